What follows belongs to an exercise in optimizing a design on an open flow for small area and a short achievable clock period; a production flow would make more cautious choices. In this exercise RTL edits were held to simulation tests only and were not proved equivalent to the original. Runs are listed by start time; runs that overlapped did not see each other's results, and the first one shown may already differ from the original design. Not every run is shown, and edits may drop behaviour that the tests do not exercise.

<file path="flow/run.sh">
#!/bin/bash
# synth_recipe.tcl (not shown) runs the flow's synth.tcl, then flattens the netlist and writes it again
# the make line also repeats each setting of config.mk as NAME=value (left out here)
make -C /OpenROAD-flow-scripts/flow DESIGN_CONFIG=/design/flow/config.mk WORK_HOME=/design/flow/orfs CLKGATE_MAP_FILE= SYNTH_SCRIPT=/design/flow/synth_recipe.tcl finish
</file>
<file path="flow/config.mk">
export PLATFORM = sky130hd
export DESIGN_NAME = slurm32_cpu_alu
export DESIGN_NICKNAME = slurm32_cpu_alu
export VERILOG_FILES = /design/flow/design.v
export SDC_FILE = /design/flow/constraint.sdc
export NUM_CORES = 4
export LEC_CHECK = 0
export CAP_MARGIN = 20
export CORE_MARGIN = 2
export CORE_UTILIZATION = 35
export CTS_CLUSTER_DIAMETER = 80
export CTS_CLUSTER_SIZE = 20
export SETUP_SLACK_MARGIN = 0.3
export SLEW_MARGIN = 20
</file>
<file path="flow/constraint.sdc">
create_clock -name core_clock -period 12.0 [get_ports {CLK}]
set_input_delay 2.4000 -clock core_clock [delete_from_list [all_inputs] [get_ports {CLK}]]
set_output_delay 2.4000 -clock core_clock [all_outputs]
set_load 0.01 [all_outputs]
</file>
<file path="flow/design.v">
module mult (
	input signed [31:0] A,
	input signed [31:0] B,
	output signed [63:0] out
);
assign out = A*B;
endmodule
module unsigned_mult (
	input [31:0] A,
	input [31:0] B,
	output [63:0] out
);
assign out = A*B;
endmodule
module slurm32_cpu_alu
#(parameter BITS = 32)
(
	input CLK,	 
	input RSTb,
	input [BITS-1:0]  A,
	input [BITS-1:0]  B,
	input [4:0]       aluOp,
	output [BITS-1:0] aluOut,
	output C,  
	output Z,  
	output S,  
	output V,  
	input C_in,
	input Z_in,
	input S_in,
	input V_in,
	input load_flags
);
reg C_flag_reg;
reg C_flag_reg_next;
assign C = C_flag_reg;
reg Z_flag_reg;
reg Z_flag_reg_next;
assign Z = Z_flag_reg;
reg S_flag_reg;
reg S_flag_reg_next;
assign S = S_flag_reg;
reg V_flag_reg;
reg V_flag_reg_next;
assign V = V_flag_reg;
wire [BITS : 0] addOp = {1'b0,A} + {1'b0,B}; 
wire [BITS : 0] subOp = {1'b0,A} - {1'b0,B}; 
wire [BITS : 0] adcOp = {1'b0,A} + {1'b0,B} + {15'b0,C}; 
wire [BITS : 0] sbbOp = {1'b0,A} - {1'b0,B} - {15'b0,C}; 
wire [BITS - 1 : 0] orOp = A | B;
wire [BITS - 1 : 0] andOp = A & B; 
wire [BITS - 1 : 0] xorOp = A ^ B;
wire [BITS - 1 : 0] rolcOp = {B[BITS - 2:0],C};
wire [BITS - 1 : 0] rorcOp = {C, B[BITS - 1:1]};
wire [BITS - 1 : 0] rolOp = {B[BITS - 2:0],B[BITS - 1]};
wire [BITS - 1 : 0] rorOp = {B[0], B[BITS - 1:1]};
wire [BITS - 1 : 0] lslOp = {B[BITS - 2:0],1'b0};
wire [BITS - 1 : 0] asrOp = {B[BITS-1], B[BITS - 1:1]};
wire [BITS - 1 : 0] lsrOp = {1'b0, B[BITS - 1:1]};
wire [2*BITS - 1 : 0] mulOp;
mult m0 (A, B, mulOp);
wire [2*BITS - 1 : 0] umulOp;
unsigned_mult m1 (A, B, umulOp);
wire [BITS - 1 : 0] rlnOp = {B[BITS - 5 : 0], B[BITS - 1 : BITS - 4]};
wire [BITS - 1 : 0] rrnOp = {B[3 : 0], B[BITS - 1 : 4]};
wire [BITS - 1 : 0] bswapOp = {B[7:0], B[BITS - 1:8]};
reg [BITS - 1 : 0] out;
reg [BITS - 1 : 0] out_r;
assign aluOut = out_r;
always @(posedge CLK)
begin
	if (RSTb == 1'b0) begin
		C_flag_reg <= 1'b0;
		Z_flag_reg <= 1'b0;
		S_flag_reg <= 1'b0;
		V_flag_reg <= 1'b0;
		out_r <= {BITS{1'b0}};
	end
	else begin
		if (load_flags == 1'b1) begin
			C_flag_reg <= C_in;
			Z_flag_reg <= Z_in;
			S_flag_reg <= S_in;
			V_flag_reg <= V_in;
		end else begin
			C_flag_reg <= C_flag_reg_next;
			Z_flag_reg <= Z_flag_reg_next;
			S_flag_reg <= S_flag_reg_next;
			V_flag_reg <= V_flag_reg_next;
		end
		out_r <= out;
	end
end
always @(*)
begin
	C_flag_reg_next = C_flag_reg;
	Z_flag_reg_next = Z_flag_reg;
	S_flag_reg_next = S_flag_reg;
	V_flag_reg_next = V_flag_reg;
	out = 0;
	case (aluOp)
		5'd0:	begin  
			out = B;				
		end
		5'd1: begin  
			out = addOp[BITS - 1:0];
			C_flag_reg_next = addOp[BITS];
			Z_flag_reg_next = (addOp[BITS - 1:0] == 16'h0000  ) ? 1'b1 : 1'b0;
			S_flag_reg_next = addOp[BITS - 1] ? 1'b1 : 1'b0;
			S_flag_reg_next = addOp[BITS - 1] ? 1'b1 : 1'b0;
			V_flag_reg_next = !(A[BITS - 1] ^ B[BITS - 1]) & (B[BITS - 1] ^ addOp[BITS - 1]);
		end
		5'd2: begin  
			out = adcOp[BITS - 1:0];
			C_flag_reg_next = adcOp[BITS];
			Z_flag_reg_next = (adcOp[BITS - 1:0] == 16'h0000  ) ? 1'b1 : 1'b0;
			S_flag_reg_next = adcOp[BITS - 1] ? 1'b1 : 1'b0;
			V_flag_reg_next = !(A[BITS - 1] ^ B[BITS - 1]) & (B[BITS - 1] ^ addOp[BITS - 1]);
		end
		5'd3: begin   
			out = subOp[BITS - 1:0];
			C_flag_reg_next = subOp[BITS];
			Z_flag_reg_next = (subOp[BITS - 1:0] == 16'h0000 ) ? 1'b1 : 1'b0;
			S_flag_reg_next = subOp[BITS - 1] ? 1'b1 : 1'b0;
			V_flag_reg_next = (A[BITS - 1] ^ B[BITS - 1]) & !(B[BITS - 1] ^ subOp[BITS - 1]);
		end
		5'd4: begin   
			out = sbbOp[BITS - 1:0];
			C_flag_reg_next = sbbOp[BITS];
			Z_flag_reg_next = (sbbOp[BITS - 1:0] == {BITS{1'b0}}) ? 1'b1 : 1'b0;
			S_flag_reg_next = sbbOp[BITS - 1] ? 1'b1 : 1'b0;
			V_flag_reg_next = (A[BITS - 1] ^ B[BITS - 1]) & !(B[BITS - 1] ^ subOp[BITS - 1]);
		end
		5'd5: begin  
			out = andOp;
			Z_flag_reg_next = (andOp[BITS - 1:0] == {BITS{1'b0}}) ? 1'b1 : 1'b0;
			C_flag_reg_next = 1'b0;
			S_flag_reg_next = andOp[BITS - 1] ? 1'b1 : 1'b0;
		end
		5'd6: begin  
			out = orOp;
			Z_flag_reg_next = (orOp[BITS - 1:0] == {BITS{1'b0}}) ? 1'b1 : 1'b0;	
			C_flag_reg_next = 1'b0;
			S_flag_reg_next = orOp[BITS - 1] ? 1'b1 : 1'b0;	
		end
		5'd7: begin  
			out = xorOp;
			C_flag_reg_next = 1'b0;
			S_flag_reg_next = orOp[BITS - 1] ? 1'b1 : 1'b0;	
			Z_flag_reg_next = (xorOp[BITS - 1:0] == {BITS{1'b0}}) ? 1'b1 : 1'b0;	
		end
		5'd8: begin  
			out = mulOp[BITS - 1:0];
			Z_flag_reg_next = (mulOp[BITS - 1:0] == {BITS{1'b0}}) ? 1'b1 : 1'b0;
			C_flag_reg_next = 1'b0;
			S_flag_reg_next = mulOp[BITS - 1] ? 1'b1 : 1'b0;
		end
		5'd9: begin  
			out = mulOp[2*BITS - 1:BITS];
			Z_flag_reg_next = (mulOp[2*BITS - 1:BITS] == {BITS{1'b0}}) ? 1'b1 : 1'b0;
			C_flag_reg_next = 1'b0;
			S_flag_reg_next = mulOp[2*BITS - 1] ? 1'b1 : 1'b0;
		end
		5'd10:   
			out = rrnOp;	
		5'd11:   
			out = rlnOp;
		5'd12: begin  
			out = A;
			C_flag_reg_next = subOp[BITS];
			Z_flag_reg_next = (subOp[BITS - 1:0] == 16'h0000 ) ? 1'b1 : 1'b0;
			S_flag_reg_next = subOp[BITS - 1] ? 1'b1 : 1'b0;
			V_flag_reg_next = (A[BITS - 1] ^ B[BITS - 1]) & !(B[BITS - 1] ^ subOp[BITS - 1]);
		end	
		5'd13: begin  
			out = A;
			Z_flag_reg_next = (andOp[BITS - 1:0] == {BITS{1'b0}}) ? 1'b1 : 1'b0;	
		end
		5'd14: begin  
			out = umulOp[2*BITS - 1:BITS];
			Z_flag_reg_next = (umulOp[2*BITS - 1:BITS] == {BITS{1'b0}}) ? 1'b1 : 1'b0;
			C_flag_reg_next = 1'b0;
			S_flag_reg_next = umulOp[2*BITS - 1] ? 1'b1 : 1'b0;
		end
		5'd15: begin  
			out = bswapOp;
		end
		5'd16: begin  
			out = asrOp;	
			Z_flag_reg_next = (asrOp[BITS - 1:0] == {BITS{1'b0}}) ? 1'b1 : 1'b0;	
		end
		5'd17: begin  
			out = lsrOp;
			Z_flag_reg_next = (lsrOp[BITS - 1:0] == {BITS{1'b0}}) ? 1'b1 : 1'b0;	
		end
		5'd18: begin  
			out = lslOp;
			Z_flag_reg_next = (lslOp[BITS - 1:0] == {BITS{1'b0}}) ? 1'b1 : 1'b0;	
		end
		5'd19: begin  
			out = rolcOp;
			C_flag_reg_next = B[BITS - 1];	
		end
		5'd20: begin  
			out = rorcOp;
			C_flag_reg_next = B[0];	
		end
		5'd21:   
			out = rolOp;
		5'd22:  
			out = rorOp;
		5'd23:	begin  
			out = 0;		
			C_flag_reg_next = 1'b0;
		end
		5'd24:	begin  
			out = 0;		
			C_flag_reg_next = 1'b1;
		end
		5'd25:	begin  
			out = 0;		
			Z_flag_reg_next = 1'b0;
		end
		5'd26:	begin  
			out = 0;		
			Z_flag_reg_next = 1'b1;
		end
		5'd27: begin  
			out = 0;
			S_flag_reg_next = 1'b0;
		end	
		5'd28: begin  
			out = 0;
			S_flag_reg_next = 1'b1;
		end
		5'd29: begin	 
			out = {12'h000, V, S, C, Z};
		end
		5'd30: begin  
			C_flag_reg_next = B[1];
			S_flag_reg_next = B[2];
			Z_flag_reg_next = B[0];
			V_flag_reg_next = B[3];
		end
		5'd31: ; 
		default: ;  	
	endcase				
end
endmodule  
</file>
==> impl_metrics.env, run 1 <==
export IMPL_outcome="no timing/DRC/antenna violations"
export IMPL_clock_skew_ns=0.0200
export IMPL_hp_start="S_flag_reg"
export IMPL_grtUsageTotal=0.354
export IMPL_drv_cap=0
export IMPL_netlist_area_um2=62700
export IMPL_start_util=0.352
export IMPL_worst_pin_slew_ns=1.16
export IMPL_insertion_delay_ns=0.35
export IMPL_drtIter0Drc=7449
export IMPL_synth_edff_count=0
export IMPL_fmaxAchievable_mhz=85.1
export IMPL_setup_tns_ns=0
export IMPL_worstSetupPathType="primary input to flip-flop"
export IMPL_end_kind="flip-flop"
export IMPL_cts_inserted_buffers=5
export IMPL_clk_path_buf_depth=2
export IMPL_ys_seq_area_frac=0.0115
export IMPL_cts_root_buf="clkbuf_16"
export IMPL_postRouteAntennaNets=0
export IMPL_setup_viol=0
export IMPL_endpoint="Z_flag_reg"
export IMPL_async_flop_share=0
export IMPL_drive_above_1_share=0.117
export IMPL_slew_viol_final=0
export IMPL_whs_ns=0.921
export IMPL_grt_overflow_total=0
export IMPL_drt_wirelength_per_cell_um=31.3
export IMPL_drt_wl_total_mm=323
export IMPL_cp_arrival_ns=12.03
export IMPL_grt_pass1_wl_mm=456
export IMPL_die_area_um2=183000
export IMPL_ys_flop_type="dfxtp_1"
export IMPL_h_tree_depth=2
export IMPL_rsz0062_at_grt="yes"
export IMPL_yosysUniqueCellTypes=113
export IMPL_hold_path_class="flip-flop to flip-flop"
export IMPL_period_share=0.979
export IMPL_yosysWarnings=1
export IMPL_crit_path_start_kind="primary input"
export IMPL_grt_max_degree=34
export IMPL_gp_congestion=1.09
export IMPL_ys_ff_latch=36
export IMPL_critPathMaxStageDelay_ns=0.56
export IMPL_die_x_um=427
export IMPL_hold_viol_final=0
export IMPL_ff2ff_path_depth=14
export IMPL_port_buffers=111
export IMPL_period_needed_ns=11.75
export IMPL_largest_register_ffs=32
export IMPL_slew_headroom=0.220
export IMPL_crit_start="B[6]"
export IMPL_slowest_stage="fa_1"
export IMPL_cts_clk_slew_worst_paths_ns=0.09
export IMPL_rrSetupSlack_ns=6.83
export IMPL_synthToLayoutAreaGrowth_pct=15.9
export IMPL_crit_required_ns=12.28
export IMPL_viasPerCell=5.75
export IMPL_dp_hpwl_mm=269
export IMPL_vias=59300
export IMPL_antenna_found_initial=28
export IMPL_grt_pass1_vias=61600
export IMPL_reg2reg_from="C_flag_reg"
export IMPL_critPathMaxFanout=16
export IMPL_nets=9979
export IMPL_largest_register="out_r"
export IMPL_dr_pass1_iters=10
export IMPL_drc_errors=0
export IMPL_cts_tree="done"
export IMPL_rows=155
export IMPL_clkSinkCount=36
export IMPL_regToRegEndpoint="Z_flag_reg"
export IMPL_cpMostUsedCell="fa_1"
export IMPL_syn_area_per_cell_um2=8.44
export IMPL_syn_inst=7426
export IMPL_core_um2=178000
export IMPL_ioPinCount=112
export IMPL_syn_nets=9461
export IMPL_die_y_um=427
-- placed cells by master, fill, tap and decap left out, types with 21 or more instances in the layout --
| cell type | netlist | layout |
|---|---|---|
| a211oi_1 | 52 | 46 |
| a21o_1 | 49 | 49 |
| a21oi_1 | 265 | 261 |
| a221oi_1 | 98 | 97 |
| a22oi_1 | 40 | 40 |
| a31oi_1 | 37 | 37 |
| and2_1 | 29 | 27 |
| and3_1 | 46 | 46 |
| buf_12 | 0 | 86 |
| buf_4 | 3 | 682 |
| clkdlybuf4s50_1 | 0 | 91 |
| clkinv_1 | 24 | 22 |
| dfxtp_1 | 36 | 36 |
| fa_1 | 1473 | 1469 |
| ha_1 | 486 | 481 |
| inv_1 | 1664 | 1661 |
| nand2_1 | 755 | 755 |
| nand2b_1 | 32 | 32 |
| nand3_1 | 97 | 95 |
| nand4_1 | 84 | 84 |
| nor2_1 | 736 | 724 |
| nor2b_1 | 32 | 32 |
| nor3_1 | 79 | 75 |
| nor4_1 | 53 | 50 |
| o2111ai_1 | 21 | 21 |
| o211ai_1 | 41 | 41 |
| o21a_1 | 27 | 27 |
| o21ai_0 | 195 | 194 |
| o221ai_1 | 22 | 22 |
| o31ai_1 | 24 | 21 |
| or3_1 | 23 | 23 |
| xnor2_1 | 131 | 130 |
| xor2_1 | 58 | 57 |
-- worst min-delay path by stage --
stage          cells after the start  slack, ns    endpoint
6_report                           2       0.92  S_flag_reg
5_1_grt                            2       1.01  S_flag_reg
4_1_cts                            2       0.95  S_flag_reg
3_5_place_dp                       2       0.94  S_flag_reg
3_3_place_gp                       2       0.94  S_flag_reg
2_1_floorplan                      2       0.63  S_flag_reg
-- logic make-up (layout without fill, tap and decap cells) --
logic type | Yosys count | count (layout) | synth area share
AND/OR/NAND/NOR | 2082 | 2082 | 0.149
AO/OA/AOI/OAI | 1076 | 1076 | 0.118
multiplexers | 14 | 14 | 0.00232
XOR/XNOR | 192 | 192 | 0.0272
adder cells (fa/ha/maj) | 1959 | 1959 | 0.567
other | 0 | 20 | 0
buffers and inverters | 2067 | 2586 | 0.124
flip-flops | 36 | 36 | 0.0115
-- layout make-up --
cell class | count | area [µm²]
antenna | 20 | 50.0
clock buffer | 6 | 139
clock inverter | 2 | 15.0
fill | 18100 | 106000
inverter | 1696 | 6370
multi-input combinational | 5323 | 54500
sequential | 36 | 721
tap | 2355 | 2950
timing repair buffer | 882 | 7950
-- synthesized netlist by cell type, drive strengths merged (17+ instances only) --
cell	instances	area (µm²)
o22ai	20	125
nand3	97	485
o31ai	24	180
dfxtp	36	721
a21oi	266	1340
nand4	84	526
o2111ai	22	210
o21ai	208	1040
nor4	57	408
a221oi	99	873
clkbuf	270	1010
buf	101	422
nor3	82	432
xnor2	133	1180
or2	17	106
inv	1672	6280
xor2	59	524
nor2b	33	209
and2	31	195
nand2	755	2830
a31oi	37	231
o221ai	22	193
clkinv	24	90.1
a22oi	40	300
and3	46	288
a211oi	57	453
nand2b	33	214
ha	486	6080
or3	24	155
a21o	49	368
fa	1473	29500
nor2	737	2770
o211ai	41	308
o21a	29	220
or4	17	135
-- stage by stage --
step / utilization / cells / instance area (µm²) / setup WS, ns
6_report: 0.408 / 10300 / 72700 / 0.252
3_3_place_gp: 0.405 / 10300 / 72200 / -0.517
4_1_cts: 0.406 / 10300 / 72400 / 0.102
3_5_place_dp: 0.405 / 10300 / 72200 / -0.503
5_1_grt: 0.408 / 10300 / 72600 / 0.0826
2_1_floorplan: - / 7426 / 62700 / 0.719
-- routing by layer --
metal  track usage  part of all wire  vias to the layer above
li1              -                 -                    24400
met1         0.451              0.38                    30200
met2         0.526              0.42                     3751
met3        0.0916              0.11                     1040
met4         0.239             0.088                       16
met5      0.000265           0.00045                        -
-- timing repair --
| item | CTS | global route |
|---|---|---|
| endpoints found under the setup margin | 7 | 16 |
| setup buffers | 0 | 2 |
| hold buffers | 0 | 0 |
| resized for setup | 5 | 59 |
| endpoints found under the hold margin | 0 | 0 |
| pin swaps | 0 | 16 |
-- worst max-delay path, delay by kind of cell --
family	cells	cell delay, ns
adder cells (fa/ha/maj)	9	4.35
AO/OA/AOI/OAI	5	1.23
AND/OR/NAND/NOR	9	2.13
buffers and inverters	12	1.88
Power of run 1 is left out: the tool's default activity adds up to more than one toggle a clock period on the data nets, which glitch-free logic cannot reach.
--- run 2: outline of the changes from run 1 ---
flow/design.v: 249 -> 4259 lines; modules unchanged: 0
  slurm32_mul: new, 4097 lines, shown in part
  slurm32_cpu_alu: edited, 235 -> 162 lines
  removed: mult, unsigned_mult
==> module slurm32_mul as of run 2, first 157 of 4097 lines <==
module slurm32_mul (
	input  [32:0] a,
	input  [32:0] b,
	output [63:0] out,
	output zlo,
	output zhi
);
wire pp1;
wire pp2;
wire pp3;
wire pp4;
wire pp5;
wire pp6;
wire pp7;
wire pp8;
wire pp9;
wire pp10;
wire pp11;
wire pp12;
wire pp13;
wire pp14;
wire pp15;
wire pp16;
wire pp17;
wire pp18;
wire pp19;
wire pp20;
wire pp21;
wire pp22;
wire pp23;
wire pp24;
wire pp25;
wire pp26;
wire pp27;
wire pp28;
wire pp29;
wire pp30;
wire pp31;
wire pp32;
wire pp33;
wire pp34;
wire pp35;
wire pp36;
wire pp37;
wire pp38;
wire pp39;
wire pp40;
wire pp41;
wire pp42;
wire pp43;
wire pp44;
wire pp45;
wire pp46;
wire pp47;
wire pp48;
wire pp49;
wire pp50;
wire pp51;
wire pp52;
wire pp53;
wire pp54;
wire pp55;
wire pp56;
wire pp57;
wire pp58;
wire pp59;
wire pp60;
wire pp61;
wire pp62;
wire pp63;
wire pp64;
wire pp65;
wire pp66;
wire pp67;
wire pp68;
wire pp69;
wire pp70;
wire pp71;
wire pp72;
wire pp73;
wire pp74;
wire pp75;
wire pp76;
wire pp77;
wire pp78;
wire pp79;
wire pp80;
wire pp81;
wire pp82;
wire pp83;
wire pp84;
wire pp85;
wire pp86;
wire pp87;
wire pp88;
wire pp89;
wire pp90;
wire pp91;
wire pp92;
wire pp93;
wire pp94;
wire pp95;
wire pp96;
wire pp97;
wire pp98;
wire pp99;
wire pp100;
wire pp101;
wire pp102;
wire pp103;
wire pp104;
wire pp105;
wire pp106;
wire pp107;
wire pp108;
wire pp109;
wire pp110;
wire pp111;
wire pp112;
wire pp113;
wire pp114;
wire pp115;
wire pp116;
wire pp117;
wire pp118;
wire pp119;
wire pp120;
wire pp121;
wire pp122;
wire pp123;
wire pp124;
wire pp125;
wire pp126;
wire pp127;
wire pp128;
wire pp129;
wire pp130;
wire pp131;
wire pp132;
wire pp133;
wire pp134;
wire pp135;
wire pp136;
wire pp137;
wire pp138;
wire pp139;
wire pp140;
wire pp141;
wire pp142;
wire pp143;
wire pp144;
wire pp145;
wire pp146;
wire pp147;
wire pp148;
wire pp149;
wire pp150;
==> module slurm32_cpu_alu as of run 2 <==
module slurm32_cpu_alu
#(parameter BITS = 32)
(
	input CLK,	 
	input RSTb,
	input [BITS-1:0]  A,
	input [BITS-1:0]  B,
	input [4:0]       aluOp,
	output [BITS-1:0] aluOut,
	output C,  
	output Z,  
	output S,  
	output V,  
	input C_in,
	input Z_in,
	input S_in,
	input V_in,
	input load_flags
);
reg C_flag_reg;
reg Z_flag_reg;
reg S_flag_reg;
reg V_flag_reg;
assign C = C_flag_reg;
assign Z = Z_flag_reg;
assign S = S_flag_reg;
assign V = V_flag_reg;
reg [31:0] out_r;
assign aluOut = out_r;
wire op_mov   = aluOp == 5'd0;
wire op_add   = aluOp == 5'd1;
wire op_adc   = aluOp == 5'd2;
wire op_sub   = aluOp == 5'd3;
wire op_sbb   = aluOp == 5'd4;
wire op_and   = aluOp == 5'd5;
wire op_or    = aluOp == 5'd6;
wire op_xor   = aluOp == 5'd7;
wire op_mul   = aluOp == 5'd8;
wire op_mulu  = aluOp == 5'd9;
wire op_rrn   = aluOp == 5'd10;
wire op_rln   = aluOp == 5'd11;
wire op_cmp   = aluOp == 5'd12;
wire op_test  = aluOp == 5'd13;
wire op_umulu = aluOp == 5'd14;
wire op_bswap = aluOp == 5'd15;
wire op_asr   = aluOp == 5'd16;
wire op_lsr   = aluOp == 5'd17;
wire op_lsl   = aluOp == 5'd18;
wire op_rolc  = aluOp == 5'd19;
wire op_rorc  = aluOp == 5'd20;
wire op_rol   = aluOp == 5'd21;
wire op_ror   = aluOp == 5'd22;
wire op_clc   = aluOp == 5'd23;
wire op_stc   = aluOp == 5'd24;
wire op_clz   = aluOp == 5'd25;
wire op_stz   = aluOp == 5'd26;
wire op_cls   = aluOp == 5'd27;
wire op_sts   = aluOp == 5'd28;
wire op_stf   = aluOp == 5'd29;
wire op_rsf   = aluOp == 5'd30;
wire is_sub = op_sub | op_sbb | op_cmp;
wire is_arith = op_add | op_adc | is_sub;
wire cin = op_add ? 1'b0 : op_adc ? C_flag_reg : (op_sbb ? ~C_flag_reg : 1'b1);
wire [31:0] Bx = B ^ {32{is_sub}};
wire [32:0] sum = {1'b0, A} + {1'b0, Bx} + {32'b0, cin};
wire [31:0] sum_k = {1'b0, A[30:0]} + {1'b0, Bx[30:0]} + {31'b0, is_sub};
wire v_arith = ~(A[31] ^ Bx[31]) & (A[31] ^ sum_k[31]);
wire c_arith = sum[32] ^ is_sub;
wire z_arith = sum[31:0] == 32'b0;
wire msgn = ~op_umulu;
wire [63:0] prod;
wire zlo, zhi;
slurm32_mul m0 (.a({msgn & A[31], A}), .b({msgn & B[31], B}), .out(prod), .zlo(zlo), .zhi(zhi));
wire mul_hi = op_mulu | op_umulu;
wire [31:0] andOp = A & B;
wire [31:0] orOp  = A | B;
wire [31:0] xorOp = A ^ B;
wire z_and = andOp == 32'b0;
wire [31:0] out =
	({32{op_mov}}   & B) |
	({32{is_arith & ~op_cmp}} & sum[31:0]) |
	({32{op_and}}   & andOp) |
	({32{op_or}}    & orOp) |
	({32{op_xor}}   & xorOp) |
	({32{op_mul}}   & prod[31:0]) |
	({32{mul_hi}}   & prod[63:32]) |
	({32{op_rrn}}   & {B[3:0], B[31:4]}) |
	({32{op_rln}}   & {B[27:0], B[31:28]}) |
	({32{op_cmp | op_test}} & A) |
	({32{op_bswap}} & {B[7:0], B[31:8]}) |
	({32{op_asr}}   & {B[31], B[31:1]}) |
	({32{op_lsr}}   & {1'b0, B[31:1]}) |
	({32{op_lsl}}   & {B[30:0], 1'b0}) |
	({32{op_rolc}}  & {B[30:0], C_flag_reg}) |
	({32{op_rorc}}  & {C_flag_reg, B[31:1]}) |
	({32{op_rol}}   & {B[30:0], B[31]}) |
	({32{op_ror}}   & {B[0], B[31:1]}) |
	({32{op_stf}}   & {28'b0, V_flag_reg, S_flag_reg, C_flag_reg, Z_flag_reg});
wire z_b31_1 = B[31:1] == 31'b0;
reg C_next, Z_next, S_next, V_next;
always @(*) begin
	C_next = C_flag_reg;
	Z_next = Z_flag_reg;
	S_next = S_flag_reg;
	V_next = V_flag_reg;
	if (is_arith) begin
		C_next = c_arith;
		Z_next = z_arith;
		S_next = sum[31];
		V_next = v_arith;
	end
	if (op_and | op_or | op_xor | op_mul | op_mulu | op_umulu)
		C_next = 1'b0;
	if (op_and) begin Z_next = z_and;        S_next = andOp[31]; end
	if (op_or)  begin Z_next = orOp == 32'b0; S_next = orOp[31]; end
	if (op_xor) begin Z_next = A == B;        S_next = orOp[31]; end
	if (op_mul) begin Z_next = zlo;           S_next = prod[31]; end
	if (mul_hi) begin Z_next = zhi;           S_next = prod[63]; end
	if (op_test) Z_next = z_and;
	if (op_asr) Z_next = z_b31_1 & ~B[31];
	if (op_lsr) Z_next = z_b31_1;
	if (op_lsl) Z_next = B[30:0] == 31'b0;
	if (op_rolc) C_next = B[31];
	if (op_rorc) C_next = B[0];
	if (op_clc) C_next = 1'b0;
	if (op_stc) C_next = 1'b1;
	if (op_clz) Z_next = 1'b0;
	if (op_stz) Z_next = 1'b1;
	if (op_cls) S_next = 1'b0;
	if (op_sts) S_next = 1'b1;
	if (op_rsf) begin
		Z_next = B[0];
		C_next = B[1];
		S_next = B[2];
		V_next = B[3];
	end
end
always @(posedge CLK)
begin
	if (RSTb == 1'b0) begin
		C_flag_reg <= 1'b0;
		Z_flag_reg <= 1'b0;
		S_flag_reg <= 1'b0;
		V_flag_reg <= 1'b0;
		out_r <= 32'b0;
	end
	else begin
		if (load_flags == 1'b1) begin
			C_flag_reg <= C_in;
			Z_flag_reg <= Z_in;
			S_flag_reg <= S_in;
			V_flag_reg <= V_in;
		end else begin
			C_flag_reg <= C_next;
			Z_flag_reg <= Z_next;
			S_flag_reg <= S_next;
			V_flag_reg <= V_next;
		end
		out_r <= out;
	end
end
endmodule
==> run 2 against run 1 <==
- global-route usage fell by 0.93 points
- non-clock buffer count shrank 577
- sequential cell count did not move
- setup slack gained 0.68 ns
- synthesized cell count shrank 30%
- first-iteration DRC count down 28%
- area after synthesis is 40% lower
- sequential share of layout area rose by 0.81 points
- register-to-register slack worse by 0.23 ns
- via count shrank 35%
- die area shrank 40%
- final area down 45%
- critical endpoint is now out_r[15]
==> impl_metrics.env, run 2 <==
export IMPL_cts_inserted_buffers=5
export IMPL_largest_register="out_r"
export IMPL_outcome="no timing/DRC/antenna violations"
export IMPL_ys_seq_area_frac=0.0193
export IMPL_yosysUniqueCellTypes=84
export IMPL_endpoint="out_r[15]"
export IMPL_holdBufCountCts=0
export IMPL_highest_layer="met5"
export IMPL_die_area_um2=109000
export IMPL_grtUsageTotal=0.344
export IMPL_ff2ff_path_depth=18
export IMPL_crit_start="B[4]"
export IMPL_ys_top_cells_by_count="1029 x nand2_1, 666 x inv_1, 622 x xnor2_1"
export IMPL_synth_edff_count=0
export IMPL_cts_tree="done"
export IMPL_rows=119
export IMPL_rsz0062_at_grt="no"
export IMPL_rrSetupSlack_ns=6.60
export IMPL_synth_area_top_cells="fa_1 25%, xnor2_1 15%, ha_1 10%, nand2_1 10%, o21ai_0 8.2%"
export IMPL_ys_flop_type="dfxtp_1"
export IMPL_grt_pass1_vias=37100
export IMPL_setup_tns_ns=0
export IMPL_worstSetupPathType="primary input to flip-flop"
export IMPL_ioPinCount=112
export IMPL_viasPerCell=5.96
export IMPL_cp_arrival_ns=11.22
export IMPL_grt_overflow_total=0
export IMPL_hold_path_class="flip-flop to flip-flop"
export IMPL_largest_register_ffs=32
export IMPL_drc_errors=0
export IMPL_period_needed_ns=11.07
export IMPL_slew_headroom=0.168
export IMPL_syn_nets=6067
export IMPL_grt_pass1_wl_mm=271
export IMPL_ys_ff_latch=36
export IMPL_final_common_cell="nand2_1"
export IMPL_grt_max_degree=62
export IMPL_clk_path_buf_depth=2
export IMPL_gp_congestion=1.07
export IMPL_drt_wl_total_mm=191
export IMPL_crit_required_ns=12.15
export IMPL_crit_path_start_kind="primary input"
export IMPL_slew_viol_final=0
export IMPL_end_kind="flip-flop"
export IMPL_cts_root_buf="clkbuf_16"
export IMPL_dp_hpwl_mm=143
export IMPL_insertion_delay_ns=0.31
export IMPL_worst_pin_slew_ns=1.24
export IMPL_fmaxAchievable_mhz=90.3
export IMPL_start_util=0.354
export IMPL_utilization=0.379
export IMPL_synth_largest_area_cell="fa_1"
export IMPL_hold_viol_final=0
export IMPL_postRouteAntennaNets=0
export IMPL_netlist_area_um2=37300
export IMPL_setup_viol=0
export IMPL_wl_met1_mm=73.6
export IMPL_dr_pass1_iters=12
export IMPL_regToRegEndpoint="out_r[22]"
export IMPL_wl_met2_mm=80.9
export IMPL_vias=38500
export IMPL_cts_clk_slew_worst_paths_ns=0.06
export IMPL_nets=5914
export IMPL_clkSinkCount=36
export IMPL_dpl_worst_slack_ns=0.823
export IMPL_num_fill_cells=11000
export IMPL_h_tree_depth=2
export IMPL_reg2reg_from="C_flag_reg"
export IMPL_cts_resized=0
export IMPL_fin_ws_ns=0.931
export IMPL_post_cts_buffers=0
export IMPL_drtIter0Drc=5361
export IMPL_yosysWarnings=1
export IMPL_die_y_um=331
export IMPL_syn_area_per_cell_um2=7.16
export IMPL_placed_area_um2=39800
export IMPL_drive_above_1_share=0.0611
export IMPL_period_share=0.922
export IMPL_syn_inst=5211
export IMPL_clock_skew_ns=0.00693
export IMPL_yosysMostFrequentCell="nand2_1"
export IMPL_final_area_um2=40000
export IMPL_final_cell_mix="1029 x nand2_1, 665 x inv_1, 622 x xnor2_1"
export IMPL_drv_cap=0
export IMPL_min_path_cells=2
export IMPL_critPathMaxFanout=12
export IMPL_async_flop_share=0
export IMPL_drt_wirelength_per_cell_um=29.6
export IMPL_antenna_found_initial=9
export IMPL_wl_met3_mm=22.3
export IMPL_port_buffers=111
export IMPL_synthDominantCellAreaShare=0.253
export IMPL_synthToLayoutAreaGrowth_pct=7.09
export IMPL_die_x_um=331
export IMPL_core_um2=106000
==> run 2: critical path: stages <==
cell	delay, ns
clkdlybuf4s50_1	0.46
buf_4	0.21
inv_1	0.21
ha_1	0.85
buf_4	0.33
nand2_1	0.07
o21ai_0	0.22
xnor2_1	0.16
fa_1	0.51
fa_1	0.42
fa_1	0.45
fa_1	0.48
fa_1	0.50
inv_1	0.05
fa_1	0.38
fa_1	0.52
ha_1	0.46
and4_1	0.31
nand3_1	0.09
o211ai_1	0.17
a21o_1	0.20
a31oi_4	0.09
a211oi_1	0.47
o311ai_0	0.22
and2b_1	0.29
o21a_1	0.20
o211ai_1	0.49
==> run 2: logic make-up (layout without fill, tap and decap cells) <==
group,count (synthesis),after routing,synth area share
AO/OA/AOI/OAI,1177,1177,0.193
XOR/XNOR,655,655,0.154
adder cells (fa/ha/maj),780,780,0.356
buffers and inverters,1142,990,0.115
flip-flops,36,36,0.0193
multiplexers,7,7,0.00191
other,0,4,0
AND/OR/NAND/NOR,1414,1414,0.161
==> run 2: how the worst min path moves through the flow <==
stage            endpoint  startpoint  slack, ns
2_1_floorplan  V_flag_reg  V_flag_reg       0.57
3_3_place_gp   V_flag_reg  V_flag_reg       0.65
3_5_place_dp   V_flag_reg  V_flag_reg       0.66
4_1_cts        V_flag_reg  V_flag_reg       0.68
5_1_grt        V_flag_reg  V_flag_reg       0.71
6_report       V_flag_reg  V_flag_reg       0.68
==> run 2: per-layer routing <==
layer  vias to the layer above  GRT usage
met5                         -          0
met4                        10      0.211
met3                       595     0.0868
met2                      2613      0.523
met1                     18700      0.439
li1                      16500          -
==> run 2: layout make-up <==
class	instances	area, µm²	share of cell area
Clock buffer	5	125	0.00313
Antenna cell	4	10.0	0.000250
Inverter	677	2540	0.0636
Sequential cell	36	721	0.0180
Tap cell	1391	1740	0.0435
Multi-Input combinational cell	4033	32400	0.811
Clock inverter	3	23.8	0.000595
Timing Repair Buffer	305	2400	0.0602
==> run 2: stage by stage <==
| step | hold slack (ns) | cells |
|---|---|---|
| after global placement | 0.654 | 6442 |
| after global routing | 0.706 | 6450 |
| after CTS | 0.679 | 6450 |
| final | 0.683 | 6454 |
| after floorplan | 0.568 | 5211 |
| after detailed placement | 0.655 | 6442 |
Power of run 2 is left out for the same reason.
--- run 3: outline of the changes from run 2 ---
flow/design.v: 4259 -> 4563 lines; modules unchanged: 0
  slurm32_mul: edited, 4097 -> 4147 lines, shown in part
  slurm32_add: new, 246 lines
  slurm32_cpu_alu: edited, 162 -> 170 lines
==> module slurm32_mul as of run 3, first 170 of 4147 lines <==
module slurm32_mul (
	input  [32:0] a,
	input  [32:0] b,
	output [63:0] out,
	output zlo,
	output zhi
);
wire G1;
wire P2;
wire G3;
wire P4;
wire G5;
wire P6;
wire G7;
wire P8;
wire G9;
wire P10;
wire G11;
wire P12;
wire G13;
wire P14;
wire G15;
wire P16;
wire G17;
wire P18;
wire G19;
wire P20;
wire G21;
wire P22;
wire G23;
wire P24;
wire G25;
wire P26;
wire G27;
wire P28;
wire G29;
wire P30;
wire G31;
wire P32;
wire G33;
wire P34;
wire G35;
wire P36;
wire G37;
wire P38;
wire G39;
wire P40;
wire G41;
wire P42;
wire G43;
wire P44;
wire G45;
wire P46;
wire G47;
wire P48;
wire G49;
wire P50;
wire G51;
wire P52;
wire G53;
wire P54;
wire G55;
wire P56;
wire G57;
wire P58;
wire G59;
wire P60;
wire G61;
wire P62;
wire G63;
wire P64;
wire G65;
wire P66;
wire G67;
wire P68;
wire G69;
wire P70;
wire G71;
wire P72;
wire G73;
wire P74;
wire G75;
wire P76;
wire G77;
wire P78;
wire G79;
wire P80;
wire G81;
wire P82;
wire G83;
wire P84;
wire G85;
wire P86;
wire G87;
wire P88;
wire G89;
wire P90;
wire G91;
wire P92;
wire G93;
wire P94;
wire G95;
wire P96;
wire G97;
wire P98;
wire G99;
wire P100;
wire G101;
wire P102;
wire G103;
wire P104;
wire G105;
wire P106;
wire G107;
wire P108;
wire G109;
wire P110;
wire G111;
wire P112;
wire G113;
wire P114;
wire G115;
wire P116;
wire G117;
wire P118;
wire G119;
wire P120;
wire G121;
wire P122;
wire G123;
wire P124;
wire G125;
wire P126;
wire G127;
wire P128;
wire G129;
wire P130;
wire G131;
wire P132;
wire G133;
wire P134;
wire G135;
wire P136;
wire G137;
wire P138;
wire G139;
wire P140;
wire G141;
wire P142;
wire G143;
wire P144;
wire G145;
wire P146;
wire G147;
wire P148;
wire G149;
wire P150;
wire G151;
wire P152;
wire G153;
wire P154;
wire G155;
wire P156;
wire G157;
wire P158;
wire G159;
wire P160;
wire G161;
wire P162;
wire G163;
==> module slurm32_add as of run 3 <==
module slurm32_add (
	input  [31:0] a,
	input  [31:0] b,
	input  cin,
	input  kin,
	output [31:0] sum,
	output cout,
	output c31k
);
wire [31:0] g = a & b;
wire [31:0] p = a ^ b;
wire G2029;
wire P2030;
wire G2031;
wire P2032;
wire G2033;
wire P2034;
wire G2035;
wire P2036;
wire G2037;
wire P2038;
wire G2039;
wire P2040;
wire G2041;
wire P2042;
wire G2043;
wire P2044;
wire G2045;
wire P2046;
wire G2047;
wire P2048;
wire G2049;
wire P2050;
wire G2051;
wire P2052;
wire G2053;
wire P2054;
wire G2055;
wire P2056;
wire G2057;
wire P2058;
wire G2059;
wire P2060;
wire G2061;
wire P2062;
wire G2063;
wire P2064;
wire G2065;
wire P2066;
wire G2067;
wire P2068;
wire G2069;
wire P2070;
wire G2071;
wire P2072;
wire G2073;
wire P2074;
wire G2075;
wire P2076;
wire G2077;
wire P2078;
wire G2079;
wire P2080;
wire G2081;
wire P2082;
wire G2083;
wire P2084;
wire G2085;
wire P2086;
wire G2087;
wire P2088;
wire G2089;
wire P2090;
wire G2091;
wire P2092;
wire G2093;
wire P2094;
wire G2095;
wire P2096;
wire G2097;
wire P2098;
wire G2099;
wire P2100;
wire G2101;
wire P2102;
wire G2103;
wire P2104;
wire G2105;
wire P2106;
wire G2107;
wire P2108;
wire G2109;
wire P2110;
wire G2111;
wire P2112;
wire G2113;
wire P2114;
wire G2115;
wire P2116;
wire G2117;
wire P2118;
wire G2119;
wire P2120;
wire G2121;
wire P2122;
wire G2123;
wire P2124;
wire G2125;
wire P2126;
wire G2127;
wire P2128;
wire G2129;
wire P2130;
wire G2131;
wire P2132;
wire G2133;
wire P2134;
wire G2135;
wire P2136;
wire G2137;
wire P2138;
wire G2139;
wire P2140;
wire G2141;
wire P2142;
assign G2029 = g[1] | (p[1] & g[0]);
assign P2030 = p[1] & p[0];
assign G2031 = g[3] | (p[3] & g[2]);
assign P2032 = p[3] & p[2];
assign G2033 = g[5] | (p[5] & g[4]);
assign P2034 = p[5] & p[4];
assign G2035 = g[7] | (p[7] & g[6]);
assign P2036 = p[7] & p[6];
assign G2037 = g[9] | (p[9] & g[8]);
assign P2038 = p[9] & p[8];
assign G2039 = g[11] | (p[11] & g[10]);
assign P2040 = p[11] & p[10];
assign G2041 = g[13] | (p[13] & g[12]);
assign P2042 = p[13] & p[12];
assign G2043 = g[15] | (p[15] & g[14]);
assign P2044 = p[15] & p[14];
assign G2045 = g[17] | (p[17] & g[16]);
assign P2046 = p[17] & p[16];
assign G2047 = g[19] | (p[19] & g[18]);
assign P2048 = p[19] & p[18];
assign G2049 = g[21] | (p[21] & g[20]);
assign P2050 = p[21] & p[20];
assign G2051 = g[23] | (p[23] & g[22]);
assign P2052 = p[23] & p[22];
assign G2053 = g[25] | (p[25] & g[24]);
assign P2054 = p[25] & p[24];
assign G2055 = g[27] | (p[27] & g[26]);
assign P2056 = p[27] & p[26];
assign G2057 = g[29] | (p[29] & g[28]);
assign P2058 = p[29] & p[28];
assign G2059 = g[31] | (p[31] & g[30]);
assign P2060 = p[31] & p[30];
assign G2061 = G2031 | (P2032 & G2029);
assign P2062 = P2032 & P2030;
assign G2063 = G2035 | (P2036 & G2033);
assign P2064 = P2036 & P2034;
assign G2065 = G2039 | (P2040 & G2037);
assign P2066 = P2040 & P2038;
assign G2067 = G2043 | (P2044 & G2041);
assign P2068 = P2044 & P2042;
assign G2069 = G2047 | (P2048 & G2045);
assign P2070 = P2048 & P2046;
assign G2071 = G2051 | (P2052 & G2049);
assign P2072 = P2052 & P2050;
assign G2073 = G2055 | (P2056 & G2053);
assign P2074 = P2056 & P2054;
assign G2075 = G2059 | (P2060 & G2057);
assign P2076 = P2060 & P2058;
assign G2077 = G2063 | (P2064 & G2061);
assign P2078 = P2064 & P2062;
assign G2079 = G2067 | (P2068 & G2065);
assign P2080 = P2068 & P2066;
assign G2081 = G2071 | (P2072 & G2069);
assign P2082 = P2072 & P2070;
assign G2083 = G2075 | (P2076 & G2073);
assign P2084 = P2076 & P2074;
assign G2085 = G2079 | (P2080 & G2077);
assign P2086 = P2080 & P2078;
assign G2087 = G2083 | (P2084 & G2081);
assign P2088 = P2084 & P2082;
assign G2089 = G2087 | (P2088 & G2085);
assign P2090 = P2088 & P2086;
assign G2091 = G2081 | (P2082 & G2085);
assign P2092 = P2082 & P2086;
assign G2093 = G2065 | (P2066 & G2077);
assign P2094 = P2066 & P2078;
assign G2095 = G2069 | (P2070 & G2085);
assign P2096 = P2070 & P2086;
assign G2097 = G2073 | (P2074 & G2091);
assign P2098 = P2074 & P2092;
assign G2099 = G2033 | (P2034 & G2061);
assign P2100 = P2034 & P2062;
assign G2101 = G2037 | (P2038 & G2077);
assign P2102 = P2038 & P2078;
assign G2103 = G2041 | (P2042 & G2093);
assign P2104 = P2042 & P2094;
assign G2105 = G2045 | (P2046 & G2085);
assign P2106 = P2046 & P2086;
assign G2107 = G2049 | (P2050 & G2095);
assign P2108 = P2050 & P2096;
assign G2109 = G2053 | (P2054 & G2091);
assign P2110 = P2054 & P2092;
assign G2111 = G2057 | (P2058 & G2097);
assign P2112 = P2058 & P2098;
assign G2113 = g[2] | (p[2] & G2029);
assign P2114 = p[2] & P2030;
assign G2115 = g[4] | (p[4] & G2061);
assign P2116 = p[4] & P2062;
assign G2117 = g[6] | (p[6] & G2099);
assign P2118 = p[6] & P2100;
assign G2119 = g[8] | (p[8] & G2077);
assign P2120 = p[8] & P2078;
assign G2121 = g[10] | (p[10] & G2101);
assign P2122 = p[10] & P2102;
assign G2123 = g[12] | (p[12] & G2093);
assign P2124 = p[12] & P2094;
assign G2125 = g[14] | (p[14] & G2103);
assign P2126 = p[14] & P2104;
assign G2127 = g[16] | (p[16] & G2085);
assign P2128 = p[16] & P2086;
assign G2129 = g[18] | (p[18] & G2105);
assign P2130 = p[18] & P2106;
assign G2131 = g[20] | (p[20] & G2095);
assign P2132 = p[20] & P2096;
assign G2133 = g[22] | (p[22] & G2107);
assign P2134 = p[22] & P2108;
assign G2135 = g[24] | (p[24] & G2091);
assign P2136 = p[24] & P2092;
assign G2137 = g[26] | (p[26] & G2109);
assign P2138 = p[26] & P2110;
assign G2139 = g[28] | (p[28] & G2097);
assign P2140 = p[28] & P2098;
assign G2141 = g[30] | (p[30] & G2111);
assign P2142 = p[30] & P2112;
wire [31:0] gg = {G2089, G2141, G2111, G2139, G2097, G2137, G2109, G2135, G2091, G2133, G2107, G2131, G2095, G2129, G2105, G2127, G2085, G2125, G2103, G2123, G2093, G2121, G2101, G2119, G2077, G2117, G2099, G2115, G2061, G2113, G2029, g[0]};
wire [31:0] pp = {P2090, P2142, P2112, P2140, P2098, P2138, P2110, P2136, P2092, P2134, P2108, P2132, P2096, P2130, P2106, P2128, P2086, P2126, P2104, P2124, P2094, P2122, P2102, P2120, P2078, P2118, P2100, P2116, P2062, P2114, P2030, p[0]};
wire [32:0] c = {gg | (pp & {32{cin}}), cin};
assign sum = p ^ c[31:0];
assign cout = c[32];
assign c31k = gg[30] | (pp[30] & kin);
endmodule
==> module slurm32_cpu_alu as of run 3 <==
module slurm32_cpu_alu
#(parameter BITS = 32)
(
	input CLK,	 
	input RSTb,
	input [BITS-1:0]  A,
	input [BITS-1:0]  B,
	input [4:0]       aluOp,
	output [BITS-1:0] aluOut,
	output C,  
	output Z,  
	output S,  
	output V,  
	input C_in,
	input Z_in,
	input S_in,
	input V_in,
	input load_flags
);
reg C_flag_reg;
reg Z_flag_reg;
reg S_flag_reg;
reg V_flag_reg;
assign C = C_flag_reg;
assign Z = Z_flag_reg;
assign S = S_flag_reg;
assign V = V_flag_reg;
reg [31:0] out_r;
assign aluOut = out_r;
wire op_mov   = aluOp == 5'd0;
wire op_add   = aluOp == 5'd1;
wire op_adc   = aluOp == 5'd2;
wire op_sub   = aluOp == 5'd3;
wire op_sbb   = aluOp == 5'd4;
wire op_and   = aluOp == 5'd5;
wire op_or    = aluOp == 5'd6;
wire op_xor   = aluOp == 5'd7;
wire op_mul   = aluOp == 5'd8;
wire op_mulu  = aluOp == 5'd9;
wire op_rrn   = aluOp == 5'd10;
wire op_rln   = aluOp == 5'd11;
wire op_cmp   = aluOp == 5'd12;
wire op_test  = aluOp == 5'd13;
wire op_umulu = aluOp == 5'd14;
wire op_bswap = aluOp == 5'd15;
wire op_asr   = aluOp == 5'd16;
wire op_lsr   = aluOp == 5'd17;
wire op_lsl   = aluOp == 5'd18;
wire op_rolc  = aluOp == 5'd19;
wire op_rorc  = aluOp == 5'd20;
wire op_rol   = aluOp == 5'd21;
wire op_ror   = aluOp == 5'd22;
wire op_clc   = aluOp == 5'd23;
wire op_stc   = aluOp == 5'd24;
wire op_clz   = aluOp == 5'd25;
wire op_stz   = aluOp == 5'd26;
wire op_cls   = aluOp == 5'd27;
wire op_sts   = aluOp == 5'd28;
wire op_stf   = aluOp == 5'd29;
wire op_rsf   = aluOp == 5'd30;
wire is_sub   = op_sub | op_sbb | op_cmp;
wire is_arith = op_add | op_adc | is_sub;
wire cin = op_adc ? C_flag_reg : op_sbb ? ~C_flag_reg : is_sub;
wire [31:0] Bx = B ^ {32{is_sub}};
wire [31:0] sum;
wire cout, c31k;
slurm32_add add0 (.a(A), .b(Bx), .cin(cin), .kin(is_sub), .sum(sum), .cout(cout), .c31k(c31k));
wire v_arith = ~(A[31] ^ Bx[31]) & (A[31] ^ c31k);
wire c_arith = cout ^ is_sub;
wire z_arith = ~|sum;
wire msgn = ~op_umulu;
wire [63:0] prod;
wire zlo, zhi;
slurm32_mul m0 (.a({msgn & A[31], A}), .b({msgn & B[31], B}), .out(prod), .zlo(zlo), .zhi(zhi));
wire mul_hi = op_mulu | op_umulu;
wire [3:0] tt = ({4{op_mov}} & 4'b1010) | ({4{op_and}} & 4'b1000) |
                ({4{op_or}}  & 4'b1110) | ({4{op_xor}} & 4'b0110) |
                ({4{op_cmp | op_test}} & 4'b1100);
wire [3:0] ttr = tt & {4{RSTb}};
wire [31:0] lg = (ttr[3] ? (A & B) : 32'b0) | (ttr[2] ? (A & ~B) : 32'b0) |
                 (ttr[1] ? (~A & B) : 32'b0) | (ttr[0] ? ~(A | B) : 32'b0);
wire sel_r1 = op_asr | op_lsr | op_rorc | op_ror;
wire sel_l1 = op_lsl | op_rolc | op_rol;
wire fill_r = (op_asr & B[31]) | (op_rorc & C_flag_reg) | (op_ror & B[0]);
wire fill_l = (op_rolc & C_flag_reg) | (op_rol & B[31]);
wire [31:0] r1 = {fill_r, B[31:1]};
wire [31:0] l1 = {B[30:0], fill_l};
wire s_sum = RSTb & is_arith & ~op_cmp;
wire s_lo  = RSTb & op_mul;
wire s_hi  = RSTb & mul_hi;
wire s_r1  = RSTb & sel_r1;
wire s_l1  = RSTb & sel_l1;
wire s_r4  = RSTb & op_rrn;
wire s_l4  = RSTb & op_rln;
wire s_r8  = RSTb & op_bswap;
wire s_stf = RSTb & op_stf;
wire [31:0] out = lg |
	({32{s_sum}} & sum) |
	({32{s_lo}}  & prod[31:0]) |
	({32{s_hi}}  & prod[63:32]) |
	({32{s_r1}}  & r1) |
	({32{s_l1}}  & l1) |
	({32{s_r4}}  & {B[3:0], B[31:4]}) |
	({32{s_l4}}  & {B[27:0], B[31:28]}) |
	({32{s_r8}}  & {B[7:0], B[31:8]}) |
	({32{s_stf}} & {28'b0, V_flag_reg, S_flag_reg, C_flag_reg, Z_flag_reg});
wire z_b31_1 = ~|B[31:1];
wire z_lg = ~|lg;
wire z_and = ~|(A & B);
reg C_next, Z_next, S_next, V_next;
always @(*) begin
	C_next = C_flag_reg;
	Z_next = Z_flag_reg;
	S_next = S_flag_reg;
	V_next = V_flag_reg;
	if (is_arith) begin
		C_next = c_arith;
		Z_next = z_arith;
		S_next = sum[31];
		V_next = v_arith;
	end
	if (op_and | op_or | op_xor | op_mul | op_mulu | op_umulu)
		C_next = 1'b0;
	if (op_and | op_or | op_xor) Z_next = z_lg;
	if (op_and | op_or) S_next = lg[31];
	if (op_xor) S_next = A[31] | B[31];
	if (op_mul) begin Z_next = zlo; S_next = prod[31]; end
	if (mul_hi) begin Z_next = zhi; S_next = prod[63]; end
	if (op_test) Z_next = z_and;
	if (op_asr) Z_next = z_b31_1 & ~B[31];
	if (op_lsr) Z_next = z_b31_1;
	if (op_lsl) Z_next = ~|B[30:0];
	if (op_rolc) C_next = B[31];
	if (op_rorc) C_next = B[0];
	if (op_clc) C_next = 1'b0;
	if (op_stc) C_next = 1'b1;
	if (op_clz) Z_next = 1'b0;
	if (op_stz) Z_next = 1'b1;
	if (op_cls) S_next = 1'b0;
	if (op_sts) S_next = 1'b1;
	if (op_rsf) begin
		Z_next = B[0];
		C_next = B[1];
		S_next = B[2];
		V_next = B[3];
	end
	if (load_flags) begin
		C_next = C_in;
		Z_next = Z_in;
		S_next = S_in;
		V_next = V_in;
	end
end
always @(posedge CLK)
begin
	if (RSTb == 1'b0) begin
		C_flag_reg <= 1'b0;
		Z_flag_reg <= 1'b0;
		S_flag_reg <= 1'b0;
		V_flag_reg <= 1'b0;
	end
	else begin
		C_flag_reg <= C_next;
		Z_flag_reg <= Z_next;
		S_flag_reg <= S_next;
		V_flag_reg <= V_next;
	end
	out_r <= out;
end
endmodule
removed: flow/run.sh
==> flow/flow/run.sh (new file) <==
#!/bin/bash
# The standard layout (standard.sh), with one change to synthesis: Yosys's
# synth runs without its internal "abc -fast" (-noabc), so that extract_fa
# sees the full/half adders as written in the RTL and maps them without
# extra inverters. Everything else (the final abc mapping, flattening,
# renaming, floorplan to finish) is the standard flow.
set -euo pipefail
WORK=$(pwd)
sed '1s/.*/proc synth {args} { yosys synth -nofsm -noshare -noabc {*}$args }/' \
  synth_recipe.tcl > noabc_synth.tcl
grep -q 'synth -nofsm -noshare -noabc' noabc_synth.tcl
sed "s#SYNTH_SCRIPT=[^ ]*#SYNTH_SCRIPT=$WORK/noabc_synth.tcl#" standard.sh > noabc_standard.sh
grep -q "SYNTH_SCRIPT=$WORK/noabc_synth.tcl" noabc_standard.sh
bash noabc_standard.sh finish > flow_make.log 2>&1
==> flow/standard.sh (new file) <==
#!/bin/bash
# synth_recipe.tcl (not shown) runs the flow's synth.tcl, then flattens the netlist and writes it again
# the make line also repeats each setting of config.mk as NAME=value (left out here)
make -C /OpenROAD-flow-scripts/flow DESIGN_CONFIG=/design/flow/config.mk WORK_HOME=/design/flow/orfs CLKGATE_MAP_FILE= SYNTH_SCRIPT=/design/flow/synth_recipe.tcl "${@:-finish}"
--- a/flow/config.mk
+++ b/flow/config.mk
@@ -7,8 +7,8 @@
 export LEC_CHECK = 0
 export CAP_MARGIN = 20
 export CORE_MARGIN = 2
-export CORE_UTILIZATION = 35
+export CORE_UTILIZATION = 45
 export CTS_CLUSTER_DIAMETER = 80
 export CTS_CLUSTER_SIZE = 20
-export SETUP_SLACK_MARGIN = 0.3
+export SETUP_SLACK_MARGIN = 4.0
 export SLEW_MARGIN = 20
==> run 3 against run 2 <==
- still clean
- maximum frequency up 8.3%
- via count down 5.1%
- clock-buffer cell count unchanged
- area after synthesis down 15%
- first-iteration DRC count up 46%
- critical path depth up 28
- sequential cell count unchanged
- die area down 34%
- final area down 5.8%
- synthesized cell count down 20%
- critical path type unchanged
==> impl_metrics.env, run 3 <==
export IMPL_multi_input_area_um2=30600
export IMPL_cpMostUsedCell="buf_4"
export IMPL_grt_pass1_wl_mm=239
export IMPL_whs_ns=0.528
export IMPL_die_area_um2=72500
export IMPL_grt_max_degree=46
export IMPL_hp_start="V_flag_reg"
export IMPL_grtUsageTotal=0.436
export IMPL_netlist_area_um2=31700
export IMPL_clock_skew_ns=0.0139
export IMPL_port_buffers=111
export IMPL_h_tree_depth=2
export IMPL_cts_clk_slew_worst_paths_ns=0.07
export IMPL_fmaxAchievable_mhz=97.8
export IMPL_whs_endpoint="V_flag_reg"
export IMPL_setup_tns_ns=0
export IMPL_die_y_um=269
export IMPL_synthToLayoutAreaGrowth_pct=18.9
export IMPL_nets=4750
export IMPL_postRouteAntennaNets=0
export IMPL_ys_seq_area_frac=0.0228
export IMPL_top_usage_layer="met2"
export IMPL_synth_compound_area_frac=0.314
export IMPL_async_flop_share=0
export IMPL_utilization=0.539
export IMPL_yosysWarnings=1
export IMPL_syn_area_per_cell_um2=7.62
export IMPL_yosysUniqueCellTypes=93
export IMPL_synth_top_family_by_area="compound AO/OA/AOI/OAI gates"
export IMPL_reg2reg_from="C_flag_reg"
export IMPL_holdBufCountCts=0
export IMPL_yosys_area_share_adder=0.280
export IMPL_period_share=0.852
export IMPL_slew_headroom=0.235
export IMPL_crit_required_ns=12.22
export IMPL_grt_overflow_total=0
export IMPL_outcome="no timing/DRC/antenna violations"
export IMPL_dr_pass1_iters=17
export IMPL_fin_cells=5077
export IMPL_end_kind="flip-flop"
export IMPL_ys_ff_latch=36
export IMPL_drive_above_1_share=0.204
export IMPL_dp_cells=4894
export IMPL_cp_arrival_ns=10.45
export IMPL_antenna_found_initial=7
export IMPL_syn_inst=4155
export IMPL_grtUsageMet3=0.152
export IMPL_gp_congestion=1.05
export IMPL_drtIter0Drc=7830
export IMPL_cts_root_buf="clkbuf_16"
export IMPL_critPathMaxStageDelay_ns=0.57
export IMPL_vias=36500
export IMPL_yosysMostFrequentCell="clkbuf_1"
export IMPL_ff2ff_path_depth=11
export IMPL_synthSimpleGateAreaFrac=0.120
export IMPL_grt_met1_usage=0.556
export IMPL_core_um2=69800
export IMPL_final_cell_mix="371 x xor2_1, 349 x o21ai_0, 323 x a222oi_1"
export IMPL_rrSetupSlack_ns=8.06
export IMPL_period_needed_ns=10.22
export IMPL_slew_viol_final=0
export IMPL_synth_xor_area_share=0.161
export IMPL_cts_tree="done"
export IMPL_slowest_stage="or4_4"
export IMPL_min_path_cells=2
export IMPL_insertion_delay_ns=0.31
export IMPL_worst_pin_slew_ns=1.15
export IMPL_rows=97
export IMPL_largest_register_ffs=32
export IMPL_drt_wirelength_per_cell_um=32.7
export IMPL_grt_met2_usage=0.617
export IMPL_critPathMaxFanout=4
export IMPL_rsz0062_at_grt="yes"
export IMPL_largest_register="out_r"
export IMPL_syn_nets=4770
export IMPL_drt_wl_total_mm=166
export IMPL_final_common_cell="xor2_1"
export IMPL_ys_flop_type="dfxtp_1"
export IMPL_synth_largest_area_cell="fa_1"
export IMPL_ys_top_cells_by_count="447 x clkbuf_1, 403 x o21ai_0, 384 x xor2_1"
export IMPL_num_fill_cells=6630
export IMPL_cts_inserted_buffers=5
export IMPL_setup_viol=0
export IMPL_synthDominantCellAreaShare=0.178
export IMPL_clk_path_buf_depth=2
export IMPL_crit_path_start_kind="primary input"
export IMPL_dp_hpwl_mm=117
export IMPL_clkSinkCount=36
export IMPL_synth_area_top_cells="fa_1 18%, xor2_1 11%, a222oi_1 10%, ha_1 10%, o21ai_0 6.4%"
export IMPL_worstSetupPathType="primary input to flip-flop"
export IMPL_viasPerCell=7.19
export IMPL_seq_area_um2=721
export IMPL_drv_cap=0
export IMPL_regToRegEndpoint="Z_flag_reg"
export IMPL_drc_errors=0
export IMPL_hold_path_class="flip-flop to flip-flop"
export IMPL_hold_viol_final=0
export IMPL_start_util=0.454
export IMPL_muxShareOfSynthArea=0.0118
export IMPL_synth_edff_count=0
export IMPL_die_x_um=269
export IMPL_ioPinCount=112
export IMPL_grt_pass1_vias=34600
[run 3: cell count changes after synthesis, sizes merged, moves of 187 or more]
cell | previous run | this run
xor2 | 33 | 384
nand2 | 1029 | 263
o21ai | 615 | 428
a222oi | 41 | 323
xnor2 | 622 | 197
fa | 471 | 281
inv | 673 | 275
[run 3: cell families after synthesis]
family,after synthesis
xor gates and xnor gates,581
DFF,36
and+or+nand+nor,792
adders and majority gates,539
AOI/OAI and AO/OA,1404
buffers and inverters,766
muxes,37
[run 3: metrics by stage]
step | setup WS, ns | instance area (µm²)
after floorplan | 2.35 | 32200
after global placement | 0.911 | 33800
after detailed placement | 0.781 | 33800
after CTS | 1.95 | 36300
after global routing | 1.65 | 37600
final | 1.78 | 37600
[run 3: metal layers]
layer | share of wire | up-vias
met3 | 0.16 | 818
met5 | 0.00030 | -
met4 | 0.086 | 8
met1 | 0.36 | 17300
met2 | 0.40 | 3305
li1 | - | 15100
[run 3: critical path: cells and delay by family]
family	cells	cell delay [ns]
and+or+nand+nor	2	0.65
AOI/OAI and AO/OA	8	1.41
xor gates and xnor gates	1	0.16
adders and majority gates	2	0.55
buffers and inverters	42	5.23
[run 3: layout make-up]
type                            count  share of cell area
Multi-Input combinational cell   3353               0.814
Timing Repair Buffer              463               0.103
Tap cell                          940              0.0312
Inverter                          276              0.0278
Sequential cell                    36              0.0191
Clock buffer                        5             0.00332
Clock inverter                      3             0.00113
Antenna cell                        1           0.0000665
[run 3: how the worst max path moves through the flow]
| stage | startpoint | cells past startpoint | slack, ns | endpoint |
|---|---|---|---|---|
| after floorplan | A[13] | 33 | 2.35 | out_r[27] |
| after global placement | A[10] | 31 | 0.91 | out_r[26] |
| after detailed placement | A[10] | 32 | 0.78 | S_flag_reg |
| after CTS | A[2] | 33 | 1.95 | out_r[30] |
| after global routing | A[1] | 34 | 1.65 | S_flag_reg |
| final | A[1] | 55 | 1.78 | Z_flag_reg |
[run 3: timing repair]
item                       CTS  global route
hold endpoints to repair     0             0
pin swaps                  119           120
gates resized for setup    257           216
setup endpoints to repair   34            34
buffers inserted           126            48
Power of run 3 is left out for the same reason.
==> run 4, diff against run 3 <==
--- a/flow/design.v
+++ b/flow/design.v
@@ -1,9 +1,9 @@
 module slurm32_mul (
 	input  [32:0] a,
 	input  [32:0] b,
-	output [63:0] out,
-	output zlo,
-	output zhi
+	output [63:0] xo,
+	output [63:0] yo,
+	output c32
 );
 wire G1;
 wire P2;
@@ -1391,648 +1391,68 @@
 wire c1384;
 wire s1385;
 wire c1386;
-wire G1387;
-wire P1388;
-wire G1389;
-wire P1390;
-wire G1391;
-wire P1392;
-wire G1393;
-wire P1394;
-wire G1395;
-wire P1396;
-wire G1397;
-wire P1398;
-wire G1399;
-wire P1400;
-wire G1401;
-wire P1402;
-wire G1403;
-wire P1404;
-wire G1405;
-wire P1406;
-wire G1407;
-wire P1408;
-wire G1409;
-wire P1410;
-wire G1411;
-wire P1412;
-wire G1413;
-wire P1414;
-wire G1415;
-wire P1416;
-wire G1417;
-wire P1418;
-wire G1419;
-wire P1420;
-wire G1421;
-wire P1422;
-wire G1423;
-wire P1424;
-wire G1425;
-wire P1426;
-wire G1427;
-wire P1428;
-wire G1429;
-wire P1430;
-wire G1431;
-wire P1432;
-wire G1433;
-wire P1434;
-wire G1435;
-wire P1436;
-wire G1437;
-wire P1438;
-wire G1439;
-wire P1440;
-wire G1441;
-wire P1442;
-wire G1443;
-wire P1444;
-wire G1445;
-wire P1446;
-wire G1447;
-wire P1448;
-wire G1449;
-wire P1450;
-wire G1451;
-wire P1452;
-wire G1453;
-wire P1454;
-wire G1455;
-wire P1456;
-wire G1457;
-wire P1458;
-wire G1459;
-wire P1460;
-wire G1461;
-wire P1462;
-wire G1463;
-wire P1464;
-wire G1465;
-wire P1466;
-wire G1467;
-wire P1468;
-wire G1469;
-wire P1470;
-wire G1471;
-wire P1472;
-wire G1473;
-wire P1474;
-wire G1475;
-wire P1476;
-wire G1477;
-wire P1478;
-wire G1479;
-wire P1480;
-wire G1481;
-wire P1482;
-wire G1483;
-wire P1484;
-wire G1485;
-wire P1486;
-wire G1487;
-wire P1488;
-wire G1489;
-wire P1490;
-wire G1491;
-wire P1492;
-wire G1493;
-wire P1494;
-wire G1495;
-wire P1496;
-wire G1497;
-wire P1498;
-wire G1499;
-wire P1500;
-wire G1501;
-wire P1502;
-wire G1503;
-wire P1504;
-wire G1505;
-wire P1506;
-wire G1507;
-wire P1508;
-wire G1509;
-wire P1510;
-wire G1511;
-wire P1512;
-wire G1513;
-wire P1514;
-wire G1515;
-wire P1516;
-wire G1517;
-wire P1518;
-wire G1519;
-wire P1520;
-wire G1521;
-wire P1522;
-wire G1523;
-wire P1524;
-wire G1525;
-wire P1526;
-wire G1527;
-wire P1528;
-wire G1529;
-wire P1530;
-wire G1531;
-wire P1532;
-wire G1533;
-wire P1534;
-wire G1535;
-wire P1536;
-wire G1537;
-wire P1538;
-wire G1539;
-wire P1540;
-wire G1541;
-wire P1542;
-wire G1543;
-wire P1544;
-wire G1545;
-wire P1546;
-wire G1547;
-wire P1548;
-wire G1549;
-wire P1550;
-wire G1551;
-wire P1552;
-wire G1553;
-wire P1554;
-wire G1555;
-wire P1556;
-wire G1557;
-wire P1558;
-wire G1559;
-wire P1560;
-wire G1561;
-wire P1562;
-wire G1563;
-wire P1564;
-wire G1565;
-wire P1566;
-wire G1567;
-wire P1568;
-wire G1569;
-wire P1570;
-wire G1571;
-wire P1572;
-wire G1573;
-wire P1574;
-wire G1575;
-wire P1576;
-wire G1577;
-wire P1578;
-wire G1579;
-wire P1580;
-wire G1581;
-wire P1582;
-wire G1583;
-wire P1584;
-wire G1585;
-wire P1586;
-wire G1587;
-wire P1588;
-wire G1589;
-wire P1590;
-wire G1591;
-wire P1592;
-wire G1593;
-wire P1594;
-wire G1595;
-wire P1596;
-wire G1597;
-wire P1598;
-wire G1599;
-wire P1600;
-wire G1601;
-wire P1602;
-wire G1603;
-wire P1604;
-wire G1605;
-wire P1606;
-wire G1607;
-wire P1608;
-wire G1609;
-wire P1610;
-wire G1611;
-wire P1612;
-wire G1613;
-wire P1614;
-wire G1615;
-wire P1616;
-wire G1617;
-wire P1618;
-wire G1619;
-wire P1620;
-wire G1621;
-wire P1622;
-wire G1623;
-wire P1624;
-wire G1625;
-wire P1626;
-wire G1627;
-wire P1628;
-wire G1629;
-wire P1630;
-wire G1631;
-wire P1632;
-wire G1633;
-wire P1634;
-wire G1635;
-wire P1636;
-wire G1637;
-wire P1638;
-wire G1639;
-wire P1640;
-wire G1641;
-wire P1642;
-wire G1643;
-wire P1644;
-wire G1645;
-wire P1646;
-wire G1647;
-wire P1648;
-wire G1649;
-wire P1650;
-wire G1651;
-wire P1652;
-wire G1653;
-wire P1654;
-wire G1655;
-wire P1656;
-wire G1657;
-wire P1658;
-wire G1659;
-wire P1660;
-wire G1661;
-wire P1662;
-wire G1663;
-wire P1664;
-wire G1665;
-wire P1666;
-wire G1667;
-wire P1668;
-wire G1669;
-wire P1670;
-wire G1671;
-wire P1672;
-wire G1673;
-wire P1674;
-wire G1675;
-wire P1676;
-wire G1677;
-wire P1678;
-wire G1679;
-wire P1680;
-wire G1681;
-wire P1682;
-wire G1683;
-wire P1684;
-wire G1685;
-wire P1686;
-wire G1687;
-wire P1688;
-wire G1689;
-wire P1690;
-wire G1691;
-wire P1692;
-wire G1693;
-wire P1694;
-wire G1695;
-wire P1696;
-wire G1697;
-wire P1698;
-wire G1699;
-wire P1700;
-wire G1701;
-wire P1702;
-wire G1703;
-wire P1704;
-wire G1705;
-wire P1706;
-wire G1707;
-wire P1708;
-wire G1709;
-wire P1710;
-wire G1711;
-wire P1712;
-wire G1713;
-wire P1714;
-wire G1715;
-wire P1716;
-wire G1717;
-wire P1718;
-wire G1719;
-wire P1720;
-wire G1721;
-wire P1722;
-wire G1723;
-wire P1724;
-wire G1725;
-wire P1726;
-wire G1727;
-wire P1728;
-wire G1729;
-wire P1730;
-wire G1731;
-wire P1732;
-wire G1733;
-wire P1734;
-wire G1735;
-wire P1736;
-wire G1737;
-wire P1738;
-wire G1739;
-wire P1740;
-wire G1741;
-wire P1742;
-wire G1743;
-wire P1744;
-wire G1745;
-wire P1746;
-wire G1747;
-wire P1748;
-wire G1749;
-wire P1750;
-wire G1751;
-wire P1752;
-wire G1753;
-wire P1754;
-wire G1755;
-wire P1756;
-wire G1757;
-wire P1758;
-wire G1759;
-wire P1760;
-wire G1761;
-wire P1762;
-wire G1763;
-wire P1764;
-wire G1765;
-wire P1766;
-wire G1767;
-wire P1768;
-wire G1769;
-wire P1770;
-wire G1771;
-wire P1772;
-wire G1773;
-wire P1774;
-wire G1775;
-wire P1776;
-wire G1777;
-wire P1778;
-wire G1779;
-wire P1780;
-wire G1781;
-wire P1782;
-wire G1783;
-wire P1784;
-wire G1785;
-wire P1786;
-wire G1787;
-wire P1788;
-wire G1789;
-wire P1790;
-wire G1791;
-wire P1792;
-wire G1793;
-wire P1794;
-wire G1795;
-wire P1796;
-wire G1797;
-wire P1798;
-wire G1799;
-wire P1800;
-wire G1801;
-wire P1802;
-wire G1803;
-wire P1804;
-wire G1805;
-wire P1806;
-wire G1807;
-wire P1808;
-wire G1809;
-wire P1810;
-wire G1811;
-wire P1812;
-wire G1813;
-wire P1814;
-wire G1815;
-wire P1816;
-wire G1817;
-wire P1818;
-wire G1819;
-wire P1820;
-wire G1821;
-wire P1822;
-wire G1823;
-wire P1824;
-wire G1825;
-wire P1826;
-wire G1827;
-wire P1828;
-wire G1829;
-wire P1830;
-wire G1831;
-wire P1832;
-wire G1833;
-wire P1834;
-wire G1835;
-wire P1836;
-wire G1837;
-wire P1838;
-wire G1839;
-wire P1840;
-wire G1841;
-wire P1842;
-wire G1843;
-wire P1844;
-wire G1845;
-wire P1846;
-wire G1847;
-wire P1848;
-wire G1849;
-wire P1850;
-wire G1851;
-wire P1852;
-wire G1853;
-wire P1854;
-wire G1855;
-wire P1856;
-wire G1857;
-wire P1858;
-wire G1859;
-wire P1860;
-wire G1861;
-wire P1862;
-wire G1863;
-wire P1864;
-wire G1865;
-wire P1866;
-wire G1867;
-wire P1868;
-wire G1869;
-wire P1870;
-wire G1871;
-wire P1872;
-wire G1873;
-wire P1874;
-wire G1875;
-wire P1876;
-wire G1877;
-wire P1878;
-wire G1879;
-wire P1880;
-wire G1881;
-wire P1882;
-wire G1883;
-wire P1884;
-wire G1885;
-wire P1886;
-wire G1887;
-wire P1888;
-wire G1889;
-wire P1890;
-wire G1891;
-wire P1892;
-wire G1893;
-wire P1894;
-wire G1895;
-wire P1896;
-wire G1897;
-wire P1898;
-wire G1899;
-wire P1900;
-wire G1901;
-wire P1902;
-wire G1903;
-wire P1904;
-wire G1905;
-wire P1906;
-wire G1907;
-wire P1908;
-wire G1909;
-wire P1910;
-wire G1911;
-wire P1912;
-wire G1913;
-wire P1914;
-wire G1915;
-wire P1916;
-wire G1917;
-wire P1918;
-wire G1919;
-wire P1920;
-wire G1921;
-wire P1922;
-wire G1923;
-wire P1924;
-wire G1925;
-wire P1926;
-wire G1927;
-wire P1928;
-wire G1929;
-wire P1930;
-wire G1931;
-wire P1932;
-wire G1933;
-wire P1934;
-wire G1935;
-wire P1936;
-wire G1937;
-wire P1938;
-wire G1939;
-wire P1940;
-wire G1941;
-wire P1942;
-wire G1943;
-wire P1944;
-wire G1945;
-wire P1946;
-wire G1947;
-wire P1948;
-wire G1949;
-wire P1950;
-wire G1951;
-wire P1952;
-wire G1953;
-wire P1954;
-wire G1955;
-wire P1956;
-wire G1957;
-wire P1958;
-wire G1959;
-wire P1960;
-wire G1961;
-wire P1962;
-wire G1963;
-wire P1964;
-wire G1965;
-wire P1966;
-wire G1967;
-wire P1968;
-wire G1969;
-wire P1970;
-wire G1971;
-wire P1972;
-wire G1973;
-wire P1974;
-wire G1975;
-wire P1976;
-wire G1977;
-wire P1978;
-wire G1979;
-wire P1980;
-wire G1981;
-wire P1982;
-wire G1983;
-wire P1984;
-wire G1985;
-wire P1986;
-wire G1987;
-wire P1988;
-wire G1989;
-wire P1990;
-wire G1991;
-wire P1992;
-wire G1993;
-wire P1994;
-wire G1995;
-wire P1996;
-wire G1997;
-wire P1998;
-wire G1999;
-wire P2000;
-wire G2001;
-wire P2002;
-wire G2003;
-wire P2004;
-wire G2005;
-wire P2006;
-wire G2007;
-wire P2008;
-wire G2009;
-wire P2010;
-wire G2011;
-wire P2012;
-wire G2013;
-wire P2014;
-wire G2015;
-wire P2016;
-wire G2017;
-wire P2018;
-wire G2019;
-wire P2020;
-wire G2021;
-wire P2022;
-wire G2023;
-wire P2024;
-wire G2025;
-wire P2026;
-wire G2027;
-wire P2028;
+wire CG1387;
+wire CT1388;
+wire CG1389;
+wire CT1390;
+wire CG1391;
+wire CT1392;
+wire CG1393;
+wire CT1394;
+wire CG1395;
+wire CT1396;
+wire CG1397;
+wire CT1398;
+wire CG1399;
+wire CT1400;
+wire CG1401;
+wire CT1402;
+wire CG1403;
+wire CT1404;
+wire CG1405;
+wire CT1406;
+wire CG1407;
+wire CT1408;
+wire CG1409;
+wire CT1410;
+wire CG1411;
+wire CT1412;
+wire CG1413;
+wire CT1414;
+wire CG1415;
+wire CT1416;
+wire CG1417;
+wire CT1418;
+wire CG1419;
+wire CT1420;
+wire CG1421;
+wire CT1422;
+wire CG1423;
+wire CT1424;
+wire CG1425;
+wire CT1426;
+wire CG1427;
+wire CT1428;
+wire CG1429;
+wire CT1430;
+wire CG1431;
+wire CT1432;
+wire CG1433;
+wire CT1434;
+wire CG1435;
+wire CT1436;
+wire CG1437;
+wire CT1438;
+wire CG1439;
+wire CT1440;
+wire CG1441;
+wire CT1442;
+wire CG1443;
+wire CT1444;
+wire CG1445;
+wire CT1446;
+wire CG1447;
+wire CT1448;
 wire [34:0] a3x = {a[32], a[32], a};
 wire [34:0] a3y = {a[32], a, 1'b0};
 wire [34:0] a3g = a3x & a3y;
@@ -3493,657 +2913,71 @@
 assign c1386 = pp688;
 wire [63:0] x = {c1384, c1382, c1378, c1374, c1370, c1364, c1358, c1352, c1344, c1336, c1328, c1318, c1308, c1298, c1286, c1274, c1262, c1248, c1234, c1220, c1204, c1188, c1172, c1154, c1136, c1118, c1098, c1078, c1058, c1038, c1018, c998, c978, c958, c940, c922, c904, c888, c872, c856, c842, c828, c814, c802, s799, c778, c768, c758, c748, c740, s737, c724, c718, s715, s709, c702, s699, s695, c692, c690, pp331, pp297, pp296, pp295};
 wire [63:0] y = {s1385, s1383, s1381, s1377, s1373, s1369, s1363, s1357, s1351, s1343, s1335, s1327, s1317, s1307, s1297, s1285, s1273, s1261, s1247, s1233, s1219, s1203, s1187, s1171, s1153, s1135, s1117, s1097, s1077, s1057, s1037, s1017, s997, s977, s957, s939, s921, s903, s887, s871, s855, s841, s827, s813, s801, s789, s777, s767, s757, s747, s739, s731, s723, s717, s711, s705, s701, s697, s693, s691, s689, 1'b0, 1'b0, neg0};
-wire [63:0] g = x & y;
-wire [63:0] p = x ^ y;
-assign G1387 = g[1] | (p[1] & g[0]);
-assign P1388 = p[1] & p[0];
-assign G1389 = g[2] | (p[2] & g[1]);
-assign P1390 = p[2] & p[1];
-assign G1391 = g[3] | (p[3] & g[2]);
-assign P1392 = p[3] & p[2];
-assign G1393 = g[4] | (p[4] & g[3]);
-assign P1394 = p[4] & p[3];
-assign G1395 = g[5] | (p[5] & g[4]);
-assign P1396 = p[5] & p[4];
-assign G1397 = g[6] | (p[6] & g[5]);
-assign P1398 = p[6] & p[5];
-assign G1399 = g[7] | (p[7] & g[6]);
-assign P1400 = p[7] & p[6];
-assign G1401 = g[8] | (p[8] & g[7]);
-assign P1402 = p[8] & p[7];
-assign G1403 = g[9] | (p[9] & g[8]);
-assign P1404 = p[9] & p[8];
-assign G1405 = g[10] | (p[10] & g[9]);
-assign P1406 = p[10] & p[9];
-assign G1407 = g[11] | (p[11] & g[10]);
-assign P1408 = p[11] & p[10];
-assign G1409 = g[12] | (p[12] & g[11]);
-assign P1410 = p[12] & p[11];
-assign G1411 = g[13] | (p[13] & g[12]);
-assign P1412 = p[13] & p[12];
-assign G1413 = g[14] | (p[14] & g[13]);
-assign P1414 = p[14] & p[13];
-assign G1415 = g[15] | (p[15] & g[14]);
-assign P1416 = p[15] & p[14];
-assign G1417 = g[16] | (p[16] & g[15]);
-assign P1418 = p[16] & p[15];
-assign G1419 = g[17] | (p[17] & g[16]);
-assign P1420 = p[17] & p[16];
-assign G1421 = g[18] | (p[18] & g[17]);
-assign P1422 = p[18] & p[17];
-assign G1423 = g[19] | (p[19] & g[18]);
-assign P1424 = p[19] & p[18];
-assign G1425 = g[20] | (p[20] & g[19]);
-assign P1426 = p[20] & p[19];
-assign G1427 = g[21] | (p[21] & g[20]);
-assign P1428 = p[21] & p[20];
-assign G1429 = g[22] | (p[22] & g[21]);
-assign P1430 = p[22] & p[21];
-assign G1431 = g[23] | (p[23] & g[22]);
-assign P1432 = p[23] & p[22];
-assign G1433 = g[24] | (p[24] & g[23]);
-assign P1434 = p[24] & p[23];
-assign G1435 = g[25] | (p[25] & g[24]);
-assign P1436 = p[25] & p[24];
-assign G1437 = g[26] | (p[26] & g[25]);
-assign P1438 = p[26] & p[25];
-assign G1439 = g[27] | (p[27] & g[26]);
-assign P1440 = p[27] & p[26];
-assign G1441 = g[28] | (p[28] & g[27]);
-assign P1442 = p[28] & p[27];
-assign G1443 = g[29] | (p[29] & g[28]);
-assign P1444 = p[29] & p[28];
-assign G1445 = g[30] | (p[30] & g[29]);
-assign P1446 = p[30] & p[29];
-assign G1447 = g[31] | (p[31] & g[30]);
-assign P1448 = p[31] & p[30];
-assign G1449 = g[32] | (p[32] & g[31]);
-assign P1450 = p[32] & p[31];
-assign G1451 = g[33] | (p[33] & g[32]);
-assign P1452 = p[33] & p[32];
-assign G1453 = g[34] | (p[34] & g[33]);
-assign P1454 = p[34] & p[33];
-assign G1455 = g[35] | (p[35] & g[34]);
-assign P1456 = p[35] & p[34];
-assign G1457 = g[36] | (p[36] & g[35]);
-assign P1458 = p[36] & p[35];
-assign G1459 = g[37] | (p[37] & g[36]);
-assign P1460 = p[37] & p[36];
-assign G1461 = g[38] | (p[38] & g[37]);
-assign P1462 = p[38] & p[37];
-assign G1463 = g[39] | (p[39] & g[38]);
-assign P1464 = p[39] & p[38];
-assign G1465 = g[40] | (p[40] & g[39]);
-assign P1466 = p[40] & p[39];
-assign G1467 = g[41] | (p[41] & g[40]);
-assign P1468 = p[41] & p[40];
-assign G1469 = g[42] | (p[42] & g[41]);
-assign P1470 = p[42] & p[41];
-assign G1471 = g[43] | (p[43] & g[42]);
-assign P1472 = p[43] & p[42];
-assign G1473 = g[44] | (p[44] & g[43]);
-assign P1474 = p[44] & p[43];
-assign G1475 = g[45] | (p[45] & g[44]);
-assign P1476 = p[45] & p[44];
-assign G1477 = g[46] | (p[46] & g[45]);
-assign P1478 = p[46] & p[45];
-assign G1479 = g[47] | (p[47] & g[46]);
-assign P1480 = p[47] & p[46];
-assign G1481 = g[48] | (p[48] & g[47]);
-assign P1482 = p[48] & p[47];
-assign G1483 = g[49] | (p[49] & g[48]);
-assign P1484 = p[49] & p[48];
-assign G1485 = g[50] | (p[50] & g[49]);
-assign P1486 = p[50] & p[49];
-assign G1487 = g[51] | (p[51] & g[50]);
-assign P1488 = p[51] & p[50];
-assign G1489 = g[52] | (p[52] & g[51]);
-assign P1490 = p[52] & p[51];
-assign G1491 = g[53] | (p[53] & g[52]);
-assign P1492 = p[53] & p[52];
-assign G1493 = g[54] | (p[54] & g[53]);
-assign P1494 = p[54] & p[53];
-assign G1495 = g[55] | (p[55] & g[54]);
-assign P1496 = p[55] & p[54];
-assign G1497 = g[56] | (p[56] & g[55]);
-assign P1498 = p[56] & p[55];
-assign G1499 = g[57] | (p[57] & g[56]);
-assign P1500 = p[57] & p[56];
-assign G1501 = g[58] | (p[58] & g[57]);
-assign P1502 = p[58] & p[57];
-assign G1503 = g[59] | (p[59] & g[58]);
-assign P1504 = p[59] & p[58];
-assign G1505 = g[60] | (p[60] & g[59]);
-assign P1506 = p[60] & p[59];
-assign G1507 = g[61] | (p[61] & g[60]);
-assign P1508 = p[61] & p[60];
-assign G1509 = g[62] | (p[62] & g[61]);
-assign P1510 = p[62] & p[61];
-assign G1511 = g[63] | (p[63] & g[62]);
-assign P1512 = p[63] & p[62];
-assign G1513 = G1389 | (P1390 & g[0]);
-assign P1514 = P1390 & p[0];
-assign G1515 = G1391 | (P1392 & G1387);
-assign P1516 = P1392 & P1388;
-assign G1517 = G1393 | (P1394 & G1389);
-assign P1518 = P1394 & P1390;
-assign G1519 = G1395 | (P1396 & G1391);
-assign P1520 = P1396 & P1392;
-assign G1521 = G1397 | (P1398 & G1393);
-assign P1522 = P1398 & P1394;
-assign G1523 = G1399 | (P1400 & G1395);
-assign P1524 = P1400 & P1396;
-assign G1525 = G1401 | (P1402 & G1397);
-assign P1526 = P1402 & P1398;
-assign G1527 = G1403 | (P1404 & G1399);
-assign P1528 = P1404 & P1400;
-assign G1529 = G1405 | (P1406 & G1401);
-assign P1530 = P1406 & P1402;
-assign G1531 = G1407 | (P1408 & G1403);
-assign P1532 = P1408 & P1404;
-assign G1533 = G1409 | (P1410 & G1405);
-assign P1534 = P1410 & P1406;
-assign G1535 = G1411 | (P1412 & G1407);
-assign P1536 = P1412 & P1408;
-assign G1537 = G1413 | (P1414 & G1409);
-assign P1538 = P1414 & P1410;
-assign G1539 = G1415 | (P1416 & G1411);
-assign P1540 = P1416 & P1412;
-assign G1541 = G1417 | (P1418 & G1413);
-assign P1542 = P1418 & P1414;
-assign G1543 = G1419 | (P1420 & G1415);
-assign P1544 = P1420 & P1416;
-assign G1545 = G1421 | (P1422 & G1417);
-assign P1546 = P1422 & P1418;
-assign G1547 = G1423 | (P1424 & G1419);
-assign P1548 = P1424 & P1420;
-assign G1549 = G1425 | (P1426 & G1421);
-assign P1550 = P1426 & P1422;
-assign G1551 = G1427 | (P1428 & G1423);
-assign P1552 = P1428 & P1424;
-assign G1553 = G1429 | (P1430 & G1425);
-assign P1554 = P1430 & P1426;
-assign G1555 = G1431 | (P1432 & G1427);
-assign P1556 = P1432 & P1428;
-assign G1557 = G1433 | (P1434 & G1429);
-assign P1558 = P1434 & P1430;
-assign G1559 = G1435 | (P1436 & G1431);
-assign P1560 = P1436 & P1432;
-assign G1561 = G1437 | (P1438 & G1433);
-assign P1562 = P1438 & P1434;
-assign G1563 = G1439 | (P1440 & G1435);
-assign P1564 = P1440 & P1436;
-assign G1565 = G1441 | (P1442 & G1437);
-assign P1566 = P1442 & P1438;
-assign G1567 = G1443 | (P1444 & G1439);
-assign P1568 = P1444 & P1440;
-assign G1569 = G1445 | (P1446 & G1441);
-assign P1570 = P1446 & P1442;
-assign G1571 = G1447 | (P1448 & G1443);
-assign P1572 = P1448 & P1444;
-assign G1573 = G1449 | (P1450 & G1445);
-assign P1574 = P1450 & P1446;
-assign G1575 = G1451 | (P1452 & G1447);
-assign P1576 = P1452 & P1448;
-assign G1577 = G1453 | (P1454 & G1449);
-assign P1578 = P1454 & P1450;
-assign G1579 = G1455 | (P1456 & G1451);
-assign P1580 = P1456 & P1452;
-assign G1581 = G1457 | (P1458 & G1453);
-assign P1582 = P1458 & P1454;
-assign G1583 = G1459 | (P1460 & G1455);
-assign P1584 = P1460 & P1456;
-assign G1585 = G1461 | (P1462 & G1457);
-assign P1586 = P1462 & P1458;
-assign G1587 = G1463 | (P1464 & G1459);
-assign P1588 = P1464 & P1460;
-assign G1589 = G1465 | (P1466 & G1461);
-assign P1590 = P1466 & P1462;
-assign G1591 = G1467 | (P1468 & G1463);
-assign P1592 = P1468 & P1464;
-assign G1593 = G1469 | (P1470 & G1465);
-assign P1594 = P1470 & P1466;
-assign G1595 = G1471 | (P1472 & G1467);
-assign P1596 = P1472 & P1468;
-assign G1597 = G1473 | (P1474 & G1469);
-assign P1598 = P1474 & P1470;
-assign G1599 = G1475 | (P1476 & G1471);
-assign P1600 = P1476 & P1472;
-assign G1601 = G1477 | (P1478 & G1473);
-assign P1602 = P1478 & P1474;
-assign G1603 = G1479 | (P1480 & G1475);
-assign P1604 = P1480 & P1476;
-assign G1605 = G1481 | (P1482 & G1477);
-assign P1606 = P1482 & P1478;
-assign G1607 = G1483 | (P1484 & G1479);
-assign P1608 = P1484 & P1480;
-assign G1609 = G1485 | (P1486 & G1481);
-assign P1610 = P1486 & P1482;
-assign G1611 = G1487 | (P1488 & G1483);
-assign P1612 = P1488 & P1484;
-assign G1613 = G1489 | (P1490 & G1485);
-assign P1614 = P1490 & P1486;
-assign G1615 = G1491 | (P1492 & G1487);
-assign P1616 = P1492 & P1488;
-assign G1617 = G1493 | (P1494 & G1489);
-assign P1618 = P1494 & P1490;
-assign G1619 = G1495 | (P1496 & G1491);
-assign P1620 = P1496 & P1492;
-assign G1621 = G1497 | (P1498 & G1493);
-assign P1622 = P1498 & P1494;
-assign G1623 = G1499 | (P1500 & G1495);
-assign P1624 = P1500 & P1496;
-assign G1625 = G1501 | (P1502 & G1497);
-assign P1626 = P1502 & P1498;
-assign G1627 = G1503 | (P1504 & G1499);
-assign P1628 = P1504 & P1500;
-assign G1629 = G1505 | (P1506 & G1501);
-assign P1630 = P1506 & P1502;
-assign G1631 = G1507 | (P1508 & G1503);
-assign P1632 = P1508 & P1504;
-assign G1633 = G1509 | (P1510 & G1505);
-assign P1634 = P1510 & P1506;
-assign G1635 = G1511 | (P1512 & G1507);
-assign P1636 = P1512 & P1508;
-assign G1637 = G1517 | (P1518 & g[0]);
-assign P1638 = P1518 & p[0];
-assign G1639 = G1519 | (P1520 & G1387);
-assign P1640 = P1520 & P1388;
-assign G1641 = G1521 | (P1522 & G1513);
-assign P1642 = P1522 & P1514;
-assign G1643 = G1523 | (P1524 & G1515);
-assign P1644 = P1524 & P1516;
-assign G1645 = G1525 | (P1526 & G1517);
-assign P1646 = P1526 & P1518;
-assign G1647 = G1527 | (P1528 & G1519);
-assign P1648 = P1528 & P1520;
-assign G1649 = G1529 | (P1530 & G1521);
-assign P1650 = P1530 & P1522;
-assign G1651 = G1531 | (P1532 & G1523);
-assign P1652 = P1532 & P1524;
-assign G1653 = G1533 | (P1534 & G1525);
-assign P1654 = P1534 & P1526;
-assign G1655 = G1535 | (P1536 & G1527);
-assign P1656 = P1536 & P1528;
-assign G1657 = G1537 | (P1538 & G1529);
-assign P1658 = P1538 & P1530;
-assign G1659 = G1539 | (P1540 & G1531);
-assign P1660 = P1540 & P1532;
-assign G1661 = G1541 | (P1542 & G1533);
-assign P1662 = P1542 & P1534;
-assign G1663 = G1543 | (P1544 & G1535);
-assign P1664 = P1544 & P1536;
-assign G1665 = G1545 | (P1546 & G1537);
-assign P1666 = P1546 & P1538;
-assign G1667 = G1547 | (P1548 & G1539);
-assign P1668 = P1548 & P1540;
-assign G1669 = G1549 | (P1550 & G1541);
-assign P1670 = P1550 & P1542;
-assign G1671 = G1551 | (P1552 & G1543);
-assign P1672 = P1552 & P1544;
-assign G1673 = G1553 | (P1554 & G1545);
-assign P1674 = P1554 & P1546;
-assign G1675 = G1555 | (P1556 & G1547);
-assign P1676 = P1556 & P1548;
-assign G1677 = G1557 | (P1558 & G1549);
-assign P1678 = P1558 & P1550;
-assign G1679 = G1559 | (P1560 & G1551);
-assign P1680 = P1560 & P1552;
-assign G1681 = G1561 | (P1562 & G1553);
-assign P1682 = P1562 & P1554;
-assign G1683 = G1563 | (P1564 & G1555);
-assign P1684 = P1564 & P1556;
-assign G1685 = G1565 | (P1566 & G1557);
-assign P1686 = P1566 & P1558;
-assign G1687 = G1567 | (P1568 & G1559);
-assign P1688 = P1568 & P1560;
-assign G1689 = G1569 | (P1570 & G1561);
-assign P1690 = P1570 & P1562;
-assign G1691 = G1571 | (P1572 & G1563);
-assign P1692 = P1572 & P1564;
-assign G1693 = G1573 | (P1574 & G1565);
-assign P1694 = P1574 & P1566;
-assign G1695 = G1575 | (P1576 & G1567);
-assign P1696 = P1576 & P1568;
-assign G1697 = G1577 | (P1578 & G1569);
-assign P1698 = P1578 & P1570;
-assign G1699 = G1579 | (P1580 & G1571);
-assign P1700 = P1580 & P1572;
-assign G1701 = G1581 | (P1582 & G1573);
-assign P1702 = P1582 & P1574;
-assign G1703 = G1583 | (P1584 & G1575);
-assign P1704 = P1584 & P1576;
-assign G1705 = G1585 | (P1586 & G1577);
-assign P1706 = P1586 & P1578;
-assign G1707 = G1587 | (P1588 & G1579);
-assign P1708 = P1588 & P1580;
-assign G1709 = G1589 | (P1590 & G1581);
-assign P1710 = P1590 & P1582;
-assign G1711 = G1591 | (P1592 & G1583);
-assign P1712 = P1592 & P1584;
-assign G1713 = G1593 | (P1594 & G1585);
-assign P1714 = P1594 & P1586;
-assign G1715 = G1595 | (P1596 & G1587);
-assign P1716 = P1596 & P1588;
-assign G1717 = G1597 | (P1598 & G1589);
-assign P1718 = P1598 & P1590;
-assign G1719 = G1599 | (P1600 & G1591);
-assign P1720 = P1600 & P1592;
-assign G1721 = G1601 | (P1602 & G1593);
-assign P1722 = P1602 & P1594;
-assign G1723 = G1603 | (P1604 & G1595);
-assign P1724 = P1604 & P1596;
-assign G1725 = G1605 | (P1606 & G1597);
-assign P1726 = P1606 & P1598;
-assign G1727 = G1607 | (P1608 & G1599);
-assign P1728 = P1608 & P1600;
-assign G1729 = G1609 | (P1610 & G1601);
-assign P1730 = P1610 & P1602;
-assign G1731 = G1611 | (P1612 & G1603);
-assign P1732 = P1612 & P1604;
-assign G1733 = G1613 | (P1614 & G1605);
-assign P1734 = P1614 & P1606;
-assign G1735 = G1615 | (P1616 & G1607);
-assign P1736 = P1616 & P1608;
-assign G1737 = G1617 | (P1618 & G1609);
-assign P1738 = P1618 & P1610;
-assign G1739 = G1619 | (P1620 & G1611);
-assign P1740 = P1620 & P1612;
-assign G1741 = G1621 | (P1622 & G1613);
-assign P1742 = P1622 & P1614;
-assign G1743 = G1623 | (P1624 & G1615);
-assign P1744 = P1624 & P1616;
-assign G1745 = G1625 | (P1626 & G1617);
-assign P1746 = P1626 & P1618;
-assign G1747 = G1627 | (P1628 & G1619);
-assign P1748 = P1628 & P1620;
-assign G1749 = G1629 | (P1630 & G1621);
-assign P1750 = P1630 & P1622;
-assign G1751 = G1631 | (P1632 & G1623);
-assign P1752 = P1632 & P1624;
-assign G1753 = G1633 | (P1634 & G1625);
-assign P1754 = P1634 & P1626;
-assign G1755 = G1635 | (P1636 & G1627);
-assign P1756 = P1636 & P1628;
-assign G1757 = G1645 | (P1646 & g[0]);
-assign P1758 = P1646 & p[0];
-assign G1759 = G1647 | (P1648 & G1387);
-assign P1760 = P1648 & P1388;
-assign G1761 = G1649 | (P1650 & G1513);
-assign P1762 = P1650 & P1514;
-assign G1763 = G1651 | (P1652 & G1515);
-assign P1764 = P1652 & P1516;
-assign G1765 = G1653 | (P1654 & G1637);
-assign P1766 = P1654 & P1638;
-assign G1767 = G1655 | (P1656 & G1639);
-assign P1768 = P1656 & P1640;
-assign G1769 = G1657 | (P1658 & G1641);
-assign P1770 = P1658 & P1642;
-assign G1771 = G1659 | (P1660 & G1643);
-assign P1772 = P1660 & P1644;
-assign G1773 = G1661 | (P1662 & G1645);
-assign P1774 = P1662 & P1646;
-assign G1775 = G1663 | (P1664 & G1647);
-assign P1776 = P1664 & P1648;
-assign G1777 = G1665 | (P1666 & G1649);
-assign P1778 = P1666 & P1650;
-assign G1779 = G1667 | (P1668 & G1651);
-assign P1780 = P1668 & P1652;
-assign G1781 = G1669 | (P1670 & G1653);
-assign P1782 = P1670 & P1654;
-assign G1783 = G1671 | (P1672 & G1655);
-assign P1784 = P1672 & P1656;
-assign G1785 = G1673 | (P1674 & G1657);
-assign P1786 = P1674 & P1658;
-assign G1787 = G1675 | (P1676 & G1659);
-assign P1788 = P1676 & P1660;
-assign G1789 = G1677 | (P1678 & G1661);
-assign P1790 = P1678 & P1662;
-assign G1791 = G1679 | (P1680 & G1663);
-assign P1792 = P1680 & P1664;
-assign G1793 = G1681 | (P1682 & G1665);
-assign P1794 = P1682 & P1666;
-assign G1795 = G1683 | (P1684 & G1667);
-assign P1796 = P1684 & P1668;
-assign G1797 = G1685 | (P1686 & G1669);
-assign P1798 = P1686 & P1670;
-assign G1799 = G1687 | (P1688 & G1671);
-assign P1800 = P1688 & P1672;
-assign G1801 = G1689 | (P1690 & G1673);
-assign P1802 = P1690 & P1674;
-assign G1803 = G1691 | (P1692 & G1675);
-assign P1804 = P1692 & P1676;
-assign G1805 = G1693 | (P1694 & G1677);
-assign P1806 = P1694 & P1678;
-assign G1807 = G1695 | (P1696 & G1679);
-assign P1808 = P1696 & P1680;
-assign G1809 = G1697 | (P1698 & G1681);
-assign P1810 = P1698 & P1682;
-assign G1811 = G1699 | (P1700 & G1683);
-assign P1812 = P1700 & P1684;
-assign G1813 = G1701 | (P1702 & G1685);
-assign P1814 = P1702 & P1686;
-assign G1815 = G1703 | (P1704 & G1687);
-assign P1816 = P1704 & P1688;
-assign G1817 = G1705 | (P1706 & G1689);
-assign P1818 = P1706 & P1690;
-assign G1819 = G1707 | (P1708 & G1691);
-assign P1820 = P1708 & P1692;
-assign G1821 = G1709 | (P1710 & G1693);
-assign P1822 = P1710 & P1694;
-assign G1823 = G1711 | (P1712 & G1695);
-assign P1824 = P1712 & P1696;
-assign G1825 = G1713 | (P1714 & G1697);
-assign P1826 = P1714 & P1698;
-assign G1827 = G1715 | (P1716 & G1699);
-assign P1828 = P1716 & P1700;
-assign G1829 = G1717 | (P1718 & G1701);
-assign P1830 = P1718 & P1702;
-assign G1831 = G1719 | (P1720 & G1703);
-assign P1832 = P1720 & P1704;
-assign G1833 = G1721 | (P1722 & G1705);
-assign P1834 = P1722 & P1706;
-assign G1835 = G1723 | (P1724 & G1707);
-assign P1836 = P1724 & P1708;
-assign G1837 = G1725 | (P1726 & G1709);
-assign P1838 = P1726 & P1710;
-assign G1839 = G1727 | (P1728 & G1711);
-assign P1840 = P1728 & P1712;
-assign G1841 = G1729 | (P1730 & G1713);
-assign P1842 = P1730 & P1714;
-assign G1843 = G1731 | (P1732 & G1715);
-assign P1844 = P1732 & P1716;
-assign G1845 = G1733 | (P1734 & G1717);
-assign P1846 = P1734 & P1718;
-assign G1847 = G1735 | (P1736 & G1719);
-assign P1848 = P1736 & P1720;
-assign G1849 = G1737 | (P1738 & G1721);
-assign P1850 = P1738 & P1722;
-assign G1851 = G1739 | (P1740 & G1723);
-assign P1852 = P1740 & P1724;
-assign G1853 = G1741 | (P1742 & G1725);
-assign P1854 = P1742 & P1726;
-assign G1855 = G1743 | (P1744 & G1727);
-assign P1856 = P1744 & P1728;
-assign G1857 = G1745 | (P1746 & G1729);
-assign P1858 = P1746 & P1730;
-assign G1859 = G1747 | (P1748 & G1731);
-assign P1860 = P1748 & P1732;
-assign G1861 = G1749 | (P1750 & G1733);
-assign P1862 = P1750 & P1734;
-assign G1863 = G1751 | (P1752 & G1735);
-assign P1864 = P1752 & P1736;
-assign G1865 = G1753 | (P1754 & G1737);
-assign P1866 = P1754 & P1738;
-assign G1867 = G1755 | (P1756 & G1739);
-assign P1868 = P1756 & P1740;
-assign G1869 = G1773 | (P1774 & g[0]);
-assign P1870 = P1774 & p[0];
-assign G1871 = G1775 | (P1776 & G1387);
-assign P1872 = P1776 & P1388;
-assign G1873 = G1777 | (P1778 & G1513);
-assign P1874 = P1778 & P1514;
-assign G1875 = G1779 | (P1780 & G1515);
-assign P1876 = P1780 & P1516;
-assign G1877 = G1781 | (P1782 & G1637);
-assign P1878 = P1782 & P1638;
-assign G1879 = G1783 | (P1784 & G1639);
-assign P1880 = P1784 & P1640;
-assign G1881 = G1785 | (P1786 & G1641);
-assign P1882 = P1786 & P1642;
-assign G1883 = G1787 | (P1788 & G1643);
-assign P1884 = P1788 & P1644;
-assign G1885 = G1789 | (P1790 & G1757);
-assign P1886 = P1790 & P1758;
-assign G1887 = G1791 | (P1792 & G1759);
-assign P1888 = P1792 & P1760;
-assign G1889 = G1793 | (P1794 & G1761);
-assign P1890 = P1794 & P1762;
-assign G1891 = G1795 | (P1796 & G1763);
-assign P1892 = P1796 & P1764;
-assign G1893 = G1797 | (P1798 & G1765);
-assign P1894 = P1798 & P1766;
-assign G1895 = G1799 | (P1800 & G1767);
-assign P1896 = P1800 & P1768;
-assign G1897 = G1801 | (P1802 & G1769);
-assign P1898 = P1802 & P1770;
-assign G1899 = G1803 | (P1804 & G1771);
-assign P1900 = P1804 & P1772;
-assign G1901 = G1805 | (P1806 & G1773);
-assign P1902 = P1806 & P1774;
-assign G1903 = G1807 | (P1808 & G1775);
-assign P1904 = P1808 & P1776;
-assign G1905 = G1809 | (P1810 & G1777);
-assign P1906 = P1810 & P1778;
-assign G1907 = G1811 | (P1812 & G1779);
-assign P1908 = P1812 & P1780;
-assign G1909 = G1813 | (P1814 & G1781);
-assign P1910 = P1814 & P1782;
-assign G1911 = G1815 | (P1816 & G1783);
-assign P1912 = P1816 & P1784;
-assign G1913 = G1817 | (P1818 & G1785);
-assign P1914 = P1818 & P1786;
-assign G1915 = G1819 | (P1820 & G1787);
-assign P1916 = P1820 & P1788;
-assign G1917 = G1821 | (P1822 & G1789);
-assign P1918 = P1822 & P1790;
-assign G1919 = G1823 | (P1824 & G1791);
-assign P1920 = P1824 & P1792;
-assign G1921 = G1825 | (P1826 & G1793);
-assign P1922 = P1826 & P1794;
-assign G1923 = G1827 | (P1828 & G1795);
-assign P1924 = P1828 & P1796;
-assign G1925 = G1829 | (P1830 & G1797);
-assign P1926 = P1830 & P1798;
-assign G1927 = G1831 | (P1832 & G1799);
-assign P1928 = P1832 & P1800;
-assign G1929 = G1833 | (P1834 & G1801);
-assign P1930 = P1834 & P1802;
-assign G1931 = G1835 | (P1836 & G1803);
-assign P1932 = P1836 & P1804;
-assign G1933 = G1837 | (P1838 & G1805);
-assign P1934 = P1838 & P1806;
-assign G1935 = G1839 | (P1840 & G1807);
-assign P1936 = P1840 & P1808;
-assign G1937 = G1841 | (P1842 & G1809);
-assign P1938 = P1842 & P1810;
-assign G1939 = G1843 | (P1844 & G1811);
-assign P1940 = P1844 & P1812;
-assign G1941 = G1845 | (P1846 & G1813);
-assign P1942 = P1846 & P1814;
-assign G1943 = G1847 | (P1848 & G1815);
-assign P1944 = P1848 & P1816;
-assign G1945 = G1849 | (P1850 & G1817);
-assign P1946 = P1850 & P1818;
-assign G1947 = G1851 | (P1852 & G1819);
-assign P1948 = P1852 & P1820;
-assign G1949 = G1853 | (P1854 & G1821);
-assign P1950 = P1854 & P1822;
-assign G1951 = G1855 | (P1856 & G1823);
-assign P1952 = P1856 & P1824;
-assign G1953 = G1857 | (P1858 & G1825);
-assign P1954 = P1858 & P1826;
-assign G1955 = G1859 | (P1860 & G1827);
-assign P1956 = P1860 & P1828;
-assign G1957 = G1861 | (P1862 & G1829);
-assign P1958 = P1862 & P1830;
-assign G1959 = G1863 | (P1864 & G1831);
-assign P1960 = P1864 & P1832;
-assign G1961 = G1865 | (P1866 & G1833);
-assign P1962 = P1866 & P1834;
-assign G1963 = G1867 | (P1868 & G1835);
-assign P1964 = P1868 & P1836;
-assign G1965 = G1901 | (P1902 & g[0]);
-assign P1966 = P1902 & p[0];
-assign G1967 = G1903 | (P1904 & G1387);
-assign P1968 = P1904 & P1388;
-assign G1969 = G1905 | (P1906 & G1513);
-assign P1970 = P1906 & P1514;
-assign G1971 = G1907 | (P1908 & G1515);
-assign P1972 = P1908 & P1516;
-assign G1973 = G1909 | (P1910 & G1637);
-assign P1974 = P1910 & P1638;
-assign G1975 = G1911 | (P1912 & G1639);
-assign P1976 = P1912 & P1640;
-assign G1977 = G1913 | (P1914 & G1641);
-assign P1978 = P1914 & P1642;
-assign G1979 = G1915 | (P1916 & G1643);
-assign P1980 = P1916 & P1644;
-assign G1981 = G1917 | (P1918 & G1757);
-assign P1982 = P1918 & P1758;
-assign G1983 = G1919 | (P1920 & G1759);
-assign P1984 = P1920 & P1760;
-assign G1985 = G1921 | (P1922 & G1761);
-assign P1986 = P1922 & P1762;
-assign G1987 = G1923 | (P1924 & G1763);
-assign P1988 = P1924 & P1764;
-assign G1989 = G1925 | (P1926 & G1765);
-assign P1990 = P1926 & P1766;
-assign G1991 = G1927 | (P1928 & G1767);
-assign P1992 = P1928 & P1768;
-assign G1993 = G1929 | (P1930 & G1769);
-assign P1994 = P1930 & P1770;
-assign G1995 = G1931 | (P1932 & G1771);
-assign P1996 = P1932 & P1772;
-assign G1997 = G1933 | (P1934 & G1869);
-assign P1998 = P1934 & P1870;
-assign G1999 = G1935 | (P1936 & G1871);
-assign P2000 = P1936 & P1872;
-assign G2001 = G1937 | (P1938 & G1873);
-assign P2002 = P1938 & P1874;
-assign G2003 = G1939 | (P1940 & G1875);
-assign P2004 = P1940 & P1876;
-assign G2005 = G1941 | (P1942 & G1877);
-assign P2006 = P1942 & P1878;
-assign G2007 = G1943 | (P1944 & G1879);
-assign P2008 = P1944 & P1880;
-assign G2009 = G1945 | (P1946 & G1881);
-assign P2010 = P1946 & P1882;
-assign G2011 = G1947 | (P1948 & G1883);
-assign P2012 = P1948 & P1884;
-assign G2013 = G1949 | (P1950 & G1885);
-assign P2014 = P1950 & P1886;
-assign G2015 = G1951 | (P1952 & G1887);
-assign P2016 = P1952 & P1888;
-assign G2017 = G1953 | (P1954 & G1889);
-assign P2018 = P1954 & P1890;
-assign G2019 = G1955 | (P1956 & G1891);
-assign P2020 = P1956 & P1892;
-assign G2021 = G1957 | (P1958 & G1893);
-assign P2022 = P1958 & P1894;
-assign G2023 = G1959 | (P1960 & G1895);
-assign P2024 = P1960 & P1896;
-assign G2025 = G1961 | (P1962 & G1897);
-assign P2026 = P1962 & P1898;
-assign G2027 = G1963 | (P1964 & G1899);
-assign P2028 = P1964 & P1900;
-wire [63:0] cy = {G2027, G2025, G2023, G2021, G2019, G2017, G2015, G2013, G2011, G2009, G2007, G2005, G2003, G2001, G1999, G1997, G1995, G1993, G1991, G1989, G1987, G1985, G1983, G1981, G1979, G1977, G1975, G1973, G1971, G1969, G1967, G1965, G1899, G1897, G1895, G1893, G1891, G1889, G1887, G1885, G1883, G1881, G1879, G1877, G1875, G1873, G1871, G1869, G1771, G1769, G1767, G1765, G1763, G1761, G1759, G1757, G1643, G1641, G1639, G1637, G1515, G1513, G1387, g[0]};
-assign out = p ^ {cy[62:0], 1'b0};
-wire [63:0] k = x | y;
-wire [63:0] t = p ^ {k[62:0], 1'b0};
-assign zlo = ~|t[31:0];
-wire zrest = ~|t[63:33];
-assign zhi = cy[31] ? (zrest & p[32]) : (zrest & ~p[32]);
+assign CG1387 = (x[31] & y[31]) | ((x[31] | y[31]) & (x[30] & y[30]));
+assign CT1388 = (x[31] | y[31]) & (x[30] | y[30]);
+assign CG1389 = (x[29] & y[29]) | ((x[29] | y[29]) & (x[28] & y[28]));
+assign CT1390 = (x[29] | y[29]) & (x[28] | y[28]);
+assign CG1391 = CG1387 | (CT1388 & CG1389);
+assign CT1392 = CT1388 & CT1390;
+assign CG1393 = (x[27] & y[27]) | ((x[27] | y[27]) & (x[26] & y[26]));
+assign CT1394 = (x[27] | y[27]) & (x[26] | y[26]);
+assign CG1395 = (x[25] & y[25]) | ((x[25] | y[25]) & (x[24] & y[24]));
+assign CT1396 = (x[25] | y[25]) & (x[24] | y[24]);
+assign CG1397 = CG1393 | (CT1394 & CG1395);
+assign CT1398 = CT1394 & CT1396;
+assign CG1399 = CG1391 | (CT1392 & CG1397);
+assign CT1400 = CT1392 & CT1398;
+assign CG1401 = (x[23] & y[23]) | ((x[23] | y[23]) & (x[22] & y[22]));
+assign CT1402 = (x[23] | y[23]) & (x[22] | y[22]);
+assign CG1403 = (x[21] & y[21]) | ((x[21] | y[21]) & (x[20] & y[20]));
+assign CT1404 = (x[21] | y[21]) & (x[20] | y[20]);
+assign CG1405 = CG1401 | (CT1402 & CG1403);
+assign CT1406 = CT1402 & CT1404;
+assign CG1407 = (x[19] & y[19]) | ((x[19] | y[19]) & (x[18] & y[18]));
+assign CT1408 = (x[19] | y[19]) & (x[18] | y[18]);
+assign CG1409 = (x[17] & y[17]) | ((x[17] | y[17]) & (x[16] & y[16]));
+assign CT1410 = (x[17] | y[17]) & (x[16] | y[16]);
+assign CG1411 = CG1407 | (CT1408 & CG1409);
+assign CT1412 = CT1408 & CT1410;
+assign CG1413 = CG1405 | (CT1406 & CG1411);
+assign CT1414 = CT1406 & CT1412;
+assign CG1415 = CG1399 | (CT1400 & CG1413);
+assign CT1416 = CT1400 & CT1414;
+assign CG1417 = (x[15] & y[15]) | ((x[15] | y[15]) & (x[14] & y[14]));
+assign CT1418 = (x[15] | y[15]) & (x[14] | y[14]);
+assign CG1419 = (x[13] & y[13]) | ((x[13] | y[13]) & (x[12] & y[12]));
+assign CT1420 = (x[13] | y[13]) & (x[12] | y[12]);
+assign CG1421 = CG1417 | (CT1418 & CG1419);
+assign CT1422 = CT1418 & CT1420;
+assign CG1423 = (x[11] & y[11]) | ((x[11] | y[11]) & (x[10] & y[10]));
+assign CT1424 = (x[11] | y[11]) & (x[10] | y[10]);
+assign CG1425 = (x[9] & y[9]) | ((x[9] | y[9]) & (x[8] & y[8]));
+assign CT1426 = (x[9] | y[9]) & (x[8] | y[8]);
+assign CG1427 = CG1423 | (CT1424 & CG1425);
+assign CT1428 = CT1424 & CT1426;
+assign CG1429 = CG1421 | (CT1422 & CG1427);
+assign CT1430 = CT1422 & CT1428;
+assign CG1431 = (x[7] & y[7]) | ((x[7] | y[7]) & (x[6] & y[6]));
+assign CT1432 = (x[7] | y[7]) & (x[6] | y[6]);
+assign CG1433 = (x[5] & y[5]) | ((x[5] | y[5]) & (x[4] & y[4]));
+assign CT1434 = (x[5] | y[5]) & (x[4] | y[4]);
+assign CG1435 = CG1431 | (CT1432 & CG1433);
+assign CT1436 = CT1432 & CT1434;
+assign CG1437 = (x[3] & y[3]) | ((x[3] | y[3]) & (x[2] & y[2]));
+assign CT1438 = (x[3] | y[3]) & (x[2] | y[2]);
+assign CG1439 = (x[1] & y[1]) | ((x[1] | y[1]) & (x[0] & y[0]));
+assign CT1440 = (x[1] | y[1]) & (x[0] | y[0]);
+assign CG1441 = CG1437 | (CT1438 & CG1439);
+assign CT1442 = CT1438 & CT1440;
+assign CG1443 = CG1435 | (CT1436 & CG1441);
+assign CT1444 = CT1436 & CT1442;
+assign CG1445 = CG1429 | (CT1430 & CG1443);
+assign CT1446 = CT1430 & CT1444;
+assign CG1447 = CG1415 | (CT1416 & CG1445);
+assign CT1448 = CT1416 & CT1446;
+assign c32 = CG1447;
+assign xo = x;
+assign yo = y;
 endmodule
 module slurm32_add (
 	input  [31:0] a,
@@ -4152,244 +2986,247 @@
 	input  kin,
 	output [31:0] sum,
 	output cout,
-	output c31k
+	output c31k,
+	output z
 );
 wire [31:0] g = a & b;
 wire [31:0] p = a ^ b;
-wire G2029;
-wire P2030;
-wire G2031;
-wire P2032;
-wire G2033;
-wire P2034;
-wire G2035;
-wire P2036;
-wire G2037;
-wire P2038;
-wire G2039;
-wire P2040;
-wire G2041;
-wire P2042;
-wire G2043;
-wire P2044;
-wire G2045;
-wire P2046;
-wire G2047;
-wire P2048;
-wire G2049;
-wire P2050;
-wire G2051;
-wire P2052;
-wire G2053;
-wire P2054;
-wire G2055;
-wire P2056;
-wire G2057;
-wire P2058;
-wire G2059;
-wire P2060;
-wire G2061;
-wire P2062;
-wire G2063;
-wire P2064;
-wire G2065;
-wire P2066;
-wire G2067;
-wire P2068;
-wire G2069;
-wire P2070;
-wire G2071;
-wire P2072;
-wire G2073;
-wire P2074;
-wire G2075;
-wire P2076;
-wire G2077;
-wire P2078;
-wire G2079;
-wire P2080;
-wire G2081;
-wire P2082;
-wire G2083;
-wire P2084;
-wire G2085;
-wire P2086;
-wire G2087;
-wire P2088;
-wire G2089;
-wire P2090;
-wire G2091;
-wire P2092;
-wire G2093;
-wire P2094;
-wire G2095;
-wire P2096;
-wire G2097;
-wire P2098;
-wire G2099;
-wire P2100;
-wire G2101;
-wire P2102;
-wire G2103;
-wire P2104;
-wire G2105;
-wire P2106;
-wire G2107;
-wire P2108;
-wire G2109;
-wire P2110;
-wire G2111;
-wire P2112;
-wire G2113;
-wire P2114;
-wire G2115;
-wire P2116;
-wire G2117;
-wire P2118;
-wire G2119;
-wire P2120;
-wire G2121;
-wire P2122;
-wire G2123;
-wire P2124;
-wire G2125;
-wire P2126;
-wire G2127;
-wire P2128;
-wire G2129;
-wire P2130;
-wire G2131;
-wire P2132;
-wire G2133;
-wire P2134;
-wire G2135;
-wire P2136;
-wire G2137;
-wire P2138;
-wire G2139;
-wire P2140;
-wire G2141;
-wire P2142;
-assign G2029 = g[1] | (p[1] & g[0]);
-assign P2030 = p[1] & p[0];
-assign G2031 = g[3] | (p[3] & g[2]);
-assign P2032 = p[3] & p[2];
-assign G2033 = g[5] | (p[5] & g[4]);
-assign P2034 = p[5] & p[4];
-assign G2035 = g[7] | (p[7] & g[6]);
-assign P2036 = p[7] & p[6];
-assign G2037 = g[9] | (p[9] & g[8]);
-assign P2038 = p[9] & p[8];
-assign G2039 = g[11] | (p[11] & g[10]);
-assign P2040 = p[11] & p[10];
-assign G2041 = g[13] | (p[13] & g[12]);
-assign P2042 = p[13] & p[12];
-assign G2043 = g[15] | (p[15] & g[14]);
-assign P2044 = p[15] & p[14];
-assign G2045 = g[17] | (p[17] & g[16]);
-assign P2046 = p[17] & p[16];
-assign G2047 = g[19] | (p[19] & g[18]);
-assign P2048 = p[19] & p[18];
-assign G2049 = g[21] | (p[21] & g[20]);
-assign P2050 = p[21] & p[20];
-assign G2051 = g[23] | (p[23] & g[22]);
-assign P2052 = p[23] & p[22];
-assign G2053 = g[25] | (p[25] & g[24]);
-assign P2054 = p[25] & p[24];
-assign G2055 = g[27] | (p[27] & g[26]);
-assign P2056 = p[27] & p[26];
-assign G2057 = g[29] | (p[29] & g[28]);
-assign P2058 = p[29] & p[28];
-assign G2059 = g[31] | (p[31] & g[30]);
-assign P2060 = p[31] & p[30];
-assign G2061 = G2031 | (P2032 & G2029);
-assign P2062 = P2032 & P2030;
-assign G2063 = G2035 | (P2036 & G2033);
-assign P2064 = P2036 & P2034;
-assign G2065 = G2039 | (P2040 & G2037);
-assign P2066 = P2040 & P2038;
-assign G2067 = G2043 | (P2044 & G2041);
-assign P2068 = P2044 & P2042;
-assign G2069 = G2047 | (P2048 & G2045);
-assign P2070 = P2048 & P2046;
-assign G2071 = G2051 | (P2052 & G2049);
-assign P2072 = P2052 & P2050;
-assign G2073 = G2055 | (P2056 & G2053);
-assign P2074 = P2056 & P2054;
-assign G2075 = G2059 | (P2060 & G2057);
-assign P2076 = P2060 & P2058;
-assign G2077 = G2063 | (P2064 & G2061);
-assign P2078 = P2064 & P2062;
-assign G2079 = G2067 | (P2068 & G2065);
-assign P2080 = P2068 & P2066;
-assign G2081 = G2071 | (P2072 & G2069);
-assign P2082 = P2072 & P2070;
-assign G2083 = G2075 | (P2076 & G2073);
-assign P2084 = P2076 & P2074;
-assign G2085 = G2079 | (P2080 & G2077);
-assign P2086 = P2080 & P2078;
-assign G2087 = G2083 | (P2084 & G2081);
-assign P2088 = P2084 & P2082;
-assign G2089 = G2087 | (P2088 & G2085);
-assign P2090 = P2088 & P2086;
-assign G2091 = G2081 | (P2082 & G2085);
-assign P2092 = P2082 & P2086;
-assign G2093 = G2065 | (P2066 & G2077);
-assign P2094 = P2066 & P2078;
-assign G2095 = G2069 | (P2070 & G2085);
-assign P2096 = P2070 & P2086;
-assign G2097 = G2073 | (P2074 & G2091);
-assign P2098 = P2074 & P2092;
-assign G2099 = G2033 | (P2034 & G2061);
-assign P2100 = P2034 & P2062;
-assign G2101 = G2037 | (P2038 & G2077);
-assign P2102 = P2038 & P2078;
-assign G2103 = G2041 | (P2042 & G2093);
-assign P2104 = P2042 & P2094;
-assign G2105 = G2045 | (P2046 & G2085);
-assign P2106 = P2046 & P2086;
-assign G2107 = G2049 | (P2050 & G2095);
-assign P2108 = P2050 & P2096;
-assign G2109 = G2053 | (P2054 & G2091);
-assign P2110 = P2054 & P2092;
-assign G2111 = G2057 | (P2058 & G2097);
-assign P2112 = P2058 & P2098;
-assign G2113 = g[2] | (p[2] & G2029);
-assign P2114 = p[2] & P2030;
-assign G2115 = g[4] | (p[4] & G2061);
-assign P2116 = p[4] & P2062;
-assign G2117 = g[6] | (p[6] & G2099);
-assign P2118 = p[6] & P2100;
-assign G2119 = g[8] | (p[8] & G2077);
-assign P2120 = p[8] & P2078;
-assign G2121 = g[10] | (p[10] & G2101);
-assign P2122 = p[10] & P2102;
-assign G2123 = g[12] | (p[12] & G2093);
-assign P2124 = p[12] & P2094;
-assign G2125 = g[14] | (p[14] & G2103);
-assign P2126 = p[14] & P2104;
-assign G2127 = g[16] | (p[16] & G2085);
-assign P2128 = p[16] & P2086;
-assign G2129 = g[18] | (p[18] & G2105);
-assign P2130 = p[18] & P2106;
-assign G2131 = g[20] | (p[20] & G2095);
-assign P2132 = p[20] & P2096;
-assign G2133 = g[22] | (p[22] & G2107);
-assign P2134 = p[22] & P2108;
-assign G2135 = g[24] | (p[24] & G2091);
-assign P2136 = p[24] & P2092;
-assign G2137 = g[26] | (p[26] & G2109);
-assign P2138 = p[26] & P2110;
-assign G2139 = g[28] | (p[28] & G2097);
-assign P2140 = p[28] & P2098;
-assign G2141 = g[30] | (p[30] & G2111);
-assign P2142 = p[30] & P2112;
-wire [31:0] gg = {G2089, G2141, G2111, G2139, G2097, G2137, G2109, G2135, G2091, G2133, G2107, G2131, G2095, G2129, G2105, G2127, G2085, G2125, G2103, G2123, G2093, G2121, G2101, G2119, G2077, G2117, G2099, G2115, G2061, G2113, G2029, g[0]};
-wire [31:0] pp = {P2090, P2142, P2112, P2140, P2098, P2138, P2110, P2136, P2092, P2134, P2108, P2132, P2096, P2130, P2106, P2128, P2086, P2126, P2104, P2124, P2094, P2122, P2102, P2120, P2078, P2118, P2100, P2116, P2062, P2114, P2030, p[0]};
+wire G1449;
+wire P1450;
+wire G1451;
+wire P1452;
+wire G1453;
+wire P1454;
+wire G1455;
+wire P1456;
+wire G1457;
+wire P1458;
+wire G1459;
+wire P1460;
+wire G1461;
+wire P1462;
+wire G1463;
+wire P1464;
+wire G1465;
+wire P1466;
+wire G1467;
+wire P1468;
+wire G1469;
+wire P1470;
+wire G1471;
+wire P1472;
+wire G1473;
+wire P1474;
+wire G1475;
+wire P1476;
+wire G1477;
+wire P1478;
+wire G1479;
+wire P1480;
+wire G1481;
+wire P1482;
+wire G1483;
+wire P1484;
+wire G1485;
+wire P1486;
+wire G1487;
+wire P1488;
+wire G1489;
+wire P1490;
+wire G1491;
+wire P1492;
+wire G1493;
+wire P1494;
+wire G1495;
+wire P1496;
+wire G1497;
+wire P1498;
+wire G1499;
+wire P1500;
+wire G1501;
+wire P1502;
+wire G1503;
+wire P1504;
+wire G1505;
+wire P1506;
+wire G1507;
+wire P1508;
+wire G1509;
+wire P1510;
+wire G1511;
+wire P1512;
+wire G1513;
+wire P1514;
+wire G1515;
+wire P1516;
+wire G1517;
+wire P1518;
+wire G1519;
+wire P1520;
+wire G1521;
+wire P1522;
+wire G1523;
+wire P1524;
+wire G1525;
+wire P1526;
+wire G1527;
+wire P1528;
+wire G1529;
+wire P1530;
+wire G1531;
+wire P1532;
+wire G1533;
+wire P1534;
+wire G1535;
+wire P1536;
+wire G1537;
+wire P1538;
+wire G1539;
+wire P1540;
+wire G1541;
+wire P1542;
+wire G1543;
+wire P1544;
+wire G1545;
+wire P1546;
+wire G1547;
+wire P1548;
+wire G1549;
+wire P1550;
+wire G1551;
+wire P1552;
+wire G1553;
+wire P1554;
+wire G1555;
+wire P1556;
+wire G1557;
+wire P1558;
+wire G1559;
+wire P1560;
+wire G1561;
+wire P1562;
+assign G1449 = g[1] | (p[1] & g[0]);
+assign P1450 = p[1] & p[0];
+assign G1451 = g[3] | (p[3] & g[2]);
+assign P1452 = p[3] & p[2];
+assign G1453 = g[5] | (p[5] & g[4]);
+assign P1454 = p[5] & p[4];
+assign G1455 = g[7] | (p[7] & g[6]);
+assign P1456 = p[7] & p[6];
+assign G1457 = g[9] | (p[9] & g[8]);
+assign P1458 = p[9] & p[8];
+assign G1459 = g[11] | (p[11] & g[10]);
+assign P1460 = p[11] & p[10];
+assign G1461 = g[13] | (p[13] & g[12]);
+assign P1462 = p[13] & p[12];
+assign G1463 = g[15] | (p[15] & g[14]);
+assign P1464 = p[15] & p[14];
+assign G1465 = g[17] | (p[17] & g[16]);
+assign P1466 = p[17] & p[16];
+assign G1467 = g[19] | (p[19] & g[18]);
+assign P1468 = p[19] & p[18];
+assign G1469 = g[21] | (p[21] & g[20]);
+assign P1470 = p[21] & p[20];
+assign G1471 = g[23] | (p[23] & g[22]);
+assign P1472 = p[23] & p[22];
+assign G1473 = g[25] | (p[25] & g[24]);
+assign P1474 = p[25] & p[24];
+assign G1475 = g[27] | (p[27] & g[26]);
+assign P1476 = p[27] & p[26];
+assign G1477 = g[29] | (p[29] & g[28]);
+assign P1478 = p[29] & p[28];
+assign G1479 = g[31] | (p[31] & g[30]);
+assign P1480 = p[31] & p[30];
+assign G1481 = G1451 | (P1452 & G1449);
+assign P1482 = P1452 & P1450;
+assign G1483 = G1455 | (P1456 & G1453);
+assign P1484 = P1456 & P1454;
+assign G1485 = G1459 | (P1460 & G1457);
+assign P1486 = P1460 & P1458;
+assign G1487 = G1463 | (P1464 & G1461);
+assign P1488 = P1464 & P1462;
+assign G1489 = G1467 | (P1468 & G1465);
+assign P1490 = P1468 & P1466;
+assign G1491 = G1471 | (P1472 & G1469);
+assign P1492 = P1472 & P1470;
+assign G1493 = G1475 | (P1476 & G1473);
+assign P1494 = P1476 & P1474;
+assign G1495 = G1479 | (P1480 & G1477);
+assign P1496 = P1480 & P1478;
+assign G1497 = G1483 | (P1484 & G1481);
+assign P1498 = P1484 & P1482;
+assign G1499 = G1487 | (P1488 & G1485);
+assign P1500 = P1488 & P1486;
+assign G1501 = G1491 | (P1492 & G1489);
+assign P1502 = P1492 & P1490;
+assign G1503 = G1495 | (P1496 & G1493);
+assign P1504 = P1496 & P1494;
+assign G1505 = G1499 | (P1500 & G1497);
+assign P1506 = P1500 & P1498;
+assign G1507 = G1503 | (P1504 & G1501);
+assign P1508 = P1504 & P1502;
+assign G1509 = G1507 | (P1508 & G1505);
+assign P1510 = P1508 & P1506;
+assign G1511 = G1501 | (P1502 & G1505);
+assign P1512 = P1502 & P1506;
+assign G1513 = G1485 | (P1486 & G1497);
+assign P1514 = P1486 & P1498;
+assign G1515 = G1489 | (P1490 & G1505);
+assign P1516 = P1490 & P1506;
+assign G1517 = G1493 | (P1494 & G1511);
+assign P1518 = P1494 & P1512;
+assign G1519 = G1453 | (P1454 & G1481);
+assign P1520 = P1454 & P1482;
+assign G1521 = G1457 | (P1458 & G1497);
+assign P1522 = P1458 & P1498;
+assign G1523 = G1461 | (P1462 & G1513);
+assign P1524 = P1462 & P1514;
+assign G1525 = G1465 | (P1466 & G1505);
+assign P1526 = P1466 & P1506;
+assign G1527 = G1469 | (P1470 & G1515);
+assign P1528 = P1470 & P1516;
+assign G1529 = G1473 | (P1474 & G1511);
+assign P1530 = P1474 & P1512;
+assign G1531 = G1477 | (P1478 & G1517);
+assign P1532 = P1478 & P1518;
+assign G1533 = g[2] | (p[2] & G1449);
+assign P1534 = p[2] & P1450;
+assign G1535 = g[4] | (p[4] & G1481);
+assign P1536 = p[4] & P1482;
+assign G1537 = g[6] | (p[6] & G1519);
+assign P1538 = p[6] & P1520;
+assign G1539 = g[8] | (p[8] & G1497);
+assign P1540 = p[8] & P1498;
+assign G1541 = g[10] | (p[10] & G1521);
+assign P1542 = p[10] & P1522;
+assign G1543 = g[12] | (p[12] & G1513);
+assign P1544 = p[12] & P1514;
+assign G1545 = g[14] | (p[14] & G1523);
+assign P1546 = p[14] & P1524;
+assign G1547 = g[16] | (p[16] & G1505);
+assign P1548 = p[16] & P1506;
+assign G1549 = g[18] | (p[18] & G1525);
+assign P1550 = p[18] & P1526;
+assign G1551 = g[20] | (p[20] & G1515);
+assign P1552 = p[20] & P1516;
+assign G1553 = g[22] | (p[22] & G1527);
+assign P1554 = p[22] & P1528;
+assign G1555 = g[24] | (p[24] & G1511);
+assign P1556 = p[24] & P1512;
+assign G1557 = g[26] | (p[26] & G1529);
+assign P1558 = p[26] & P1530;
+assign G1559 = g[28] | (p[28] & G1517);
+assign P1560 = p[28] & P1518;
+assign G1561 = g[30] | (p[30] & G1531);
+assign P1562 = p[30] & P1532;
+wire [31:0] gg = {G1509, G1561, G1531, G1559, G1517, G1557, G1529, G1555, G1511, G1553, G1527, G1551, G1515, G1549, G1525, G1547, G1505, G1545, G1523, G1543, G1513, G1541, G1521, G1539, G1497, G1537, G1519, G1535, G1481, G1533, G1449, g[0]};
+wire [31:0] pp = {P1510, P1562, P1532, P1560, P1518, P1558, P1530, P1556, P1512, P1554, P1528, P1552, P1516, P1550, P1526, P1548, P1506, P1546, P1524, P1544, P1514, P1542, P1522, P1540, P1498, P1538, P1520, P1536, P1482, P1534, P1450, p[0]};
 wire [32:0] c = {gg | (pp & {32{cin}}), cin};
 assign sum = p ^ c[31:0];
 assign cout = c[32];
 assign c31k = gg[30] | (pp[30] & kin);
+wire [31:0] k = a | b;
+assign z = ~|(p ^ {k[30:0], cin});
 endmodule
 module slurm32_cpu_alu
 #(parameter BITS = 32)
@@ -4453,19 +3290,21 @@
 wire op_rsf   = aluOp == 5'd30;
 wire is_sub   = op_sub | op_sbb | op_cmp;
 wire is_arith = op_add | op_adc | is_sub;
-wire cin = op_adc ? C_flag_reg : op_sbb ? ~C_flag_reg : is_sub;
+wire mul_hi   = op_mulu | op_umulu;
+wire msgn = ~op_umulu;
+wire [63:0] mx, my;
+wire mc32;
+slurm32_mul m0 (.a({msgn & A[31], A}), .b({msgn & B[31], B}), .xo(mx), .yo(my), .c32(mc32));
+wire cin_alu = op_adc ? C_flag_reg : op_sbb ? ~C_flag_reg : is_sub;
 wire [31:0] Bx = B ^ {32{is_sub}};
+wire [31:0] add_a = op_mul ? mx[31:0] : mul_hi ? mx[63:32] : A;
+wire [31:0] add_b = op_mul ? my[31:0] : mul_hi ? my[63:32] : Bx;
+wire add_c = op_mul ? 1'b0 : mul_hi ? mc32 : cin_alu;
 wire [31:0] sum;
-wire cout, c31k;
-slurm32_add add0 (.a(A), .b(Bx), .cin(cin), .kin(is_sub), .sum(sum), .cout(cout), .c31k(c31k));
+wire cout, c31k, z_sum;
+slurm32_add add0 (.a(add_a), .b(add_b), .cin(add_c), .kin(is_sub), .sum(sum), .cout(cout), .c31k(c31k), .z(z_sum));
 wire v_arith = ~(A[31] ^ Bx[31]) & (A[31] ^ c31k);
 wire c_arith = cout ^ is_sub;
-wire z_arith = ~|sum;
-wire msgn = ~op_umulu;
-wire [63:0] prod;
-wire zlo, zhi;
-slurm32_mul m0 (.a({msgn & A[31], A}), .b({msgn & B[31], B}), .out(prod), .zlo(zlo), .zhi(zhi));
-wire mul_hi = op_mulu | op_umulu;
 wire [3:0] tt = ({4{op_mov}} & 4'b1010) | ({4{op_and}} & 4'b1000) |
                 ({4{op_or}}  & 4'b1110) | ({4{op_xor}} & 4'b0110) |
                 ({4{op_cmp | op_test}} & 4'b1100);
@@ -4478,9 +3317,7 @@
 wire fill_l = (op_rolc & C_flag_reg) | (op_rol & B[31]);
 wire [31:0] r1 = {fill_r, B[31:1]};
 wire [31:0] l1 = {B[30:0], fill_l};
-wire s_sum = RSTb & is_arith & ~op_cmp;
-wire s_lo  = RSTb & op_mul;
-wire s_hi  = RSTb & mul_hi;
+wire s_sum = RSTb & ((is_arith & ~op_cmp) | op_mul | mul_hi);
 wire s_r1  = RSTb & sel_r1;
 wire s_l1  = RSTb & sel_l1;
 wire s_r4  = RSTb & op_rrn;
@@ -4489,8 +3326,6 @@
 wire s_stf = RSTb & op_stf;
 wire [31:0] out = lg |
 	({32{s_sum}} & sum) |
-	({32{s_lo}}  & prod[31:0]) |
-	({32{s_hi}}  & prod[63:32]) |
 	({32{s_r1}}  & r1) |
 	({32{s_l1}}  & l1) |
 	({32{s_r4}}  & {B[3:0], B[31:4]}) |
@@ -4508,7 +3343,7 @@
 	V_next = V_flag_reg;
 	if (is_arith) begin
 		C_next = c_arith;
-		Z_next = z_arith;
+		Z_next = z_sum;
 		S_next = sum[31];
 		V_next = v_arith;
 	end
@@ -4517,8 +3352,7 @@
 	if (op_and | op_or | op_xor) Z_next = z_lg;
 	if (op_and | op_or) S_next = lg[31];
 	if (op_xor) S_next = A[31] | B[31];
-	if (op_mul) begin Z_next = zlo; S_next = prod[31]; end
-	if (mul_hi) begin Z_next = zhi; S_next = prod[63]; end
+	if (op_mul | mul_hi) begin Z_next = z_sum; S_next = sum[31]; end
 	if (op_test) Z_next = z_and;
 	if (op_asr) Z_next = z_b31_1 & ~B[31];
 	if (op_lsr) Z_next = z_b31_1;
==> flow/flow/run.sh (replaced) <==
#!/bin/bash
# The standard layout (standard.sh), with two changes:
# - synthesis: Yosys's synth runs without its internal "abc -fast" (-noabc),
#   so that extract_fa sees the full/half adders as written in the RTL and
#   maps them without extra inverters. The final abc mapping, flattening and
#   renaming are the standard flow's own synthesis script unchanged.
# - the port buffers that global placement inserts are buf_2 cells instead of
#   the tool's default pick (a delay cell, clkdlybuf4s50_1).
# Each step's full output is in orfs/logs/ (ORFS's logs) and flow_make.log.
set -euo pipefail
WORK=$(pwd)
sed '1s/.*/proc synth {args} { yosys synth -nofsm -noshare -noabc {*}$args }/' \
  synth_recipe.tcl > noabc_synth.tcl
grep -q 'synth -nofsm -noshare -noabc' noabc_synth.tcl
sed "s#SYNTH_SCRIPT=[^ ]*#SYNTH_SCRIPT=$WORK/noabc_synth.tcl 'BUFFER_PORTS_ARGS=-buffer_cell sky130_fd_sc_hd__buf_2'#" \
  standard.sh > noabc_standard.sh
grep -q "SYNTH_SCRIPT=$WORK/noabc_synth.tcl" noabc_standard.sh
bash noabc_standard.sh finish > flow_make.log 2>&1
--- a/flow/config.mk
+++ b/flow/config.mk
@@ -7,8 +7,8 @@
 export LEC_CHECK = 0
 export CAP_MARGIN = 20
 export CORE_MARGIN = 2
-export CORE_UTILIZATION = 45
+export CORE_UTILIZATION = 35
 export CTS_CLUSTER_DIAMETER = 80
 export CTS_CLUSTER_SIZE = 20
-export SETUP_SLACK_MARGIN = 4.0
+export SETUP_SLACK_MARGIN = 1.5
 export SLEW_MARGIN = 20
==> run 4 against run 3 <==
- still clean on timing, DRC and antenna
- area after synthesis is 7.6% lower
- clock-buffer cell count is 1 higher
- maximum frequency down 2.1%
- critical path depth down 25
- non-clock buffer count decreased by 87
- core utilization down 14 points
- setup slack lost 0.22 ns
- first-iteration DRC count is 6.3% lower
- critical endpoint unchanged
==> impl_metrics.env, run 4 <==
export IMPL_syn_area_per_cell_um2=7.69
export IMPL_num_fill_cells=8441
export IMPL_fin_ws_ns=1.56
export IMPL_gp_congestion=1.05
export IMPL_clock_skew_ns=0.00879
export IMPL_drive_above_1_share=0.172
export IMPL_worst_pin_slew_ns=1.08
export IMPL_syn_nets=4325
export IMPL_hold_path_class="flip-flop to flip-flop"
export IMPL_dp_cells=4695
export IMPL_dr_pass1_iters=16
export IMPL_drt_wirelength_per_cell_um=34.2
export IMPL_period_share=0.870
export IMPL_postRouteAntennaNets=0
export IMPL_slew_headroom=0.276
export IMPL_synth_compound_area_frac=0.306
export IMPL_hp_start="V_flag_reg"
export IMPL_cts_clk_slew_worst_paths_ns=0.07
export IMPL_ys_top_cells_by_count="448 x clkbuf_1, 314 x a222oi_1, 313 x o21ai_0"
export IMPL_syn_inst=3803
export IMPL_drt_wl_total_mm=163
export IMPL_yosysUniqueCellTypes=74
export IMPL_cts_inserted_buffers=5
export IMPL_crit_path_start_kind="primary input"
export IMPL_core_um2=83200
export IMPL_grt_overflow_total=0
export IMPL_die_y_um=293
export IMPL_min_path_cells=2
export IMPL_critPathMaxFanout=6
export IMPL_synthDominantCellAreaShare=0.192
export IMPL_synth_area_top_cells="fa_1 19%, a222oi_1 11%, xor2_1 8.1%, ha_1 7.1%, xnor2_1 6.7%"
export IMPL_rrSetupSlack_ns=8.90
export IMPL_fmaxAchievable_mhz=95.8
export IMPL_netlist_area_um2=29200
export IMPL_synth_xor_area_share=0.148
export IMPL_final_common_cell="a222oi_1"
export IMPL_ys_flop_type="dfxtp_1"
export IMPL_ys_ff_latch=36
export IMPL_largest_register_ffs=32
export IMPL_synth_edff_count=0
export IMPL_start_util=0.352
export IMPL_vias=33300
export IMPL_slew_viol_final=0
export IMPL_slowest_stage="or4_4"
export IMPL_h_tree_depth=2
export IMPL_nets=4208
export IMPL_cp_arrival_ns=10.67
export IMPL_final_cell_mix="314 x a222oi_1, 287 x o21ai_0, 270 x nand2_1"
export IMPL_cts_tree="done"
export IMPL_synthSimpleGateAreaFrac=0.112
export IMPL_hold_viol_final=0
export IMPL_insertion_delay_ns=0.30
export IMPL_largest_register="out_r"
export IMPL_rows=106
export IMPL_cpMostUsedCell="fa_1"
export IMPL_grt_pass1_vias=31300
export IMPL_synth_largest_area_cell="fa_1"
export IMPL_ff2ff_path_depth=9
export IMPL_drc_errors=0
export IMPL_drv_cap=0
export IMPL_cts_root_buf="clkbuf_16"
export IMPL_ys_seq_area_frac=0.0246
export IMPL_clkSinkCount=36
export IMPL_end_kind="flip-flop"
export IMPL_crit_required_ns=12.23
export IMPL_dpl_worst_slack_ns=-0.0568
export IMPL_setup_viol=0
export IMPL_rsz0062_at_grt="yes"
export IMPL_yosys_area_share_adder=0.264
export IMPL_async_flop_share=0
export IMPL_outcome="no timing/DRC/antenna violations"
export IMPL_worstSetupPathType="primary input to flip-flop"
export IMPL_period_needed_ns=10.44
export IMPL_clk_path_buf_depth=2
export IMPL_port_buffers=111
export IMPL_whs_ns=0.517
export IMPL_regToRegEndpoint="Z_flag_reg"
export IMPL_fin_cells=4768
export IMPL_synth_top_family_by_area="compound AO/OA/AOI/OAI gates"
export IMPL_yosysWarnings=1
export IMPL_dp_hpwl_mm=117
export IMPL_muxShareOfSynthArea=0.0560
export IMPL_ioPinCount=112
export IMPL_reg2reg_from="C_flag_reg"
export IMPL_synthToLayoutAreaGrowth_pct=12.7
export IMPL_utilization=0.396
export IMPL_grtUsageTotal=0.362
export IMPL_whs_endpoint="V_flag_reg"
export IMPL_die_area_um2=85900
export IMPL_grt_pass1_wl_mm=228
export IMPL_yosysMostFrequentCell="clkbuf_1"
export IMPL_grt_max_degree=66
export IMPL_viasPerCell=6.99
export IMPL_die_x_um=293
export IMPL_drtIter0Drc=7339
export IMPL_antenna_found_initial=3
export IMPL_critPathMaxStageDelay_ns=0.57
## run 4: cell count changes after synthesis, moves of 26 or more
cell,delta
inv_1,-81
o21ai_0,-90
a21o_1,-37
a21boi_0,+32
ha_1,-93
a21oi_1,-33
o22ai_1,+29
xor2_1,-113
nor2_1,+26
a221oi_1,-29
xnor2_1,+26
a22oi_1,-32
mux2i_1,+123
nor2b_1,-28
## run 4: cell type report
cell class / count / area (µm²) / area share
multi-input combinational: 3072 / 27200 / 0.827
antenna: 1 / 2.50 / 0.0000759
clock buffer: 6 / 139 / 0.00421
clock inverter: 2 / 13.8 / 0.000418
timing repair buffer: 376 / 2760 / 0.0836
inverter: 195 / 732 / 0.0222
tap: 1080 / 1350 / 0.0410
sequential: 36 / 721 / 0.0219
## run 4: layer usage
layer	routed length, µm	vias to the layer above	track usage	part of all wire
met1	58000	15800	0.451	0.36
met2	66000	3097	0.531	0.41
met5	61	-	0	0.00037
li1	-	13600	-	-
met4	14700	4	0.243	0.090
met3	24200	839	0.118	0.15
## run 4: cell families (layout without fill, tap and decap cells)
logic type	count (synthesis)	after routing
buf+inv	695	579
simple gates	728	728
mux	163	163
compound gates	1239	1239
flops	36	36
xor+xnor	494	494
other cells	0	1
fa+ha+maj	448	448
## run 4: critical path, delay by kind of cell
kind | cells | cell delay (ns)
AOI/OAI and AO/OA | 13 | 2.23
xor gates and xnor gates | 2 | 0.45
adders and majority gates | 8 | 3.51
buffers and inverters | 2 | 0.30
and+or+nand+nor | 5 | 1.77
## run 4: timing repair
action / in CTS / in global routing
hold buffers: 0 / 0
pin swaps: 52 / 113
cloned: 0 / 1
setup endpoints to repair: 36 / 29
setup buffers: 31 / 32
gates resized for setup: 108 / 173
## run 4: worst max-delay path by stage
stage                     start          to  slack, ns  depth (start not counted)
after floorplan            A[0]  Z_flag_reg       1.51                         29
after global placement     A[1]  C_flag_reg      0.003                         32
after detailed placement   A[8]  C_flag_reg      -0.06                         33
after CTS                  A[1]  C_flag_reg       1.49                         33
after global routing      A[12]  C_flag_reg       1.31                         34
final                      A[7]  Z_flag_reg       1.56                         30
## run 4: metrics by stage
stage / TNS [ns] / area, µm²
global route: 0 / 33000
detailed placement: -0.0832 / 31100
floorplan: 0 / 29300
global placement: 0 / 31100
finish: 0 / 33000
CTS: 0 / 32000
Power of run 4 is not shown: the default activity estimate is doubtful for this run.

[afterwards: timing with drivers on the ports]
Ports are ideal in the flow. The routed layouts listed here were re-timed in OpenROAD.
Step 1: set_driving_cell puts a clkbuf_16 on CLK and a buf_2 on each other input, an assumption about the parent block.
Step 2 moves the port delays by t, midway between the first and last clock arrival at a register: inputs arrive t later, outputs are due t later. That takes back most of the time a late clock gives input paths.
Slacks: no drivers / after step 1 / after step 2; pairs: no drivers / after step 1.
run | shift t [ns] | setup WS [ns] | worst setup path at the end | worst data-port slew with drivers (ns)
run 1 | 0.382 | 0.252 / 0.227 / -0.154 | input to register | 0.19
run 2 | 0.353 | 0.931 / 0.950 / 0.596 | input to register | 0.22
run 3 | 0.351 | 1.778 / 1.775 / 1.423 | input to register | 0.07
run 4 | 0.337 | 1.561 / 1.587 / 1.250 | input to register | 0.05
Met with ideal ports but missed after step 2: setup timing in run 1. For run 1, which loses most, drivers alone change the setup slack by -0.025 ns; drivers and shift together by -0.406 ns.
